Context: an optimization exercise on an open-source flow, tuned for small area. The choices shown serve that exercise and are no tape-out recipe. Where RTL was checked, it was by simulation tests only, not by an equivalence proof against the original. Runs are listed by start time; runs that overlapped did not see each other's results, and the first one shown may already differ from the original design. Some runs may be left out. An edit can pass the tests and still lose a function that they never use. For run 3, only the layout was checked, not whether the RTL still works. Power is estimated from default activity; no workload was simulated.

File: run.sh
#!/bin/bash
# synth_recipe.tcl (not shown) runs the flow's synth.tcl, then flattens the netlist and writes it again
# the make line also repeats each setting of config.mk as NAME=value (left out here)
make -C /OpenROAD-flow-scripts/flow DESIGN_CONFIG=/design/flow/config.mk WORK_HOME=/design/flow/orfs CLKGATE_MAP_FILE= SYNTH_SCRIPT=/design/flow/synth_recipe.tcl finish
File: config.mk
export PLATFORM = sky130hd
export DESIGN_NAME = ram
export DESIGN_NICKNAME = ram
export VERILOG_FILES = /design/flow/design.v
export SDC_FILE = /design/flow/constraint.sdc
export NUM_CORES = 4
export LEC_CHECK = 0
export CAP_MARGIN = 30
export CORE_MARGIN = 2
export CORE_UTILIZATION = 40
export SLEW_MARGIN = 30
File: constraint.sdc
create_clock -name core_clock -period 8.0 [get_ports {CLK_I}]
set_input_delay 1.6000 -clock core_clock [delete_from_list [all_inputs] [get_ports {CLK_I}]]
set_output_delay 1.6000 -clock core_clock [all_outputs]
set_load 0.01 [all_outputs]
File: design.v
`timescale 1ns / 1ps
module ram(                       input               CLK_I                         ,
                                  input               RST_N_I                       ,
                                  input               WR_EN_I                       ,
                                  input  [7:0]        WR_ADDR_I                     ,
                                  input               RD_EN_I                       ,
                                  input  [7:0]        RD_ADDR_I                     ,
                                  input  [7:0]        DATA_IN_I                     ,
                                  output [7:0]        DATA_OUT_O                   );
reg [7:0] mem[255:0]                                                                ;
reg [7:0] data_out_r                                                                ;
reg [1:0] ram_state_machine                                                         ;
assign DATA_OUT_O                                     = data_out_r                  ;
integer i                                                                           ;
localparam                        IDLE_S              = 2'b00                       ,
                                  READ_S              = 2'b01                       ,
                                  WRITE_S             = 2'b10                       ;
always @(posedge CLK_I ) 
begin
  if(!RST_N_I)
  begin
    for(i=0;i<256; i= i +1)
    begin
      mem[i]                                          <= 0                          ;
    end
    data_out_r                                        <= 8'b0000_0000               ;
    ram_state_machine                                 <= IDLE_S                     ;
  end
  else
  begin
    case(ram_state_machine)
    IDLE_S :
    begin
      if(WR_EN_I)
      begin
        ram_state_machine                             <= WRITE_S                    ;
      end
      else
      begin
        if(RD_EN_I)
        begin
          ram_state_machine                           <= READ_S                     ;
        end
        else
        begin
          ram_state_machine                           <= IDLE_S                     ;
        end
      end
    end
    WRITE_S :
    begin
      mem[WR_ADDR_I]                                  <= DATA_IN_I                  ;
      ram_state_machine                               <= IDLE_S                     ;
    end
    READ_S :
    begin
      data_out_r                                      <= mem[RD_ADDR_I]             ;
      ram_state_machine                               <= IDLE_S                     ;
    end
    default : ram_state_machine                       <= IDLE_S                     ;
    endcase
  end  
end
endmodule
==> results.toml, run 1 <==
[drt]
antenna_left = 0
vias = 60000
post-route-drc-count = 0
routed_via_density = 6.17
drt_pass1_iterations = 6
wl_per_cell_um = 30.3
drtIter0Drc = 8438
wl_mm = 295

[clock_network]
cts_resized = 0
post_cts_buffers = 0
cts.path.max_buffers = 3
h-tree-depth = 4
cts_buffers = 216
holdBufCountCts = 0
clock_latency_ns = 0.89
cts-root-buf = "clkbuf_16"
cts_tree = "built"
clkTransAtPathRegs_ns = 0.06
cts_sinks = 2058

[layout]
nFillCells = 21000
syn2layout_area_growth_pct = 9.09
layout_common_cells = "edfxtp_1, and3_1, nand2_1"
layout.nets = 6394
drive_above_1_share_pct = 14.1
final_common_cell = "edfxtp_1"

[die]
core_mm2 = 0.241
initial_core_util_pct = 40.3
ios = 36
num_rows = 180
die-area_mm2 = 0.246
die_w_um = 496
die_y_um = 496

[synthesis]
yosysTopAreaCellShare_pct = 63.4
ys_ff_latch = 2058
synthDistinctLibCells = 80
yosys-top-cells-area = "edfxtp_1, and3_1, mux4_2"
yosys.area.top_type = "edfxtp_1"
yosys_warnings = 1
syn_area_mm2 = 0.0970
synth_edf_count = 2048
synthCells = 6848
synth.yosys.seq_area_share_pct = 63.6
synthFlopType = "edfxtp_1"
synthArstFlopShare_pct = 0
syn_nets = 6876
syn-mean-instance-area_um2 = 14.2

[timing]
hold_violations = 0
grt_setup_unrepaired = "false"
clock.fmax_ghz = 0.214
slew_headroom_pct = 19.7
max_slew.worst_pin.slew_ns = 1.19
min_period_ns = 4.67
finalClockSkew_ns = 0.0589
drv_slew = 0
setup_viol = 0
fin_crit_sh_pct = 58.3
tns_ns = 0

[grt]
grt_pass1_wl_mm = 424
overflow = 0
grt_pass1_vias = 57500
antenna_found_initial = 23
grt_max_degree = 213
grtUsageTotal_pct = 23.6

[pwr]
swShare_pct = 23.7
combPwrFrac_pct = 7.1
p_int_mw = 18.1
switching_power_mw = 5.61
power.density_mw_per_mm2 = 224
power_leakage_nw = 43.6
ir_worst_vdd_uv = 199
p_total_mw = 23.7
power_frac_seq_pct = 51.9
clkPwrFrac_pct = 41.0

[worst_setup_path]
critPathRequiredTime_ns = 8.80
path_class = "in -> reg"
slowest_delay_ns = 1.03
crit_buf_inv = 1
cp_cell_sequence = "clkdlybuf4s50_1, or3b_2, nor2_1, a221oi_1, nand4_1, or3_1, o211ai_1"
crit_family = "simple AND/OR/NAND/NOR gates"
cp-end-kind = "register"
arrival_ns = 5.46
startpoint_type = "input port"
crit_fanout = 19
slowest_stage = "clkdlybuf4s50_1"

[place]
io_buffers = 35
finalWeightedCongestion = 0.871
dp_hpwl_mm = 174

[hold_path]
hold_class = "reg -> reg"

[run]
drv_cap = 0

[outcome]
status = "finished clean"
==> per-stage QoR <==
stage	cells	cell area [um^2]	hold slack [ns]	util (%)	worst slack, ns
finish	9727	106000	0.589	43.9	3.33
global route	9722	106000	0.625	43.9	3.40
CTS	9717	106000	0.586	43.9	3.67
detailed placement	9329	99000	0.580	41.1	2.73
global placement	9329	99000	0.566	41.1	2.20
floorplan	6848	97000	0.501	-	4.20
==> cell usage after synthesis, types with 11 or more instances <==
master,number
a22oi_1,45
a22o_1,12
a21oi_1,21
buf_1,11
nand2b_1,19
nand3_1,30
buf_6,18
edfxtp_1,2048
a2111oi_0,11
and2_1,216
a211oi_1,26
buf_12,20
mux2i_1,245
buf_8,19
o221ai_1,39
buf_4,25
o21ai_0,50
and3_1,1842
mux4_1,21
mux2_2,14
clkbuf_1,740
clkbuf_8,14
buf_2,44
nand4_1,13
nand2_1,551
nor2_1,79
o22ai_1,88
a32oi_1,11
nor3_1,44
mux4_2,394
==> logic make-up after synthesis <==
family | count (synthesis) | synth area share (%)
compound gates | 373 | 2.76
buf+inv | 896 | 4.47
flops | 2058 | 63.6
mux | 674 | 12.4
simple gates | 2847 | 16.7
==> path summary, 6_finish.rpt <==
kind                              from              endpoint  slack, ns  depth (start not counted)
setup / recovery          RD_ADDR_I[3]         data_out_r[1]       3.33                          7
hold / removal    ram_state_machine[0]  ram_state_machine[1]       0.59                          1
setup reg to reg  ram_state_machine[0]           mem[108][4]       4.70                          5
hold reg to reg   ram_state_machine[0]  ram_state_machine[1]       0.59                          1
==> metal layers <==
layer / track usage, % / vias up / routed length, um
met5: 0 / - / 135
met4: 8.25 / 20 / 10500
met3: 4.68 / 506 / 28300
met2: 36.6 / 3101 / 138000
met1: 33.0 / 31000 / 118000
li1: - / 25400 / -
==> flip-flops by register name, summed over array words and instances (netlist names) <==
register           cells
data_out_r             8
mem                 2048
ram_state_machine      2
==> layout make-up <==
type / instances / area [um^2] / area share, %
clock inverter: 105 / 968 / 0.916
tap: 3185 / 3990 / 3.77
clock buffer: 283 / 5730 / 5.42
multi-input combinational: 3894 / 31200 / 29.5
timing repair buffer: 193 / 2120 / 2.01
inverter: 3 / 16.3 / 0.0154
antenna: 6 / 15.0 / 0.0142
sequential: 2058 / 61700 / 58.3
==> power by group through the flow <==
stage	Combinational [mW]	Sequential, mW	Clock (mW)
global placement	1.65	12.5	0
floorplan	1.03	12.5	0
finish	1.68	12.3	9.71
CTS	1.67	12.3	9.78
detailed placement	1.67	12.5	0
global route	1.74	12.3	10.2
==> run 2: changes to the inputs <==
==> design.v (replaced) <==
`timescale 1ns / 1ps
module ram(
  input        CLK_I,
  input        RST_N_I,
  input        WR_EN_I,
  input  [7:0] WR_ADDR_I,
  input        RD_EN_I,
  input  [7:0] RD_ADDR_I,
  input  [7:0] DATA_IN_I,
  output [7:0] DATA_OUT_O
);
reg       wr_q;    
reg       rd_q;    
reg [7:0] data_out_r;
reg [7:0] mem [0:255];
assign DATA_OUT_O = data_out_r;
wire idle = ~wr_q & ~rd_q;
always @(posedge CLK_I) begin
  wr_q <= RST_N_I & idle & WR_EN_I;
  rd_q <= RST_N_I & idle & ~WR_EN_I & RD_EN_I;
end
wire [7:0] wdata = DATA_IN_I & {8{RST_N_I}};
genvar w;
generate
  for (w = 0; w < 256; w = w + 1) begin : g_word
    wire we = ~RST_N_I | (wr_q & (WR_ADDR_I == w));
    always @(posedge CLK_I)
      if (we) mem[w] <= wdata;
  end
endgenerate
wire [15:0] lsel, hsel;
reg  [7:0]  grp [0:15];
reg  [7:0]  rdata;
integer k, j;
genvar r;
generate
  for (r = 0; r < 16; r = r + 1) begin : g_rsel
    assign lsel[r] = (RD_ADDR_I[3:0] == r);
    assign hsel[r] = RST_N_I & (RD_ADDR_I[7:4] == r);
  end
endgenerate
always @* begin
  rdata = 8'd0;
  for (j = 0; j < 16; j = j + 1) begin
    grp[j] = 8'd0;
    for (k = 0; k < 16; k = k + 1)
      grp[j] = grp[j] | (mem[16*j+k] & {8{lsel[k]}});
    rdata = rdata | (grp[j] & {8{hsel[j]}});
  end
end
always @(posedge CLK_I)
  if (~RST_N_I | rd_q)
    data_out_r <= rdata;
endmodule
==> results.toml, run 2 <==
[outcome]
status = "finished clean"

[grt]
grt_max_degree = 201
overflow = 0
grt_pass1_wl_mm = 316
grtUsageTotal_pct = 22.6
grt_pass1_vias = 42700
antenna_found_initial = 11

[synthesis]
synth_edf_count = 2056
syn_nets = 4236
synthArstFlopShare_pct = 0
synthFlopType = "edfxtp_1"
syn_area_mm2 = 0.0764
synth_commonest_cells = "edfxtp_1, a22oi_1, o21ai_0, clkbuf_1, nand3_1"
synthDistinctLibCells = 54
synthCells = 4208
yosys-top-cells-area = "edfxtp_1, a22oi_1, o21ai_0"
yosys.area.top_type = "edfxtp_1"
yosysTopAreaCellShare_pct = 80.8
syn-mean-instance-area_um2 = 18.2
ys_ff_latch = 2058
yosys_warnings = 3
synth.yosys.seq_area_share_pct = 80.9
yosysMostFrequentCell = "edfxtp_1"

[worst_setup_path]
r2r_end = "data_out_r[6]"
critPathRequiredTime_ns = 8.59
slowest_stage = "o21ai_0"
startpoint_type = "input port"
crit_family = "simple AND/OR/NAND/NOR gates"
arrival_ns = 5.68
slowest_delay_ns = 0.65
cp-end-kind = "register"
r2r_slack_ns = 4.52
path_class = "in -> reg"
crit_fanout = 48
crit_buf_inv = 3
cp_cell_sequence = "buf_2, buf_16, and4b_4, buf_4, a22o_1, a221oi_2, o221ai_1, o21ai_0, nand4_1, or4_1"
reg2reg_depth = 7
reg2reg_from = "mem[230][6]"

[hold_path]
holdPathEnd = "wr_q"
holdPathStages = 1
hold_path_startpoint = "wr_q"
hold_class = "reg -> reg"

[pwr]
power.density_mw_per_mm2 = 269
switching_power_mw = 5.26
power_leakage_nw = 28.2
power_frac_seq_pct = 55.5
ir_worst_vdd_uv = 226
combPwrFrac_pct = 5.4
p_int_mw = 18.3
swShare_pct = 22.3
clkPwrFrac_pct = 39.1

[clock_network]
cts_sinks = 2058
cts-root-buf = "clkbuf_16"
holdBufCountCts = 0
clock_latency_ns = 0.85
cts_buffers = 202
clkTransAtPathRegs_ns = 0.06
post_cts_buffers = 0
cts.path.max_buffers = 3
cts_resized = 0
h-tree-depth = 4
cts_tree = "built"

[drt]
post-route-drc-count = 0
wl_mm = 222
drt_pass1_iterations = 8
routed_via_density = 6.19
wl_per_cell_um = 31.3
vias = 43900
drtIter0Drc = 6853
antenna_left = 0

[timing]
hold_violations = 0
finalClockSkew_ns = 0.0453
whs_ns = 0.564
tns_ns = 0
max_slew.worst_pin.slew_ns = 1.12
grt_setup_unrepaired = "false"
clock.fmax_ghz = 0.196
min_period_ns = 5.09
setup_viol = 0
slew_headroom_pct = 25.2
fin_crit_sh_pct = 63.6
drv_slew = 0

[die]
die-area_mm2 = 0.194
die_y_um = 441
core_mm2 = 0.190
ios = 36
die_w_um = 441
num_rows = 160
initial_core_util_pct = 40.2

[layout]
regMostFlops = "mem"
finalNonFillerCells = 7095
regArea_mm2 = 0.0618
nFillCells = 15900
largest_reg_flops = 2048
reg_top3 = "mem x2048, data_out_r x8"
syn2layout_area_growth_pct = 14.6
final_common_cell = "edfxtp_1"
layout_common_cells = "edfxtp_1, a22oi_1, o21ai_0"
drive_above_1_share_pct = 14.7
layout.nets = 4438
multiInputGateArea_mm2 = 0.0136

[place]
io_buffers = 35
dp_hpwl_mm = 131
dpl.cell_count = 6713
finalWeightedCongestion = 0.864

[run]
drv_cap = 0
[run 2: cell count changes in the layout (fill, tap and decap cells not counted), moves of 67 or more]
cell,change
nand3_1,+102
a221oi_1,+67
and2_1,-214
o21ai_1,+76
a22oi_1,+568
o22ai_1,-86
a222oi_1,+71
mux2i_1,-183
mux4_2,-394
o21ai_0,+231
and3_1,-1840
nand4_1,+82
buf_4,+139
nand2_1,-514
[run 2: kinds of logic after synthesis]
family          share of synthesized area [%]
compound gates                           13.8
buf+inv                                  1.75
flops                                    80.9
mux                                     0.857
simple gates                             2.70
[run 2: power groups by stage]
stage / Combinational (mW) / Clock [mW] / Sequential [mW]
finish: 1.28 / 9.20 / 13.1
global route: 1.35 / 9.72 / 13.1
CTS: 1.27 / 9.31 / 13.1
detailed placement: 1.26 / 0 / 13.3
global placement: 1.24 / 0 / 13.3
floorplan: 0.653 / 0 / 13.3
[run 2: per-stage QoR]
step           instance area, um^2  total power [mW]  setup WS (ns)  utilization (%)
2_1_floorplan                76400              13.9           1.55                -
3_3_place_gp                 80900              14.5           1.87             42.6
3_5_place_dp                 81000              14.6           2.09             42.6
4_1_cts                      87400              23.7           3.00             46.0
5_1_grt                      87600              24.2           2.85             46.1
6_report                     87600              23.6           2.91             46.1
[run 2: final cells by class]
class	count	area share, %
clock buffers	246	5.98
diodes	7	0.0200
flip-flops and latches	2058	70.5
multi-input cells	1840	15.5
repair buffers	307	3.04
clock inverters	125	1.32
inverters	1	0.00429
well taps	2511	3.59
[run 2: metal layers]
| metal | share of wire (%) | track usage [%] | wire length, um | vias to the layer above |
|---|---|---|---|---|
| met5 | 0.0050 | 0 | 11 | - |
| met3 | 10 | 4.11 | 22300 | 378 |
| met1 | 40 | 31.4 | 87900 | 22700 |
| met4 | 3.7 | 8.34 | 8280 | 2 |
| li1 | - | - | - | 18300 |
| met2 | 47 | 35.6 | 103000 | 2490 |
[run 2: how the worst max path moves through the flow]
stage	startpoint	to	slack, ns	depth (start not counted)
final	RD_ADDR_I[1]	data_out_r[0]	2.91	10
after global routing	RD_ADDR_I[1]	data_out_r[0]	2.85	10
after CTS	RD_ADDR_I[1]	data_out_r[0]	3.00	10
after detailed placement	RD_ADDR_I[1]	data_out_r[0]	2.09	10
after global placement	RD_ADDR_I[2]	data_out_r[2]	1.87	9
after floorplan	RST_N_I	mem[0][3]	1.55	4
==> run 3: changes to the inputs <==
--- a/design.v
+++ b/design.v
@@ -19,11 +19,16 @@
   wr_q <= RST_N_I & idle & WR_EN_I;
   rd_q <= RST_N_I & idle & ~WR_EN_I & RD_EN_I;
 end
-wire [7:0] wdata = DATA_IN_I & {8{RST_N_I}};
-genvar w;
+wire [7:0]  wdata = DATA_IN_I & {8{RST_N_I}};
+wire [15:0] wlo_n, whi_n;    
+genvar i, w, b;
 generate
+  for (i = 0; i < 16; i = i + 1) begin : g_wdec
+    assign wlo_n[i] = ~(~RST_N_I | (wr_q & (WR_ADDR_I[3:0] == i)));
+    assign whi_n[i] = ~(~RST_N_I | (WR_ADDR_I[7:4] == i));
+  end
   for (w = 0; w < 256; w = w + 1) begin : g_word
-    wire we = ~RST_N_I | (wr_q & (WR_ADDR_I == w));
+    wire we = ~(wlo_n[w % 16] | whi_n[w / 16]);
     always @(posedge CLK_I)
       if (we) mem[w] <= wdata;
   end
--- a/config.mk
+++ b/config.mk
@@ -7,5 +7,8 @@
 export LEC_CHECK = 0
 export CAP_MARGIN = 30
 export CORE_MARGIN = 2
-export CORE_UTILIZATION = 40
+export CORE_UTILIZATION = 50
+export CTS_BUF_LIST = sky130_fd_sc_hd__clkbuf_16
+export CTS_CLUSTER_DIAMETER = 60
+export CTS_CLUSTER_SIZE = 30
 export SLEW_MARGIN = 30
==> results.toml, run 3 <==
[drt]
antenna_left = 0
post-route-drc-count = 0
drt_pass1_iterations = 8
wl_mm = 213
routed_via_density = 6.73
drtIter0Drc = 6178
vias = 42600
wl_per_cell_um = 33.7

[synthesis]
synthCells = 4197
synthFlopType = "edfxtp_1"
yosys.area.top_type = "edfxtp_1"
synthArstFlopShare_pct = 0
synth.yosys.seq_area_share_pct = 81.7
synth-simple-area-share_pct = 4.01
synth_compound_area_share_pct = 11.8
synth_top_family_by_area = "compound AO/OA/AOI/OAI gates"
syn_area_mm2 = 0.0756
ys_ff_latch = 2058
synth_commonest_cells = "edfxtp_1, a22oi_1, nor2_1, clkbuf_1, nand4_1"
synthMuxAreaShare_pct = 0.978
synthAdderAreaFrac_pct = 0
yosys_warnings = 3
synthXorXnorAreaFrac_pct = 0
syn-mean-instance-area_um2 = 18.0
yosysMostFrequentCell = "edfxtp_1"
yosys-top-cells-area = "edfxtp_1, a22oi_1, nor2_1"
synthDistinctLibCells = 46
syn_nets = 4225
yosysTopAreaCellShare_pct = 81.7
synth_edf_count = 2056

[layout]
multiInputGateArea_mm2 = 0.0131
layout_common_cells = "edfxtp_1, a22oi_1, nor2_1"
final_util_pct = 55.7
largest_reg_flops = 2048
regArea_mm2 = 0.0618
nFillCells = 11500
syn2layout_area_growth_pct = 10.5
layout.nets = 4225
reg_top3 = "mem x2048, data_out_r x8"
drive_above_1_share_pct = 11.1
final_common_cell = "edfxtp_1"
regMostFlops = "mem"

[timing]
grt_setup_unrepaired = "false"
slew_headroom_pct = 20.4
max_slew.worst_pin.slew_ns = 1.19
drv_slew = 0
min_period_ns = 5.09
finalClockSkew_ns = 0.0366
tns_ns = 0
setup_viol = 0
clock.fmax_ghz = 0.197
fin_crit_sh_pct = 63.6
hold_violations = 0

[clock_network]
clkTransAtPathRegs_ns = 0.09
cts_sinks = 2058
cts-root-buf = "clkbuf_16"
cts_tree = "built"
cts_resized = 0
cts_buffers = 134
clock_latency_ns = 0.82
holdBufCountCts = 0
cts.path.max_buffers = 3
post_cts_buffers = 0
h-tree-depth = 4

[worst_setup_path]
arrival_ns = 5.65
path_class = "in -> reg"
cp-end-kind = "register"
startpoint_type = "input port"
crit_fanout = 89
critPathRequiredTime_ns = 8.56

[grt]
overflow = 0
grt_pass1_vias = 40100
grt_max_degree = 213
grt_pass1_wl_mm = 302
antenna_found_initial = 14
grtUsageTotal_pct = 27.6

[die]
die_w_um = 393
core_mm2 = 0.150
num_rows = 142
die_y_um = 393
initial_core_util_pct = 50.4
die-area_mm2 = 0.154
ios = 36

[pwr]
ir_worst_vdd_uv = 253
power.density_mw_per_mm2 = 252
power_leakage_nw = 27.2

[place]
finalWeightedCongestion = 0.868
dp_hpwl_mm = 126
io_buffers = 35

[run]
drv_cap = 0

[outcome]
status = "finished clean"

[hold_path]
hold_class = "reg -> reg"
-- run 3: cell count changes in the layout (fill, tap and decap cells not counted), sizes merged, moves of 57 or more --
cell,before,now
o21ai,385,125
nor2,21,299
a22oi,613,731
nand3,135,68
mux2,3,63
mux2i,62,3
buf,276,111
o2bb2ai,57,0
clkbuf,247,139
clkinv,101,34
a221oi,127,70
inv,5,65
-- run 3: cells by family (layout without fill, tap and decap cells) --
logic type,after synthesis,in the layout
buffers and inverters,287,393
AND/OR/NAND/NOR,611,611
AO/OA/AOI/OAI,1175,1175
multiplexers,66,66
other,0,5
flip-flops,2058,2058
-- run 3: per-stage QoR --
step,cell area [um^2],cells,worst slack (ns),power [mW],hold slack (ns)
4_1_cts,83200,6310,2.98,21.1,0.560
3_5_place_dp,78800,6068,2.11,14.0,0.551
6_report,83500,6324,2.91,21.0,0.584
3_3_place_gp,78600,6058,2.11,13.9,0.544
2_1_floorplan,75600,4197,2.05,13.4,0.474
5_1_grt,83500,6319,2.91,21.6,0.603
-- run 3: path summary, 6_finish.rpt --
check | cells after the start | start | endpoint | slack [ns]
setup / recovery | 9 | RD_ADDR_I[2] | data_out_r[1] | 2.91
hold / removal | 1 | wr_q | wr_q | 0.58
setup reg to reg | 6 | mem[134][7] | data_out_r[7] | 4.90
hold reg to reg | 1 | wr_q | wr_q | 0.58
-- run 3: layout make-up --
| class | count | share of cell area [%] |
|---|---|---|
| Clock inverter | 105 | 1.23 |
| Tap cell | 2016 | 3.02 |
| Inverter | 7 | 0.0345 |
| Timing Repair Buffer | 144 | 1.87 |
| Sequential cell | 2058 | 74.0 |
| Clock buffer | 137 | 4.11 |
| Antenna cell | 5 | 0.0150 |
| Multi-Input combinational cell | 1852 | 15.7 |
-- run 3: layer usage --
layer,global-route usage (%),wire (um),vias up
li1,-,-,17600
met1,40.2,86300,22100
met2,42.2,98500,2486
met3,5.61,21800,333
met4,8.36,6320,18
met5,0,101,-
-- run 3: power by group --
group          total (mW)  switching (mW)  leakage, nW  internal [mW]
clock network        7.30            3.84         2.20           3.46
registers            12.5           0.114         20.5           12.4
logic                1.22           0.970         4.49          0.250
total                21.0            4.93         27.2           16.1
-- run 3: worst max-delay path, stage by stage --
cell and delay (ns):
buf_2 0.72, and4b_4 0.49, buf_12 0.35, a22o_1 0.26, a221oi_1 0.38, o221ai_1 0.26, o21ai_0 0.51, nand4_1 0.41
or4_1 0.60
==> run 4: changes to the inputs <==
--- a/design.v
+++ b/design.v
@@ -28,32 +28,87 @@
     assign whi_n[i] = ~(~RST_N_I | (WR_ADDR_I[7:4] == i));
   end
   for (w = 0; w < 256; w = w + 1) begin : g_word
-    wire we = ~(wlo_n[w % 16] | whi_n[w / 16]);
+    wire we;
+    rd_nor2 u_we (.a(wlo_n[w % 16]), .b(whi_n[w / 16]), .y(we));
     always @(posedge CLK_I)
       if (we) mem[w] <= wdata;
   end
 endgenerate
-wire [15:0] lsel, hsel;
-reg  [7:0]  grp [0:15];
-reg  [7:0]  rdata;
-integer k, j;
-genvar r;
+wire [15:0] lsel;            
+wire [15:0] hsel_n;          
 generate
-  for (r = 0; r < 16; r = r + 1) begin : g_rsel
-    assign lsel[r] = (RD_ADDR_I[3:0] == r);
-    assign hsel[r] = RST_N_I & (RD_ADDR_I[7:4] == r);
+  for (i = 0; i < 16; i = i + 1) begin : g_rdec
+    assign lsel[i]   = (RD_ADDR_I[3:0] == i);
+    assign hsel_n[i] = ~(RST_N_I & (RD_ADDR_I[7:4] == i));
   end
 endgenerate
-always @* begin
-  rdata = 8'd0;
-  for (j = 0; j < 16; j = j + 1) begin
-    grp[j] = 8'd0;
-    for (k = 0; k < 16; k = k + 1)
-      grp[j] = grp[j] | (mem[16*j+k] & {8{lsel[k]}});
-    rdata = rdata | (grp[j] & {8{hsel[j]}});
+wire [7:0] rdata;
+generate
+  for (b = 0; b < 8; b = b + 1) begin : g_bit
+    wire [15:0] gn;          
+    for (i = 0; i < 16; i = i + 1) begin : g_grp
+      wire [15:0] d;
+      for (w = 0; w < 16; w = w + 1) begin : g_d
+        assign d[w] = mem[16*i + w][b];
+      end
+      rd_grp16 u_grp (.d(d), .sel(lsel), .y_n(gn[i]));
+    end
+    rd_out16 u_out (.g_n(gn), .sel_n(hsel_n), .y(rdata[b]));
   end
-end
+endgenerate
 always @(posedge CLK_I)
   if (~RST_N_I | rd_q)
     data_out_r <= rdata;
 endmodule
+module rd_aoi3(input [2:0] a, input [2:0] s, output y_n);
+assign y_n = ~|(a & s);
+endmodule
+module rd_nand3(input a, input b, input c, output y);
+assign y = ~(a & b & c);
+endmodule
+module rd_nand2(input a, input b, output y);
+assign y = ~(a & b);
+endmodule
+module rd_nor2(input a, input b, output y);
+assign y = ~(a | b);
+endmodule
+module rd_grp16(
+  input  [15:0] d,
+  input  [15:0] sel,
+  output        y_n
+);
+wire [5:0] t_n;
+wire [1:0] u;
+rd_aoi3  u0 (.a(d[2:0]),   .s(sel[2:0]),   .y_n(t_n[0]));
+rd_aoi3  u1 (.a(d[5:3]),   .s(sel[5:3]),   .y_n(t_n[1]));
+rd_aoi3  u2 (.a(d[8:6]),   .s(sel[8:6]),   .y_n(t_n[2]));
+rd_aoi3  u3 (.a(d[11:9]),  .s(sel[11:9]),  .y_n(t_n[3]));
+rd_aoi3  u4 (.a(d[14:12]), .s(sel[14:12]), .y_n(t_n[4]));
+rd_nand2 u5 (.a(d[15]), .b(sel[15]), .y(t_n[5]));
+rd_nand3 u6 (.a(t_n[0]), .b(t_n[1]), .c(t_n[2]), .y(u[0]));
+rd_nand3 u7 (.a(t_n[3]), .b(t_n[4]), .c(t_n[5]), .y(u[1]));
+rd_nor2  u8 (.a(u[0]), .b(u[1]), .y(y_n));
+endmodule
+module rd_oai22(input [1:0] a, input [1:0] s, output y);
+assign y = ~((a[0] | s[0]) & (a[1] | s[1]));
+endmodule
+module rd_nor4(input [3:0] a, output y);
+assign y = ~|a;
+endmodule
+module rd_out16(
+  input  [15:0] g_n,
+  input  [15:0] sel_n,
+  output        y
+);
+wire [7:0] t;
+wire [1:0] u_n;
+genvar k;
+generate
+  for (k = 0; k < 8; k = k + 1) begin : g_t
+    rd_oai22 u_t (.a(g_n[2*k+1:2*k]), .s(sel_n[2*k+1:2*k]), .y(t[k]));
+  end
+endgenerate
+rd_nor4  u0 (.a(t[3:0]), .y(u_n[0]));
+rd_nor4  u1 (.a(t[7:4]), .y(u_n[1]));
+rd_nand2 u2 (.a(u_n[0]), .b(u_n[1]), .y(y));
+endmodule
--- a/config.mk
+++ b/config.mk
@@ -12,3 +12,5 @@
 export CTS_CLUSTER_DIAMETER = 60
 export CTS_CLUSTER_SIZE = 30
 export SLEW_MARGIN = 30
+export SYNTH_HIERARCHICAL = 1
+export SYNTH_MINIMUM_KEEP_SIZE = 0
==> results.toml, run 4 <==
[outcome]
status = "finished clean"

[clock_network]
cts-root-buf = "clkbuf_16"
cts_resized = 0
clkTransAtPathRegs_ns = 0.09
cts.path.max_buffers = 3
cts_tree = "built"
h-tree-depth = 4
clock_latency_ns = 0.78
post_cts_buffers = 0
cts_buffers = 134
holdBufCountCts = 0
cts_sinks = 2058

[layout]
drive_above_1_share_pct = 9.00
layout.nets = 3934
postLayoutCellArea_mm2 = 0.0813
layout_common_cells = "edfxtp_1, a222oi_1, nor2_1"
syn2layout_area_growth_pct = 11.8
regMostFlops = "mem"
reg_top3 = "mem x2048, data_out_r x8"
nFillCells = 10800
largest_reg_flops = 2048
final_common_cell = "edfxtp_1"

[timing]
fin_crit_sh_pct = 63.8
hold_violations = 0
slew_headroom_pct = 26.0
drv_slew = 0
setup_viol = 0
whs_ns = 0.615
max_slew.worst_pin.slew_ns = 1.11
min_period_ns = 5.10
tns_ns = 0
finalClockSkew_ns = 0.0389
grt_setup_unrepaired = "false"
clock.fmax_ghz = 0.196

[hold_path]
hold_class = "reg -> reg"

[pwr]
power_leakage_nw = 27.0
combPwrFrac_pct = 5.4
clkPwrFrac_pct = 35.1
ir_worst_vdd_uv = 230
p_int_mw = 16.3
switching_power_mw = 4.77
swShare_pct = 22.7
power_frac_seq_pct = 59.5
power.density_mw_per_mm2 = 259

[run]
drv_cap = 0

[worst_setup_path]
reg2reg_from = "mem[0][6]"
crit_buf_inv = 3
startpoint_type = "input port"
r2r_end = "data_out_r[6]"
cp-end-kind = "register"
path_class = "in -> reg"
path_depth = 11
crit_family = "simple AND/OR/NAND/NOR gates"
critPathRequiredTime_ns = 8.52
r2r_slack_ns = 5.18
endpoint = "data_out_r[6]"
arrival_ns = 5.62
crit_path_start = "RD_ADDR_I[2]"
cp_cell_sequence = "clkdlybuf4s50_1, nand2b_1, nor2_4, buf_16, buf_4, a222oi_1, nand3_1, nor2_1, o22ai_1, nor4_2, nand2_1"
crit_fanout = 36
slowest_delay_ns = 0.78
reg2reg_depth = 6
slowest_stage = "clkdlybuf4s50_1"

[grt]
grtUsageTotal_pct = 26.2
antenna_found_initial = 7
grt_max_degree = 214
grt_pass1_vias = 37600
overflow = 0
grt_pass1_wl_mm = 277

[die]
initial_core_util_pct = 50.5
die-area_mm2 = 0.148
core_mm2 = 0.144
num_rows = 139
ios = 36
die_w_um = 385
die_y_um = 385

[synthesis]
yosys_warnings = 8
yosysMostFrequentCell = "edfxtp_1"
synthCells = 3665
synthArstFlopShare_pct = 0
ys_ff_latch = 2058
syn_nets = 3693
synth_commonest_cells = "edfxtp_1, a222oi_1, nor2_1, nand3_1, nand2_1"
synthFlopType = "edfxtp_1"
syn-mean-instance-area_um2 = 19.8
synth.yosys.seq_area_share_pct = 85.0
synthDistinctLibCells = 29
yosys.area.top_type = "edfxtp_1"
syn_area_mm2 = 0.0727
yosys-top-cells-area = "edfxtp_1, a222oi_1, nor2_1"
yosysTopAreaCellShare_pct = 84.9
synth_edf_count = 2056

[drt]
wl_mm = 196
vias = 40300
antenna_left = 0
post-route-drc-count = 0
drtIter0Drc = 8073
routed_via_density = 6.81
wl_per_cell_um = 33.1
drt_pass1_iterations = 14

[place]
place_area_mm2 = 0.0766
io_buffers = 35
finalWeightedCongestion = 0.854
dp_hpwl_mm = 110
run 4: worst min-delay path by stage:
| stage | slack, ns | to | cells past startpoint | start |
|---|---|---|---|---|
| after floorplan | 0.51 | wr_q | 2 | wr_q |
| final | 0.62 | wr_q | 1 | wr_q |
| after CTS | 0.61 | wr_q | 1 | wr_q |
| after global placement | 0.60 | wr_q | 1 | wr_q |
| after detailed placement | 0.59 | wr_q | 1 | wr_q |
| after global routing | 0.66 | rd_q | 1 | wr_q |
run 4: cell families (layout without fill, tap and decap cells):
kind of cell	after synthesis	after routing	share of synthesized area (%)
other cells	0	2	0
simple gates	863	863	5.24
compound gates	736	736	9.68
buf+inv	8	353	0.0723
flops	2058	2058	85.0
run 4: per-layer routing:
metal	track usage (%)	vias up	part of all wire, %
met2	38.7	2452	45
met1	39.9	20700	40
li1	-	16900	-
met4	7.34	6	2.7
met3	5.28	254	12
met5	0	-	0.014
run 4: final cells by class:
class / instances / area, um^2 / share of cell area, %
diodes: 2 / 5.00 / 0.00616
clock buffers: 138 / 3450 / 4.25
clock inverters: 102 / 1130 / 1.39
inverters: 1 / 3.75 / 0.00462
multi-input cells: 1599 / 11100 / 13.7
flip-flops and latches: 2058 / 61800 / 76.0
well taps: 1903 / 2380 / 2.93
repair buffers: 112 / 1380 / 1.70
run 4: per-module statistics from Yosys (local to each module, per instance), excerpt:
| module | cell area, um^2 | copies in the design | cells inside |
|---|---|---|---|
| ram | 62400 | 1 | 2169 |
| rd_nand3 | 5.00 | 256 | 1 |
| rd_oai22 | 6.26 | 64 | 1 |
| rd_nor4 | 12.5 | 16 | 1 |
| rd_aoi3 | 10.0 | 640 | 1 |
| rd_nand2 | 3.75 | 136 | 1 |
| rd_nor2 | 3.75 | 384 | 1 |
run 4: power by group through the flow:
stage          combinational, mW  sequential [mW]  clock, mW
2_1_floorplan              0.571             12.8          0
3_3_place_gp                1.11             12.8          0
3_5_place_dp                1.13             12.8          0
4_1_cts                     1.13             12.5       7.51
5_1_grt                     1.20             12.6       7.86
6_report                    1.14             12.5       7.39
run 4: worst reg2reg max path, stage by stage (launching register included):
cell	delay, ns
edfxtp_1	0.36
a222oi_1	0.60
nand3_1	0.22
nor2_1	0.28
o22ai_1	0.28
nor4_2	0.71
nand2_1	0.12
run 4: through the flow:
step | std cells | setup WS [ns] | util, % | total power [mW]
global placement | 5667 | 2.16 | 53.1 | 13.9
global route | 5913 | 2.85 | 56.4 | 21.6
CTS | 5910 | 3.00 | 56.4 | 21.2
finish | 5915 | 2.90 | 56.4 | 21.1
floorplan | 3665 | 0.266 | - | 13.3
detailed placement | 5670 | 2.15 | 53.2 | 13.9
==> run 5: changes to the inputs <==
--- a/config.mk
+++ b/config.mk
@@ -8,9 +8,9 @@
 export CAP_MARGIN = 30
 export CORE_MARGIN = 2
 export CORE_UTILIZATION = 50
-export CTS_BUF_LIST = sky130_fd_sc_hd__clkbuf_16
-export CTS_CLUSTER_DIAMETER = 60
-export CTS_CLUSTER_SIZE = 30
+export CTS_BUF_LIST = sky130_fd_sc_hd__clkbuf_8
+export CTS_CLUSTER_DIAMETER = 45
+export CTS_CLUSTER_SIZE = 18
 export SLEW_MARGIN = 30
 export SYNTH_HIERARCHICAL = 1
 export SYNTH_MINIMUM_KEEP_SIZE = 0
==> results.toml, run 5 <==
[layout]
layout.nets = 3978
layout_common_cells = "edfxtp_1, a222oi_1, nor2_1"
postLayoutCellArea_mm2 = 0.0808
largest_reg_flops = 2048
finalNonFillerCells = 6007
drive_above_1_share_pct = 11.1
final_common_cell = "edfxtp_1"
regMostFlops = "mem"
syn2layout_area_growth_pct = 11.2
nFillCells = 10900
reg_top3 = "mem x2048, data_out_r x8"

[worst_setup_path]
r2r_end = "mem[56][5]"
arrival_ns = 5.62
cp-end-kind = "register"
crit_fanout = 36
cp_cell_sequence = "clkdlybuf4s50_1, nand2b_1, nor2_4, buf_16, buf_4, a222oi_1, nand3_1, nor2_1, o22ai_1, nor4_2, nand2_1"
path_class = "in -> reg"
startpoint_type = "input port"
critPathRequiredTime_ns = 8.70
reg2reg_depth = 3
slowest_stage = "clkdlybuf4s50_1"
slowest_delay_ns = 0.78
reg2reg_from = "wr_q"
r2r_slack_ns = 5.17

[place]
place_area_mm2 = 0.0766
dp_hpwl_mm = 110
post-place-ws_ns = 2.15
finalWeightedCongestion = 0.854
io_buffers = 35
dpl.cell_count = 5670

[timing]
setup_viol = 0
finalClockSkew_ns = 0.0795
drv_slew = 0
slew_headroom_pct = 28.0
tns_ns = 0
clock.fmax_ghz = 0.203
timing.final.ws_setup_ns = 3.08
min_period_ns = 4.92
max_slew.worst_pin.slew_ns = 1.08
hold_violations = 0
fin_crit_sh_pct = 61.5
grt_setup_unrepaired = "false"

[synthesis]
yosys_warnings = 8
synthCells = 3665
synth.yosys.seq_area_share_pct = 85.0
synthDistinctLibCells = 29
syn-mean-instance-area_um2 = 19.8
yosysMostFrequentCell = "edfxtp_1"
yosys.area.top_type = "edfxtp_1"
ys_ff_latch = 2058
synth_edf_count = 2056
synth_commonest_cells = "edfxtp_1, a222oi_1, nor2_1, nand3_1, nand2_1"
synthArstFlopShare_pct = 0
synthFlopType = "edfxtp_1"
syn_nets = 3693
syn_area_mm2 = 0.0727
yosys-top-cells-area = "edfxtp_1, a222oi_1, nor2_1"
yosysTopAreaCellShare_pct = 84.9

[clock_network]
cts_buffers = 177
h-tree-depth = 4
clock_latency_ns = 0.98
cts_resized = 0
cts-root-buf = "clkbuf_8"
cts_tree = "built"
clkTransAtPathRegs_ns = 0.09
cts_sinks = 2058
post_cts_buffers = 0
cts.path.max_buffers = 3
holdBufCountCts = 0

[grt]
grt_pass1_wl_mm = 278
grt_max_degree = 214
overflow = 0
antenna_found_initial = 5
grt_pass1_vias = 37900
grtUsageTotal_pct = 26.3

[drt]
drtIter0Drc = 8364
wl_mm = 197
antenna_left = 0
routed_via_density = 6.77
wl_per_cell_um = 32.8
post-route-drc-count = 0
vias = 40700
drt_pass1_iterations = 15

[pwr]
ir_worst_vdd_uv = 122
power_leakage_nw = 26.8
p_int_mw = 15.5
combPwrFrac_pct = 5.6
swShare_pct = 23.8
power.density_mw_per_mm2 = 252
power_frac_seq_pct = 61.5
switching_power_mw = 4.85
clkPwrFrac_pct = 32.9

[die]
die_w_um = 385
core_mm2 = 0.144
num_rows = 139
ios = 36
die_y_um = 385
die-area_mm2 = 0.148
initial_core_util_pct = 50.5

[outcome]
status = "finished clean"

[hold_path]
holdPathEnd = "wr_q"
holdPathStages = 1
hold_class = "reg -> reg"
hold_path_startpoint = "wr_q"

[run]
drv_cap = 0
==> run 5: cell counts after synthesis <==
Identical to the previous run, type by type.
==> run 5: worst max path at each step <==
stage                     slack, ns  depth (start not counted)         start       endpoint
final                          3.08                         11  RD_ADDR_I[2]  data_out_r[6]
after global routing           2.96                         11  RD_ADDR_I[2]  data_out_r[7]
after CTS                      3.21                         11  RD_ADDR_I[2]  data_out_r[6]
after detailed placement       2.15                         11  RD_ADDR_I[2]  data_out_r[6]
after global placement         2.16                         10  RD_ADDR_I[0]  data_out_r[5]
after floorplan                0.27                          7  RD_ADDR_I[0]  data_out_r[0]
==> run 5: per-layer routing <==
metal  global-route usage, %  up-vias  share of wire, %
li1                        -    16900                 -
met1                    39.9    21000                41
met2                    38.7     2497                45
met3                    5.60      275                12
met4                    7.43        6               2.7
met5                       0        -             0.012
==> run 5: power by group through the flow <==
stage | clock [mW] | sequential (mW) | combinational [mW]
after floorplan | 0 | 12.8 | 0.571
after global placement | 0 | 12.8 | 1.11
after detailed placement | 0 | 12.8 | 1.13
after CTS | 6.80 | 12.5 | 1.13
after global routing | 7.18 | 12.6 | 1.21
final | 6.69 | 12.5 | 1.14
==> run 5: cell type report <==
cell class	count	area, um^2	share of cell area (%)
Clock inverter	151	1620	2.00
Antenna cell	3	7.51	0.00929
Multi-Input combinational cell	1599	11100	13.8
Clock buffer	179	2460	3.05
Tap cell	1903	2380	2.95
Sequential cell	2058	61800	76.5
Timing Repair Buffer	113	1410	1.74
Inverter	1	3.75	0.00465
==> run 5: logic make-up (layout without fill, tap and decap cells) <==
| logic type | after synthesis | after routing | share of synthesized area (%) |
|---|---|---|---|
| flops | 2058 | 2058 | 85.0 |
| simple gates | 863 | 863 | 5.24 |
| buf+inv | 8 | 444 | 0.0723 |
| other cells | 0 | 3 | 0 |
| compound gates | 736 | 736 | 9.68 |
==> run 5: per-module statistics from Yosys (local to each module, per instance), a selection <==
module    times used  cells  area [um^2]  flip-flops and latches
rd_nor4           16      1         12.5                       0
rd_nor2          384      1         3.75                       0
ram                1   2169        62400                    2058
rd_nand2         136      1         3.75                       0
rd_aoi3          640      1         10.0                       0
rd_nand3         256      1         5.00                       0
rd_oai22          64      1         6.26                       0
==> run 5: per-stage QoR <==
| step | utilization [%] | hold slack [ns] | total power [mW] |
|---|---|---|---|
| floorplan | - | 0.508 | 13.3 |
| global placement | 53.1 | 0.598 | 13.9 |
| detailed placement | 53.2 | 0.594 | 13.9 |
| CTS | 56.0 | 0.612 | 20.5 |
| global route | 56.1 | 0.661 | 20.9 |
| finish | 56.1 | 0.633 | 20.4 |
==> run 5: critical path: cells and delay by family <==
family / cells / cell delay (ns)
buffers and inverters: 3 / 1.28
AND/OR/NAND/NOR: 6 / 1.89
AO/OA/AOI/OAI: 2 / 0.79
==> run 6: changes to the inputs <==
==> flow/run.sh (new file) <==
#!/bin/bash
set -e -o pipefail
cp standard.sh standard.sh.log.copy 2>/dev/null || true
export CTS_ARGS="-sink_clustering_enable -repair_clock_nets -sink_clustering_size 18 -sink_clustering_max_diameter 45 -buf_list sky130_fd_sc_hd__clkbuf_8 -dont_use_dummy_load"
bash standard.sh > standard.log 2>&1
==> standard.sh (new file) <==
#!/bin/bash
# synth_recipe.tcl (not shown) runs the flow's synth.tcl, then flattens the netlist and writes it again
# the make line also repeats each setting of config.mk as NAME=value (left out here)
make -C /OpenROAD-flow-scripts/flow DESIGN_CONFIG=/design/flow/config.mk WORK_HOME=/design/flow/orfs CLKGATE_MAP_FILE= SYNTH_SCRIPT=/design/flow/synth_recipe.tcl "${@:-finish}"
removed: run.sh
==> results.toml, run 6 <==
[pwr]
swShare_pct = 22.2
power_leakage_nw = 26.0
clkPwrFrac_pct = 27.2
power.density_mw_per_mm2 = 237
p_int_mw = 14.6
switching_power_mw = 4.17
power_frac_seq_pct = 66.7
combPwrFrac_pct = 6.1
ir_worst_vdd_uv = 111
p_total_mw = 18.8

[timing]
finalClockSkew_ns = 0.138
hold_violations = 0
whs_ns = 0.621
setup_viol = 0
fin_crit_sh_pct = 62.4
grt_setup_unrepaired = "false"
timing.final.ws_setup_ns = 3.00
drv_slew = 0
clock.fmax_ghz = 0.200
max_slew.worst_pin.slew_ns = 1.05
slew_headroom_pct = 30.1
min_period_ns = 5.00
tns_ns = 0

[die]
ios = 36
die-area_mm2 = 0.148
initial_core_util_pct = 50.5
die_y_um = 385
num_rows = 139
die_w_um = 385
core_mm2 = 0.144

[worst_setup_path]
r2r_slack_ns = 5.20
crit_fanout = 36
path_class = "in -> reg"
slowest_stage = "clkdlybuf4s50_1"
reg2reg_from = "wr_q"
crit_family = "simple AND/OR/NAND/NOR gates"
startpoint_type = "input port"
r2r_end = "mem[152][6]"
arrival_ns = 5.63
reg2reg_depth = 3
critPathRequiredTime_ns = 8.64
cp-end-kind = "register"
cp_cell_sequence = "clkdlybuf4s50_1, nand2b_1, nor2_4, buf_16, buf_4, a222oi_1, nand3_1, nor2_1, o22ai_1, nor4_2, nand2_1"
crit_buf_inv = 3
slowest_delay_ns = 0.78

[synthesis]
syn-mean-instance-area_um2 = 19.8
yosysTopAreaCellShare_pct = 84.9
synth_edf_count = 2056
synth.yosys.seq_area_share_pct = 85.0
synthFlopType = "edfxtp_1"
yosys.area.top_type = "edfxtp_1"
synthArstFlopShare_pct = 0
yosysMostFrequentCell = "edfxtp_1"
syn_area_mm2 = 0.0727
synthDistinctLibCells = 29
yosys_warnings = 8
synthCells = 3665
yosys-top-cells-area = "edfxtp_1, a222oi_1, nor2_1"
ys_ff_latch = 2058
synth_commonest_cells = "edfxtp_1, a222oi_1, nor2_1, nand3_1, nand2_1"
syn_nets = 3693

[layout]
layout_common_cells = "edfxtp_1, a222oi_1, nor2_1"
nFillCells = 11000
largest_reg_flops = 2048
regArea_mm2 = 0.0618
regMostFlops = "mem"
final_common_cell = "edfxtp_1"
reg_top3 = "mem x2048, data_out_r x8"
drive_above_1_share_pct = 8.08
syn2layout_area_growth_pct = 8.90
layout.nets = 3978
multiInputGateArea_mm2 = 0.0111

[drt]
antenna_left = 0
wl_mm = 196
vias = 40200
drt_pass1_iterations = 14
post-route-drc-count = 0
routed_via_density = 6.86
drtIter0Drc = 8076
wl_per_cell_um = 33.4

[hold_path]
hold_path_startpoint = "wr_q"
holdPathStages = 1
hold_class = "reg -> reg"
holdPathEnd = "wr_q"

[run]
drv_cap = 0

[outcome]
status = "finished clean"

[clock_network]
clock_latency_ns = 0.95
cts_tree = "built"
cts-root-buf = "clkbuf_8"
holdBufCountCts = 0
h-tree-depth = 4
cts_resized = 0
clkTransAtPathRegs_ns = 0.07
cts_buffers = 177
cts_sinks = 2058
cts.path.max_buffers = 3
post_cts_buffers = 0

[place]
dp_hpwl_mm = 110
post-place-ws_ns = 2.15
io_buffers = 35
finalWeightedCongestion = 0.854

[grt]
antenna_found_initial = 6
grtUsageTotal_pct = 26.2
overflow = 0
grt_pass1_wl_mm = 277
grt_max_degree = 214
grt_pass1_vias = 37700
run 6: cell counts after synthesis:
Identical to the previous run, type by type.
run 6: layer usage:
layer | GRT usage (%) | share of wire (%)
met5 | 0 | 0.014
met4 | 7.47 | 2.7
met3 | 5.68 | 12
met2 | 38.5 | 45
met1 | 39.7 | 40
run 6: logic make-up after synthesis:
kind of cell	count (synthesis)	share of synthesized area [%]
DFF	2058	85.0
buffers and inverters	8	0.0723
and+or+nand+nor	863	5.24
AOI/OAI and AO/OA	736	9.68
run 6: modules after synthesis, one instance, submodules excluded, excerpt:
module / cells / area [um^2]
rd_nand3: 1 / 5.00
rd_nor4: 1 / 12.5
rd_oai22: 1 / 6.26
rd_nor2: 1 / 3.75
ram: 2169 / 62400
rd_aoi3: 1 / 10.0
rd_nand2: 1 / 3.75
run 6: power by group through the flow:
stage	clock network, mW	registers (mW)	logic (mW)
finish	5.11	12.5	1.14
global route	5.55	12.6	1.20
CTS	5.20	12.5	1.13
detailed placement	0	12.8	1.13
global placement	0	12.8	1.11
floorplan	0	12.8	0.571
run 6: layout make-up:
cell class | count | share of cell area, %
antenna | 2 | 0.00632
clock buffer | 177 | 3.08
inverter | 1 | 0.00474
multi-input combinational | 1599 | 14.1
sequential | 2058 | 78.1
tap | 1903 | 3.01
timing repair buffer | 113 | 1.78
run 6: worst max path at each step:
stage	from	endpoint	slack, ns	cells after the start
2_1_floorplan	RD_ADDR_I[0]	data_out_r[0]	0.27	7
3_3_place_gp	RD_ADDR_I[0]	data_out_r[5]	2.16	10
3_5_place_dp	RD_ADDR_I[2]	data_out_r[6]	2.15	11
4_1_cts	RD_ADDR_I[2]	data_out_r[6]	3.15	11
5_1_grt	RD_ADDR_I[2]	data_out_r[7]	2.91	11
6_report	RD_ADDR_I[2]	data_out_r[6]	3.00	11
run 6: through the flow:
step | cell area [um^2] | instances | utilization (%)
2_1_floorplan | 72700 | 3665 | -
3_3_place_gp | 76400 | 5667 | 53.1
3_5_place_dp | 76600 | 5670 | 53.2
4_1_cts | 79000 | 5847 | 54.9
5_1_grt | 79100 | 5852 | 55.0
6_report | 79100 | 5853 | 55.0
==> run 7: changes to the inputs <==
==> flow/run.sh (replaced) <==
#!/bin/bash
set -e -o pipefail
export CTS_ARGS="-sink_clustering_enable -repair_clock_nets -sink_clustering_size 18 -sink_clustering_max_diameter 45 -buf_list sky130_fd_sc_hd__clkbuf_8 -dont_use_dummy_load"
bash standard.sh > standard.log 2>&1
--- a/config.mk
+++ b/config.mk
@@ -5,12 +5,12 @@
 export SDC_FILE = /design/flow/constraint.sdc
 export NUM_CORES = 4
 export LEC_CHECK = 0
-export CAP_MARGIN = 30
+export CAP_MARGIN = 20
 export CORE_MARGIN = 2
 export CORE_UTILIZATION = 50
 export CTS_BUF_LIST = sky130_fd_sc_hd__clkbuf_8
 export CTS_CLUSTER_DIAMETER = 45
 export CTS_CLUSTER_SIZE = 18
-export SLEW_MARGIN = 30
+export SLEW_MARGIN = 20
 export SYNTH_HIERARCHICAL = 1
 export SYNTH_MINIMUM_KEEP_SIZE = 0
==> results.toml, run 7 <==
[die]
die_w_um = 385
core_mm2 = 0.144
initial_core_util_pct = 50.5
num_rows = 139
ios = 36
die-area_mm2 = 0.148
die_y_um = 385

[drt]
antenna_left = 0
drtIter0Drc = 8553
wl_mm = 196
vias = 40200
drt_pass1_iterations = 15
wl_per_cell_um = 33.5
post-route-drc-count = 0
routed_via_density = 6.87

[worst_setup_path]
crit_buf_inv = 2
path_class = "in -> reg"
slowest_delay_ns = 0.96
crit_family = "simple AND/OR/NAND/NOR gates"
critPathRequiredTime_ns = 8.79
cpMostUsedCell = "nand2_1"
cp_cell_sequence = "clkdlybuf4s50_1, nand2_1, nor2_4, buf_4, a222oi_1, nand3_1, nor2_1, o22ai_1, nor4_2, nand2_1"
slowest_stage = "nor2_4"
arrival_ns = 5.91
cp-end-kind = "register"
crit_fanout = 36
startpoint_type = "input port"

[layout]
syn2layout_area_growth_pct = 8.60
reg_top3 = "mem x2048, data_out_r x8"
drive_above_1_share_pct = 7.89
layout_common_cells = "edfxtp_1, a222oi_1, nor2_1"
largest_reg_flops = 2048
layout.nets = 3972
regMostFlops = "mem"
final_common_cell = "edfxtp_1"

[grt]
grt_pass1_vias = 37900
grt_max_degree = 214
overflow = 0
grt_pass1_wl_mm = 278
grtUsageTotal_pct = 26.2
antenna_found_initial = 2

[timing]
whs_ns = 0.620
max_slew.worst_pin.slew_ns = 1.18
drv_slew = 0
min_period_ns = 5.12
tns_ns = 0
setup_viol = 0
finalClockSkew_ns = 0.0911
hold_violations = 0
fin_crit_sh_pct = 64.0
slew_headroom_pct = 21.5
clock.fmax_ghz = 0.195
grt_setup_unrepaired = "false"

[synthesis]
synthArstFlopShare_pct = 0
syn_nets = 3693
yosys_warnings = 8
syn-mean-instance-area_um2 = 19.8
syn_area_mm2 = 0.0727
synthMuxAreaShare_pct = 0
yosys.area.top_type = "edfxtp_1"
synthFlopType = "edfxtp_1"
ys_ff_latch = 2058
synth.yosys.seq_area_share_pct = 85.0
synth_edf_count = 2056
synth-simple-area-share_pct = 5.24
yosysMostFrequentCell = "edfxtp_1"
synthDistinctLibCells = 29
yosysTopAreaCellShare_pct = 84.9
synth_commonest_cells = "edfxtp_1, a222oi_1, nor2_1, nand3_1, nand2_1"
yosys-top-cells-area = "edfxtp_1, a222oi_1, nor2_1"
synth_compound_area_share_pct = 9.68
synthAdderAreaFrac_pct = 0
synthXorXnorAreaFrac_pct = 0
synth_top_family_by_area = "compound AO/OA/AOI/OAI gates"
synthCells = 3665

[place]
io_buffers = 35
dp_hpwl_mm = 109
finalWeightedCongestion = 0.854

[hold_path]
hold_class = "reg -> reg"

[clock_network]
post_cts_buffers = 0
cts_tree = "built"
cts_sinks = 2058
holdBufCountCts = 0
cts_resized = 0
cts-root-buf = "clkbuf_8"
cts_buffers = 178
cts.path.max_buffers = 3
clkTransAtPathRegs_ns = 0.09
h-tree-depth = 4
clock_latency_ns = 0.94

[pwr]
ir_worst_vdd_uv = 108
p_total_mw = 18.8
power.density_mw_per_mm2 = 238
power_leakage_nw = 25.9

[outcome]
status = "finished clean"

[run]
drv_cap = 0
## run 7: cell counts after synthesis
Identical to the previous run, type by type.
## run 7: Yosys stat by module (local to each module, per instance), excerpt
| module | copies in the design | flops+latches | cells |
|---|---|---|---|
| rd_oai22 | 64 | 0 | 1 |
| rd_aoi3 | 640 | 0 | 1 |
| rd_nor2 | 384 | 0 | 1 |
| rd_nand2 | 136 | 0 | 1 |
| rd_nand3 | 256 | 0 | 1 |
| rd_nor4 | 16 | 0 | 1 |
| ram | 1 | 2058 | 2169 |
## run 7: path summary, 6_finish.rpt
kind              slack [ns]  cells after the start          from            end
setup / recovery        2.88                     10  RD_ADDR_I[0]  data_out_r[6]
hold / removal          0.62                      1          wr_q           wr_q
setup reg to reg        5.15                      6     mem[0][6]  data_out_r[6]
hold reg to reg         0.62                      1          wr_q           wr_q
## run 7: cell families after synthesis
logic type	after synthesis
compound gates	736
simple gates	863
flops	2058
buf+inv	8
## run 7: cell type report
cell class | count | area [um^2]
diodes | 7 | 17.5
clock buffers | 178 | 2450
fillers | 11100 | 65100
inverters | 1 | 3.75
multi-input cells | 1599 | 11100
flip-flops and latches | 2058 | 61800
well taps | 1903 | 2380
repair buffers | 106 | 1220
## run 7: where the power goes
group	switching (mW)	internal, mW
sequential	0.115	12.4
clock	3.15	1.98
combinational	0.911	0.209
total	4.17	14.6
## run 7: metrics by stage
step	worst slack (ns)	cells	utilization [%]	instance area, um^2
2_1_floorplan	0.266	3665	-	72700
3_3_place_gp	2.16	5667	53.1	76400
3_5_place_dp	2.12	5667	53.1	76500
4_1_cts	3.15	5845	54.8	78900
5_1_grt	2.86	5846	54.8	78900
6_report	2.88	5852	54.8	78900
## run 7: metal layers
metal  share of wire (%)  routed length [um]  vias up  GRT usage, %
met4                 2.4                4730        0          7.16
li1                    -                   -    16700             -
met3                  12               23900      272          5.30
met2                  45               88800     2584          38.8
met1                  40               78400    20600          39.9
met5                   0                   0        -             0
==> run 8: changes to the inputs <==
==> flow/run.sh (replaced) <==
#!/bin/bash
set -e -o pipefail
export CTS_ARGS="-sink_clustering_enable -repair_clock_nets -sink_clustering_size 10 -sink_clustering_max_diameter 35 -buf_list sky130_fd_sc_hd__clkbuf_4 -dont_use_dummy_load"
export BUFFER_PORTS_ARGS="-buffer_cell sky130_fd_sc_hd__buf_1"
bash standard.sh > standard.log 2>&1
==> config.mk (replaced) <==
export PLATFORM = sky130hd
export DESIGN_NAME = ram
export DESIGN_NICKNAME = ram
export VERILOG_FILES = /design/flow/design.v
export SDC_FILE = /design/flow/constraint.sdc
export NUM_CORES = 4
export LEC_CHECK = 0
export CAP_MARGIN = 30
export CORE_MARGIN = 2
export CORE_UTILIZATION = 50
export CTS_BUF_LIST = sky130_fd_sc_hd__clkbuf_4
export CTS_CLUSTER_DIAMETER = 35
export CTS_CLUSTER_SIZE = 10
export SLEW_MARGIN = 30
export SYNTH_HIERARCHICAL = 1
export SYNTH_MINIMUM_KEEP_SIZE = 0
==> results.toml, run 8 <==
[outcome]
status = "finished clean"

[drt]
wl_mm = 194
drt_pass1_iterations = 13
antenna_left = 0
vias = 40800
post-route-drc-count = 0
wl_per_cell_um = 32.4
routed_via_density = 6.81
drtIter0Drc = 7101

[pwr]
clkPwrFrac_pct = 27.0
p_int_mw = 14.4
switching_power_mw = 4.27
ir_worst_vdd_uv = 119
combPwrFrac_pct = 6.0
power.density_mw_per_mm2 = 237
power_leakage_nw = 26.1
power_frac_seq_pct = 67.1
swShare_pct = 22.9

[timing]
min_period_ns = 4.31
clock.fmax_ghz = 0.232
fin_crit_sh_pct = 53.9
setup_viol = 0
drv_slew = 0
whs_ns = 0.584
hold_violations = 0
timing.final.ws_setup_ns = 3.69
slew_headroom_pct = 33.5
max_slew.worst_pin.slew_ns = 0.995
finalClockSkew_ns = 0.114
grt_setup_unrepaired = "false"
tns_ns = 0

[layout]
reg_top3 = "mem x2048, data_out_r x8"
drive_above_1_share_pct = 11.1
largest_reg_flops = 2048
final_common_cell = "edfxtp_1"
layout.nets = 4110
regMostFlops = "mem"
layout_common_cells = "edfxtp_1, a222oi_1, nor2_1"
syn2layout_area_growth_pct = 8.34
nFillCells = 11100

[clock_network]
cts_resized = 0
cts_sinks = 2058
h-tree-depth = 5
post_cts_buffers = 0
holdBufCountCts = 0
cts-root-buf = "clkbuf_4"
cts.path.max_buffers = 4
cts_buffers = 312
clkTransAtPathRegs_ns = 0.06
cts_tree = "built"
clock_latency_ns = 1.30

[hold_path]
hold_class = "reg -> reg"

[worst_setup_path]
cp-end-kind = "register"
r2r_slack_ns = 5.37
path_depth = 11
crit_buf_inv = 3
arrival_ns = 5.26
startpoint_type = "input port"
crit_fanout = 49
slowest_delay_ns = 0.57
slowest_stage = "nor4_2"
critPathRequiredTime_ns = 8.95
reg2reg_depth = 4
r2r_end = "mem[88][1]"
crit_family = "simple AND/OR/NAND/NOR gates"
path_class = "in -> reg"
cpMostUsedCell = "buf_4"
crit_path_start = "RD_ADDR_I[1]"
endpoint = "data_out_r[1]"
cp_cell_sequence = "buf_1, nand2b_1, nor2_4, buf_4, buf_4, a222oi_1, nand3_1, nor2_1, o22ai_1, nor4_2, nand2_1"
reg2reg_from = "wr_q"

[grt]
overflow = 0
grtUsageMet2_pct = 39.2
grt_pass1_vias = 39100
grtUsageTotal_pct = 26.0
use_met3_pct = 5.61
grt_pass1_wl_mm = 277
grt_max_degree = 217
grt_use_met1_pct = 38.3
antenna_found_initial = 9
busiest_layer = "met2"

[synthesis]
syn-mean-instance-area_um2 = 19.8
syn_nets = 3693
synthMuxAreaShare_pct = 0
synth_top_family_by_area = "compound AO/OA/AOI/OAI gates"
synth.yosys.seq_area_share_pct = 85.0
synth_commonest_cells = "edfxtp_1, a222oi_1, nor2_1, nand3_1, nand2_1"
synth_compound_area_share_pct = 9.68
syn_area_mm2 = 0.0727
synthXorXnorAreaFrac_pct = 0
synthCells = 3665
ys_ff_latch = 2058
synth_edf_count = 2056
synthAdderAreaFrac_pct = 0
synthArstFlopShare_pct = 0
yosysTopAreaCellShare_pct = 84.9
yosys_warnings = 8
yosys.area.top_type = "edfxtp_1"
yosys-top-cells-area = "edfxtp_1, a222oi_1, nor2_1"
synthDistinctLibCells = 29
yosysMostFrequentCell = "edfxtp_1"
synthFlopType = "edfxtp_1"
synth-simple-area-share_pct = 5.24

[place]
finalWeightedCongestion = 0.850
dp_hpwl_mm = 108
io_buffers = 35
post-place-ws_ns = 2.51

[die]
die-area_mm2 = 0.148
ios = 36
die_w_um = 385
core_mm2 = 0.144
initial_core_util_pct = 50.5
die_y_um = 385
num_rows = 139

[run]
drv_cap = 0
run 8: cell counts after synthesis:
Identical to the previous run, type by type.
run 8: logic make-up (layout without fill, tap and decap cells):
kind of cell | after synthesis | after routing
other | 0 | 10
and+or+nand+nor | 863 | 863
buffers and inverters | 8 | 423
AOI/OAI and AO/OA | 736 | 736
DFF | 2058 | 2058
run 8: final cells by class:
type / instances / area (um^2) / share of cell area [%]
diodes: 10 / 25.0 / 0.0318
inverters: 1 / 3.75 / 0.00477
well taps: 1903 / 2380 / 3.02
multi-input cells: 1599 / 11200 / 14.2
repair buffers: 110 / 1040 / 1.32
clock buffers: 312 / 2340 / 2.97
flip-flops and latches: 2058 / 61800 / 78.5
run 8: through the flow:
| stage | total power, mW | util (%) | std cells | instance area (um^2) |
|---|---|---|---|---|
| after floorplan | 13.3 | - | 3665 | 72700 |
| after global placement | 13.8 | 52.8 | 5663 | 76100 |
| after detailed placement | 13.9 | 52.9 | 5666 | 76200 |
| after CTS | 18.8 | 54.6 | 5978 | 78600 |
| after global routing | 19.3 | 54.7 | 5992 | 78700 |
| final | 18.7 | 54.7 | 5993 | 78700 |
run 8: power groups by stage:
stage | Sequential (mW) | Clock [mW] | Combinational (mW)
after CTS | 12.5 | 5.15 | 1.10
after floorplan | 12.8 | 0 | 0.571
after detailed placement | 12.8 | 0 | 1.10
after global routing | 12.6 | 5.55 | 1.18
final | 12.5 | 5.03 | 1.11
after global placement | 12.8 | 0 | 1.08
run 8: modules after synthesis, one instance, submodules excluded, a selection:
module / copies in the design / flops+latches / area [um^2] / cells
rd_nor2: 384 / 0 / 3.75 / 1
ram: 1 / 2058 / 62400 / 2169
rd_aoi3: 640 / 0 / 10.0 / 1
rd_nor4: 16 / 0 / 12.5 / 1
rd_nand3: 256 / 0 / 5.00 / 1
rd_oai22: 64 / 0 / 6.26 / 1
rd_nand2: 136 / 0 / 3.75 / 1
run 8: worst min path at each step:
stage                  from   end  slack, ns  cells after the start
floorplan              wr_q  wr_q       0.51                      2
global placement       wr_q  wr_q       0.57                      1
detailed placement     wr_q  wr_q       0.57                      1
CTS                 WR_EN_I  rd_q       0.49                      2
global route        WR_EN_I  rd_q       0.53                      2
finish                 wr_q  wr_q       0.58                      1
run 8: per-layer routing:
layer	vias up	share of wire [%]
met5	-	0.028
met4	10	2.7
met3	345	12
met2	2522	46
met1	20700	39
li1	17200	-
==> run 9: changes to the inputs <==
--- a/config.mk
+++ b/config.mk
@@ -5,12 +5,12 @@
 export SDC_FILE = /design/flow/constraint.sdc
 export NUM_CORES = 4
 export LEC_CHECK = 0
-export CAP_MARGIN = 30
+export CAP_MARGIN = 20
 export CORE_MARGIN = 2
 export CORE_UTILIZATION = 50
 export CTS_BUF_LIST = sky130_fd_sc_hd__clkbuf_4
 export CTS_CLUSTER_DIAMETER = 35
 export CTS_CLUSTER_SIZE = 10
-export SLEW_MARGIN = 30
+export SLEW_MARGIN = 20
 export SYNTH_HIERARCHICAL = 1
 export SYNTH_MINIMUM_KEEP_SIZE = 0
==> results.toml, run 9 <==
[drt]
wl_per_cell_um = 32.5
antenna_left = 0
drt_pass1_iterations = 13
drtIter0Drc = 7492
post-route-drc-count = 0
routed_via_density = 6.84
vias = 40900
wl_mm = 195

[synthesis]
yosysMostFrequentCell = "edfxtp_1"
ys_ff_latch = 2058
syn_nets = 3693
synth_commonest_cells = "edfxtp_1, a222oi_1, nor2_1, nand3_1, nand2_1"
yosys_warnings = 8
syn_area_mm2 = 0.0727
synthAdderAreaFrac_pct = 0
synth_compound_area_share_pct = 9.68
synth.yosys.seq_area_share_pct = 85.0
synth-simple-area-share_pct = 5.24
synthFlopType = "edfxtp_1"
syn-mean-instance-area_um2 = 19.8
synth_top_family_by_area = "compound AO/OA/AOI/OAI gates"
synthArstFlopShare_pct = 0
yosysTopAreaCellShare_pct = 84.9
synthXorXnorAreaFrac_pct = 0
yosys-top-cells-area = "edfxtp_1, a222oi_1, nor2_1"
synthCells = 3665
synthDistinctLibCells = 29
synth_edf_count = 2056
yosys.area.top_type = "edfxtp_1"
synthMuxAreaShare_pct = 0

[worst_setup_path]
cpMostUsedCell = "buf_4"
crit_fanout = 49
cp-end-kind = "register"
path_class = "in -> reg"
cp_cell_sequence = "buf_1, nand2b_1, nor2_4, buf_4, buf_4, a222oi_1, nand3_1, nor2_1, o22ai_1, nor4_2, nand2_1"
critPathRequiredTime_ns = 9.03
slowest_stage = "nor4_2"
slowest_delay_ns = 0.60
arrival_ns = 5.31
startpoint_type = "input port"

[layout]
final_util_pct = 54.5
final_common_cell = "edfxtp_1"
drive_above_1_share_pct = 11.0
layout_common_cells = "edfxtp_1, a222oi_1, nor2_1"
layout.nets = 4106
regArea_mm2 = 0.0618
nFillCells = 11200
largest_reg_flops = 2048
regMostFlops = "mem"
syn2layout_area_growth_pct = 7.98
finalNonFillerCells = 5988
reg_top3 = "mem x2048, data_out_r x8"
multiInputGateArea_mm2 = 0.0111

[timing]
drv_slew = 0
setup_viol = 0
grt_setup_unrepaired = "false"
tns_ns = 0
finalClockSkew_ns = 0.111
min_period_ns = 4.28
hold_violations = 0
slew_headroom_pct = 20.2
clock.fmax_ghz = 0.234
whs_ns = 0.543
fin_crit_sh_pct = 53.5
max_slew.worst_pin.slew_ns = 1.20

[die]
die_w_um = 385
num_rows = 139
core_mm2 = 0.144
ios = 36
die-area_mm2 = 0.148
die_y_um = 385
initial_core_util_pct = 50.5

[run]
drv_cap = 0

[pwr]
power.density_mw_per_mm2 = 238
power_leakage_nw = 26.0
ir_worst_vdd_uv = 106

[place]
finalWeightedCongestion = 0.850
dpl.cell_count = 5663
dp_hpwl_mm = 108
io_buffers = 35

[outcome]
status = "finished clean"

[grt]
grt_pass1_vias = 39200
grt_max_degree = 217
grt_pass1_wl_mm = 277
overflow = 0
grtUsageTotal_pct = 26.0
antenna_found_initial = 8

[clock_network]
clock_latency_ns = 1.32
cts-root-buf = "clkbuf_4"
cts_buffers = 315
cts_tree = "built"
holdBufCountCts = 0
h-tree-depth = 5
cts_sinks = 2058
clkTransAtPathRegs_ns = 0.07
post_cts_buffers = 0
cts_resized = 0
cts.path.max_buffers = 4

[hold_path]
hold_class = "in -> reg"
-- run 9: cell counts after synthesis --
Identical to the previous run, type by type.
-- run 9: kinds of logic after synthesis --
kind of cell | Yosys count
flip-flops | 2058
AND/OR/NAND/NOR | 863
AO/OA/AOI/OAI | 736
buffers and inverters | 8
-- run 9: path summary, 6_finish.rpt --
kind                     start            end  slack [ns]  cells after the start
setup / recovery  RD_ADDR_I[1]  data_out_r[1]        3.72                     11
hold / removal         WR_EN_I           rd_q        0.54                      2
setup reg to reg          wr_q     mem[64][0]        5.20                      3
hold reg to reg           wr_q           wr_q        0.60                      1
-- run 9: power by group --
part	total, mW	internal [mW]	switching (mW)
Sequential	12.5	12.4	0.119
Combinational	1.10	0.190	0.910
Clock	5.07	1.81	3.25
Total	18.7	14.4	4.28
-- run 9: metrics by stage --
| stage | instance area [um^2] | worst slack, ns | power [mW] |
|---|---|---|---|
| after floorplan | 72700 | 0.266 | 13.3 |
| after global placement | 76100 | 2.50 | 13.8 |
| after detailed placement | 76100 | 2.47 | 13.9 |
| after CTS | 78400 | 3.86 | 18.8 |
| after global routing | 78500 | 3.68 | 19.3 |
| final | 78500 | 3.72 | 18.7 |
-- run 9: per-layer routing --
metal	track usage [%]	vias up	wire, um
met3	6.06	347	22000
met5	0	-	34
met1	38.0	21000	77800
li1	-	17200	-
met4	7.86	6	4990
met2	39.3	2399	89800
-- run 9: layout make-up --
type	count	share of cell area, %
repair buffers	103	1.08
flip-flops and latches	2058	78.7
clock buffers	315	3.01
diodes	9	0.0287
multi-input cells	1599	14.1
inverters	1	0.00478
well taps	1903	3.03
-- run 9: worst max-delay path, delay by kind of cell --
family          cells  cell delay [ns]
buf+inv             3             1.18
compound gates      2             0.73
simple gates        6             1.67
-- run 9: Yosys stat by module, one instance, submodules excluded, excerpt --
module / times used / flip-flops and latches / cells inside
ram: 1 / 2058 / 2169
rd_aoi3: 640 / 0 / 1
rd_nand2: 136 / 0 / 1
rd_nand3: 256 / 0 / 1
rd_nor2: 384 / 0 / 1
rd_nor4: 16 / 0 / 1
rd_oai22: 64 / 0 / 1
==> run 10: changes to the inputs <==
--- a/config.mk
+++ b/config.mk
@@ -7,7 +7,7 @@
 export LEC_CHECK = 0
 export CAP_MARGIN = 20
 export CORE_MARGIN = 2
-export CORE_UTILIZATION = 50
+export CORE_UTILIZATION = 60
 export CTS_BUF_LIST = sky130_fd_sc_hd__clkbuf_4
 export CTS_CLUSTER_DIAMETER = 35
 export CTS_CLUSTER_SIZE = 10
==> results.toml, run 10 <==
[die]
die_y_um = 352
ios = 36
num_rows = 127
die-area_mm2 = 0.124
die_w_um = 352
core_mm2 = 0.120
initial_core_util_pct = 60.6

[timing]
tns_ns = 0
clock.fmax_ghz = 0.207
setup_viol = 0
slew_headroom_pct = 19.3
min_period_ns = 4.83
drv_slew = 0
max_slew.worst_pin.slew_ns = 1.21
finalClockSkew_ns = 0.105
grt_setup_unrepaired = "false"
fin_crit_sh_pct = 60.3
hold_violations = 0

[clock_network]
post_cts_buffers = 0
cts_tree = "built"
cts_resized = 0
clock_latency_ns = 1.29
h-tree-depth = 5
holdBufCountCts = 0
clkTransAtPathRegs_ns = 0.07
cts.path.max_buffers = 4
cts_buffers = 305
cts-root-buf = "clkbuf_4"
cts_sinks = 2058

[grt]
antenna_found_initial = 16
grt_pass1_wl_mm = 278
grt_max_degree = 193
grt_pass1_vias = 40400
grtUsageTotal_pct = 31.2
overflow = 0

[place]
dp_hpwl_mm = 112
place_area_mm2 = 0.0758
io_buffers = 35
finalWeightedCongestion = 0.853

[drt]
post-route-drc-count = 0
wl_mm = 193
wl_per_cell_um = 33.9
drt_pass1_iterations = 12
routed_via_density = 7.23
drtIter0Drc = 7995
vias = 41200
antenna_left = 0

[worst_setup_path]
cp-end-kind = "register"
cp_cell_sequence = "buf_1, nand2b_1, nor2_4, buf_4, buf_4, a222oi_1, nand3_1, nor2_1, o22ai_1, nor4_2, nand2_1"
reg2reg_from = "wr_q"
r2r_slack_ns = 5.26
arrival_ns = 5.92
slowest_stage = "nor2_4"
crit_buf_inv = 3
startpoint_type = "input port"
critPathRequiredTime_ns = 9.09
slowest_delay_ns = 0.81
crit_family = "simple AND/OR/NAND/NOR gates"
crit_fanout = 40
crit_path_start = "RD_ADDR_I[1]"
cpMostUsedCell = "buf_4"
path_class = "in -> reg"

[layout]
final_common_cell = "edfxtp_1"
syn2layout_area_growth_pct = 7.52
regMostFlops = "mem"
nFillCells = 8271
drive_above_1_share_pct = 11.0
regArea_mm2 = 0.0618
multiInputGateArea_mm2 = 0.0110
layout_common_cells = "edfxtp_1, a222oi_1, nor2_1"
layout.nets = 4117
postLayoutCellArea_mm2 = 0.0781
largest_reg_flops = 2048
reg_top3 = "mem x2048, data_out_r x8"

[synthesis]
yosysTopAreaCellShare_pct = 84.9
synthArstFlopShare_pct = 0
yosys_warnings = 8
syn_nets = 3693
syn-mean-instance-area_um2 = 19.8
yosysMostFrequentCell = "edfxtp_1"
yosys-top-cells-area = "edfxtp_1, a222oi_1, nor2_1"
syn_area_mm2 = 0.0727
synthDistinctLibCells = 29
synthCells = 3665
yosys.area.top_type = "edfxtp_1"
synth.yosys.seq_area_share_pct = 85.0
synth_edf_count = 2056
ys_ff_latch = 2058
synthFlopType = "edfxtp_1"
synth_commonest_cells = "edfxtp_1, a222oi_1, nor2_1, nand3_1, nand2_1"

[run]
drv_cap = 0

[outcome]
status = "finished clean"

[pwr]
p_total_mw = 18.5
ir_worst_vdd_uv = 180
power.density_mw_per_mm2 = 237
power_leakage_nw = 26.0

[hold_path]
hold_class = "in -> reg"
hold_path_startpoint = "WR_EN_I"
[run 10: cell types whose count changed in the layout (fill, tap and decap cells not counted), sizes merged]
| cell | previous run | this run |
|---|---|---|
| diode | 9 | 7 |
| buf | 103 | 124 |
| clkbuf | 315 | 305 |
[run 10: metrics by stage]
step | worst slack (ns) | hold slack, ns | cells | util [%]
floorplan | 0.266 | 0.508 | 3665 | -
global placement | 2.07 | 0.616 | 5391 | 63.1
detailed placement | 2.10 | 0.657 | 5392 | 63.2
CTS | 3.45 | 0.387 | 5697 | 65.1
global route | 3.13 | 0.462 | 5702 | 65.1
finish | 3.17 | 0.512 | 5706 | 65.1
[run 10: cell families (layout without fill, tap and decap cells)]
logic type             after synthesis  in the layout  share of synthesized area [%]
buffers and inverters                8            430                         0.0723
AND/OR/NAND/NOR                    863            863                           5.24
AO/OA/AOI/OAI                      736            736                           9.68
other                                0              7                              0
flip-flops                        2058           2058                           85.0
[run 10: path summary, 6_finish.rpt]
| path | to | cells after the start |
|---|---|---|
| setup / recovery | data_out_r[0] | 11 |
| hold / removal | rd_q | 2 |
| setup reg to reg | mem[40][2] | 3 |
| hold reg to reg | rd_q | 1 |
[run 10: layout make-up]
cell class | instances | share of cell area [%]
flip-flops and latches | 2058 | 79.1
multi-input cells | 1599 | 14.1
clock buffers | 305 | 2.93
well taps | 1612 | 2.58
repair buffers | 124 | 1.27
diodes | 7 | 0.0224
inverters | 1 | 0.00480
[run 10: metal layers]
layer / global-route usage, % / up-vias / share of wire (%)
li1: - / 17200 / -
met2: 47.2 / 2788 / 46
met3: 7.67 / 316 / 13
met4: 8.98 / 12 / 2.4
met5: 0 / - / 0.034
met1: 45.8 / 21000 / 38
[run 10: power breakdown]
group          internal [mW]  switching [mW]  leakage, nW
clock network           1.76            3.15         1.40
registers               12.4           0.118         20.5
logic                  0.194           0.901         4.06
total                   14.4            4.17         26.0
[run 10: Yosys stat by module, one instance, submodules excluded, excerpt]
module	cell area, um^2	times used
rd_nor4	12.5	16
rd_nand2	3.75	136
ram	62400	1
rd_nand3	5.00	256
rd_oai22	6.26	64
rd_aoi3	10.0	640
rd_nor2	3.75	384
==> run 11: changes to the inputs <==
==> config.mk (replaced) <==
export PLATFORM = sky130hd
export DESIGN_NAME = ram
export DESIGN_NICKNAME = ram
export VERILOG_FILES = /design/flow/design.v
export SDC_FILE = /design/flow/constraint.sdc
export NUM_CORES = 4
export LEC_CHECK = 0
export CAP_MARGIN = 10
export CORE_MARGIN = 2
export CORE_UTILIZATION = 50
export CTS_BUF_LIST = sky130_fd_sc_hd__clkbuf_4
export CTS_CLUSTER_DIAMETER = 35
export CTS_CLUSTER_SIZE = 10
export SLEW_MARGIN = 10
export SYNTH_HIERARCHICAL = 1
export SYNTH_MINIMUM_KEEP_SIZE = 0
==> results.toml, run 11 <==
[layout]
nFillCells = 11200
layout.nets = 4113
reg_top3 = "mem x2048, data_out_r x8"
finalNonFillerCells = 5999
regMostFlops = "mem"
largest_reg_flops = 2048
drive_above_1_share_pct = 11.1
syn2layout_area_growth_pct = 8.04
layout_common_cells = "edfxtp_1, a222oi_1, nor2_1"
final_common_cell = "edfxtp_1"

[synthesis]
yosys.area.top_type = "edfxtp_1"
synthDistinctLibCells = 29
syn_area_mm2 = 0.0727
synth_commonest_cells = "edfxtp_1, a222oi_1, nor2_1, nand3_1, nand2_1"
ys_ff_latch = 2058
yosys-top-cells-area = "edfxtp_1, a222oi_1, nor2_1"
synth_edf_count = 2056
synthArstFlopShare_pct = 0
syn_nets = 3693
syn-mean-instance-area_um2 = 19.8
synthCells = 3665
synth.yosys.seq_area_share_pct = 85.0
synthFlopType = "edfxtp_1"
yosysMostFrequentCell = "edfxtp_1"
yosysTopAreaCellShare_pct = 84.9
yosys_warnings = 8

[clock_network]
post_cts_buffers = 0
clkTransAtPathRegs_ns = 0.08
cts_resized = 0
cts.path.max_buffers = 4
cts_buffers = 323
cts_tree = "built"
clock_latency_ns = 1.30
h-tree-depth = 5
cts_sinks = 2058
holdBufCountCts = 0
cts-root-buf = "clkbuf_4"

[worst_setup_path]
crit_buf_inv = 3
critPathRequiredTime_ns = 9.03
slowest_delay_ns = 0.58
cp_cell_sequence = "buf_1, nand2b_1, nor2_4, buf_4, buf_4, a222oi_1, nand3_1, nor2_1, o22ai_1, nor4_2, nand2_1"
slowest_stage = "nor4_2"
startpoint_type = "input port"
path_class = "in -> reg"
crit_fanout = 49
crit_family = "simple AND/OR/NAND/NOR gates"
cp-end-kind = "register"
arrival_ns = 5.28
cpMostUsedCell = "buf_4"

[drt]
antenna_left = 0
vias = 40800
routed_via_density = 6.81
drt_pass1_iterations = 13
drtIter0Drc = 7050
post-route-drc-count = 0
wl_mm = 194
wl_per_cell_um = 32.4

[die]
num_rows = 139
die_y_um = 385
die_w_um = 385
die-area_mm2 = 0.148
core_mm2 = 0.144
initial_core_util_pct = 50.5
ios = 36

[place]
io_buffers = 35
finalWeightedCongestion = 0.850
dpl.cell_count = 5663
dp_hpwl_mm = 108

[timing]
clock.fmax_ghz = 0.235
hold_violations = 0
min_period_ns = 4.25
max_slew.worst_pin.slew_ns = 1.18
fin_crit_sh_pct = 53.1
tns_ns = 0
setup_viol = 0
grt_setup_unrepaired = "false"
slew_headroom_pct = 21.2
drv_slew = 0
finalClockSkew_ns = 0.118

[outcome]
status = "finished clean"

[grt]
antenna_found_initial = 7
grt_pass1_wl_mm = 277
grt_pass1_vias = 39300
grtUsageTotal_pct = 26.0
grt_max_degree = 217
overflow = 0

[pwr]
power_leakage_nw = 26.0
power.density_mw_per_mm2 = 239
ir_worst_vdd_uv = 96.1

[run]
drv_cap = 0

[hold_path]
hold_class = "in -> reg"
run 11: changes by cell type in the layout (fill, tap and decap cells not counted), sizes merged:
cell	change
buf	-22
clkbuf	+18
diode	+6
run 11: cells by family after synthesis:
logic type,count (synthesis),synth area share [%]
AO/OA/AOI/OAI,736,9.68
buffers and inverters,8,0.0723
flip-flops,2058,85.0
AND/OR/NAND/NOR,863,5.24
run 11: final cells by class:
cell class	instances	area (um^2)	area share (%)
diodes	13	32.5	0.0414
clock buffers	323	2420	3.09
inverters	1	3.75	0.00478
multi-input cells	1599	11100	14.1
flip-flops and latches	2058	61800	78.7
well taps	1903	2380	3.03
repair buffers	102	822	1.05
run 11: modules after synthesis, one instance, submodules excluded, excerpt:
module    flip-flops and latches  area (um^2)  cells
ram                         2058        62400   2169
rd_aoi3                        0         10.0      1
rd_nor2                        0         3.75      1
rd_oai22                       0         6.26      1
rd_nor4                        0         12.5      1
rd_nand3                       0         5.00      1
rd_nand2                       0         3.75      1
run 11: path summary, 6_finish.rpt:
| path | startpoint | endpoint | slack [ns] | cells after the start |
|---|---|---|---|---|
| setup / recovery | RD_ADDR_I[1] | data_out_r[1] | 3.75 | 11 |
| hold / removal | WR_EN_I | rd_q | 0.54 | 2 |
| hold reg to reg | wr_q | wr_q | 0.60 | 1 |
| setup reg to reg | wr_q | mem[152][3] | 5.17 | 3 |
run 11: power by group:
group	internal (mW)	switching (mW)	leakage (nW)	total, mW
clock	1.86	3.26	1.49	5.11
sequential	12.4	0.120	20.5	12.5
combinational	0.189	0.907	3.95	1.10
run 11: metrics by stage:
| step | cell area [um^2] | worst slack [ns] | power (mW) | utilization (%) | hold slack (ns) |
|---|---|---|---|---|---|
| global route | 78500 | 3.75 | 19.4 | 54.5 | 0.433 |
| detailed placement | 76100 | 2.49 | 13.9 | 52.8 | 0.578 |
| floorplan | 72700 | 0.266 | 13.3 | - | 0.508 |
| CTS | 78500 | 3.90 | 18.9 | 54.5 | 0.396 |
| global placement | 76100 | 2.50 | 13.8 | 52.8 | 0.568 |
| finish | 78500 | 3.75 | 18.7 | 54.5 | 0.542 |
run 11: metal layers:
metal  vias up  global-route usage, %  share of wire (%)
li1      17200                      -                  -
met1     20800                   38.3                 39
met2      2498                   39.2                 46
met3       330                   5.43                 12
met4         4                   8.11                2.7
met5         -                      0              0.010

port drivers added, routing unchanged:
Ports are ideal in the flow. The routed layouts listed here were re-timed in OpenROAD. Step 1 assumes that a clkbuf_16 drives the clock port and a buf_2 every other input. Step 2 moves the port delays by t, midway between the first and last clock arrival at a register: inputs arrive t later, outputs are due t later. That takes back most of the time a late clock gives input paths. a / b / c = ideal / step 1 / step 2; a / b = the first two.
run	t (ns)	setup WS [ns]	worst setup path after step 2	pins driven straight from the clock port
run 1	0.945	3.332 / 3.398 / 2.453	input to register	1
run 2	0.924	2.908 / 2.880 / 1.956	input to register	1
run 3	0.881	2.912 / 2.890 / 2.009	input to register	1
run 4	0.840	2.898 / 2.941 / 2.101	input to register	1
run 5	1.012	3.083 / 3.119 / 2.107	input to register	1
run 6	0.960	3.005 / 3.040 / 2.079	input to register	1
run 7	0.972	2.880 / 2.922 / 1.950	input to register	1
run 8	1.316	3.690 / 3.731 / 2.416	input to register	1
run 9	1.329	3.723 / 3.769 / 2.440	input to register	1
run 10	1.317	3.174 / 3.201 / 1.883	input to register	1
run 11	1.332	3.749 / 3.800 / 2.468	input to register	1
After both steps every run listed still meets setup and hold. The setup slack of run 10, which loses most, moves by +0.027 ns with the drivers and by -1.291 ns with both steps.
